From an optimization exercise on the open Yosys and OpenROAD flow, aimed at small area; shortcuts taken in it are not production practice.
Where RTL was checked, it was by simulation tests only, not by an equivalence proof against the original.
Order is by start time. A run may have started before the one above it ended, and the first run may already hold edits.
Some runs may be left out. An edit can pass the tests and still lose a function that they never use.
For runs 1 to 3, only the layout was checked, not whether the RTL still works.
Power and IR drop assume default switching activity.

<file path="flow/config.mk">
export PLATFORM = sky130hd
export DESIGN_NAME = RAM_
export DESIGN_NICKNAME = RAM_
export VERILOG_FILES = /design/flow/design.v
export SDC_FILE = /design/flow/constraint.sdc
export NUM_CORES = 4
export LEC_CHECK = 0
export CAP_MARGIN = 40
export CORE_MARGIN = 2
export CORE_UTILIZATION = 40
export SLEW_MARGIN = 20
export SYNTH_MEMORY_MAX_BITS = 4096
</file>
<file path="flow/constraint.sdc">
create_clock -name core_clock -period 6.0 [get_ports {clk}]
set_input_delay 1.2000 -clock core_clock [delete_from_list [all_inputs] [get_ports {clk}]]
set_output_delay 1.2000 -clock core_clock [all_outputs]
set_load 0.01 [all_outputs]
</file>
<file path="flow/run.sh">
#!/bin/bash
# synth_recipe.tcl (not shown) runs the flow's synth.tcl, then flattens the netlist and writes it again
# the make line also repeats each setting of config.mk as NAME=value (left out here)
make -C /OpenROAD-flow-scripts/flow DESIGN_CONFIG=/design/flow/config.mk WORK_HOME=/design/flow/orfs CLKGATE_MAP_FILE= SYNTH_SCRIPT=/design/flow/synth_recipe.tcl finish
</file>
<file path="flow/design.v">
module RAM_(clk,rst_n,din,rx_valid,dout,tx_valid);
parameter MEM_DEPTH = 256;
parameter ADDR_SIZE = 8;
parameter DATA_WIDTH = 8;
input clk,rst_n,rx_valid;
input wire [9:0] din;
output reg [7:0] dout;
output reg tx_valid;
reg [DATA_WIDTH-1:0] mem [MEM_DEPTH-1:0];
reg [7:0] temp_address;
always @(posedge clk or negedge rst_n) begin
	if (~rst_n) 
		begin
			dout <= 'b0;
			tx_valid <= 0;
		end
	else begin
		case(din[9:8])
			'b00 : begin 
			if(rx_valid)
				temp_address <= din[7:0];
			tx_valid <= 0;
			end
			'b01 : begin 
			if(rx_valid)
				mem[temp_address] <= din[7:0];
			tx_valid <= 0; 
			end
			'b10 : begin
				temp_address <= din[7:0];
			end
			'b11 : begin
				 dout<= mem[temp_address]; 
				 tx_valid <= 1;
			end
		endcase
	end
end
endmodule
</file>
==> reports/metrics.csv, run 1 <==
stage,metric,value,unit
cts,post-cts resize count,0,
power,Power Density,329,nW/um^2
drt,drt total wl,387000,um
global_route,vias in the first global route,51874,
floorplanning,Die ar.,199000,sq um
cells_and_area,post-route cell area,92400,sq um
cts,Root Buffer,clkbuf_16,
logic_synthesis,Syn Area/Cell,16.3,sq um
logic_synthesis,Yosys warning total,2,
power,Worst VDD drop,0.269,mV
power,Leak Pwr,28.2,nW
setup_path,Crit. End Element,flop,
cells_and_area,Final Core Density,47.4,%
cts,Clock transition at path regs,0.07,ns
cts,CTS HTree Levels,4,
floorplanning,Die X,446,um
global_route,initial antenna violation count,44,
cts,Worst-Skew Late Latency,0.92,ns
drt,DRC violations left,0,
cts,CTS tree,yes,
logic_synthesis,"Seq/Total Area, Yosys",79.1,%
logic_synthesis,area fraction of the dominant cell type after synthesis,78.9,%
drt,Post-DRT Antenna Nets,0,
cts,Setup Buffers After CTS,0,
drt,Initial DRC Count,14497,
status,run status,timing/DRC/antenna clean,
place,Placer Congestion,1.10,
logic_synthesis,top post-synthesis cells by area,"edfxtp_1 79%, a22oi_1 5.1%, nand3_1 2.6%, nor2_1 1.4%, a32oi_1 1.4%",
floorplanning,# IOs,22,
logic_synthesis,Post-Syn Nets,4827,
drt,vias per inst,7.31,
floorplanning,initial core utilization,40.2,%
min_path,hold crit path type,reg -> reg,
sta,setup TNS,0,ns
setup_path,Critical Path Most Common Cell,buf_4,
logic_synthesis,Cells after Synth,4814,
sta,Max Slew Vio Count,0,
setup_path,Startpoint Class,flop,
setup_path,Critical Path RT,6.77,ns
cts,CTS Buf Count,208,
cells_and_area,share of layout cells above drive strength 1,16.8,%
floorplanning,Core Area,195000,sq um
logic_synthesis,Yosys reg bits,2065,
sta,Final Hold Viols,0,
sta,period utilization,87.3,%
place,Port Buffers,21,
cts,clk sink count,2065,
floorplanning,Die Y,446,um
setup_path,Crit Path Category,reg -> reg,
sta,# setup viols final,0,
setup_path,reg2reg setup slack,0.76,ns
global_route,first-pass GRT wire length,500000,um
cts,CTS Hold Buffers Added,0,
cells_and_area,"commonest non-fill, non-tap cell in the layout",edfxtp_1,
setup_path,"Data arrival, critical path",6.01,ns
sta,RSZ-0062 raised after global routing,no,
global_route,largest net degree at the start of global routing,159,
drt,DRT Pass-1 Iters,8,
cells_and_area,nets,5180,
cells_and_area,"commonest non-fill, non-tap cells in the layout","2056 x edfxtp_1, 527 x a22oi_1, 406 x nand3_1",
global_route,total grt overflow,0,
logic_synthesis,Cell variety after synth,51,
logic_synthesis,Post-synth EDFFs,2056,
setup_path,CP max-delay cell,nor4_2,
cts,CTS Buffer Depth,3,
run,max_cap viols,0,
logic_synthesis,main flop type after synthesis,edfxtp_1,
place,DP Area,85200,sq um
cells_and_area,P&R area growth vs syn,18.0,%
power,Final Power,30.4,mW
logic_synthesis,Post-synth ARST share,0.436,%
global_route,GR Util All Layers,38.2,%
drt,via count,58606,
logic_synthesis,top cell type by total area after synthesis,edfxtp_1,
sta,Slew @ Worst Pin,1.38,ns
sta,Max Freq,191,MHz
sta,Rel. slew slack,8.05,%
setup_path,largest stage delay on the critical path,0.88,ns
drt,post-DR wirelength/cell,48.2,um
floorplanning,row cnt,162,
setup_path,CP Cell Sequence,buf_4 > buf_4 > and4_4 > buf_4 > buf_4 > a222oi_1 > o211ai_1 > a2111oi_0 > buf_1 > nand4_1 > nor4_2 > a21oi_1,
setup_path,CP max FO,29,
sta,minimum clock period after layout,5.24,ns
logic_synthesis,mapped cell area,78300,sq um
sta,Fin Clk Skew,0.0813,ns
place,dpl hpwl,254000,um
synthesized netlist by cell type, drive strengths merged, types with 5 or more instances:
cell type,instances
a2111oi,12
a21oi,126
a221o,6
a221oi,20
a222oi,14
a22o,51
a22oi,528
a31oi,6
a32o,10
a32oi,126
and3,36
and4,10
and4b,10
buf,236
clkbuf,149
dfrtp,9
edfxtp,2056
nand2,106
nand3,406
nand4,142
nand4b,8
nand4bb,11
nor2,302
nor3,62
nor3b,6
nor4,87
nor4b,9
nor4bb,14
o2111ai,5
o211ai,13
o21ai,19
o22ai,160
or3,11
or4,26
or4b,7
metrics by stage:
stage	worst slack, ns	hold WS (ns)	std cells
detailed placement	0.792	0.486	7547
floorplan	2.93	0.516	4814
CTS	1.05	0.499	7939
finish	0.761	0.494	8017
global route	0.866	0.506	7979
global placement	-0.173	0.466	7479
per-layer routing:
| metal | vias up | routed length, um | GRT usage, % |
|---|---|---|---|
| li1 | 20657 | - | - |
| met1 | 28933 | 124000 | 46.0 |
| met2 | 7108 | 151000 | 51.4 |
| met3 | 1872 | 72600 | 20.8 |
| met4 | 36 | 38500 | 27.4 |
| met5 | - | 437 | 1.12 |
path summary, 6_finish.rpt:
path	endpoint	cells past startpoint	startpoint
max	dout[3]$_DFFE_PN0P_	12	temp_address[7]$_DFFE_PP_
min	tx_valid$_DFFE_PN0P_	1	tx_valid$_DFFE_PN0P_
max reg2reg	dout[3]$_DFFE_PN0P_	12	temp_address[7]$_DFFE_PP_
min reg2reg	tx_valid$_DFFE_PN0P_	1	tx_valid$_DFFE_PN0P_
min in group asynchronous	dout[5]$_DFFE_PN0P_	2	rst_n
max in group asynchronous	dout[6]$_DFFE_PN0P_	2	rst_n
cell type report:
class / count / area (sq um)
clock buffer: 259 / 5400
sequential: 2065 / 62000
multi-input combinational: 2364 / 15300
timing repair buffer: 528 / 4920
clock inverter: 133 / 1380
fill: 16475 / 102000
antenna: 44 / 110
tap: 2624 / 3280
kinds of logic (layout without fill, tap and decap cells):
logic type	count (synthesis)	count (layout)	synth area share, %
buffers and inverters	385	920	2.14
AND/OR/NAND/NOR	1262	1262	8.42
AO/OA/AOI/OAI	1101	1101	10.3
other	0	44	0
multiplexers	1	1	0.0128
flip-flops	2065	2065	79.1
flip-flops by register name, indices dropped and copies added (netlist names):
signal	flops
temp_address	8
tx_valid	1
mem	2048
dout	8
report_power, final:
part | internal, mW | switching (mW) | total, mW
combinational | 0.293 | 1.13 | 1.42
sequential | 15.9 | 0.0361 | 15.9
clock | 7.10 | 5.95 | 13.1
total | 23.3 | 7.12 | 30.4
critical path: cells and delay by family (launching register included):
kind | cells | cell delay [ns]
buf+inv | 5 | 1.32
flops | 1 | 0.63
simple gates | 3 | 1.41
compound gates | 4 | 1.79
==> inputs of run 2 (changes only) <==
==> flow/design.v (replaced) <==
module RAM_aoi3(s0, d0, s1, d1, s2, d2, y);
input s0, d0, s1, d1, s2, d2;
output y;
assign y = ~((s0 & d0) | (s1 & d1) | (s2 & d2));
endmodule
module RAM_nor2(a, b, y);
input a, b;
output y;
assign y = ~(a | b);
endmodule
module RAM_(clk,rst_n,din,rx_valid,dout,tx_valid);
parameter MEM_DEPTH = 256;
parameter ADDR_SIZE = 8;
parameter DATA_WIDTH = 8;
input clk,rst_n,rx_valid;
input wire [9:0] din;
output reg [7:0] dout;
output reg tx_valid;
reg [DATA_WIDTH-1:0] mem [MEM_DEPTH-1:0];
reg [7:0] temp_address;
wire [15:0] lo_n, hi_n;
genvar gi, gj;
generate
	for (gi = 0; gi < 16; gi = gi + 1) begin : g_pre
		assign lo_n[gi] = ~(temp_address[3:0] == gi);
		assign hi_n[gi] = ~(temp_address[7:4] == gi);
	end
endgenerate
wire [MEM_DEPTH-1:0] sel;
generate
	for (gi = 0; gi < MEM_DEPTH; gi = gi + 1) begin : g_sel
		RAM_nor2 u_sel(.a(lo_n[gi % 16]), .b(hi_n[gi / 16]), .y(sel[gi]));
	end
endgenerate
reg [7:0] rdata;
wire [85:0] term_n [7:0];
generate
	for (gj = 0; gj < 8; gj = gj + 1) begin : g_bit
		for (gi = 0; gi < 85; gi = gi + 1) begin : g_term
			RAM_aoi3 u_t(.s0(sel[3*gi]),   .d0(mem[3*gi][gj]),
			             .s1(sel[3*gi+1]), .d1(mem[3*gi+1][gj]),
			             .s2(sel[3*gi+2]), .d2(mem[3*gi+2][gj]),
			             .y(term_n[gj][gi]));
		end
		assign term_n[gj][85] = ~(sel[255] & mem[255][gj]);
	end
endgenerate
integer i, j;
always @(*) begin
	for (j = 0; j < 8; j = j + 1)
		rdata[j] = ~(&term_n[j]);
end
wire wr = rst_n & (din[9:8] == 2'b01) & rx_valid;
wire [7:0] wdata = wr ? din[7:0] : rdata;
integer k;
always @(posedge clk) begin
	for (k = 0; k < MEM_DEPTH; k = k + 1)
		if (sel[k])
			mem[k] <= wdata;
end
always @(posedge clk) begin
	if (rst_n & ((din[9:8] == 2'b00 & rx_valid) | (din[9:8] == 2'b10)))
		temp_address <= din[7:0];
end
always @(posedge clk or negedge rst_n) begin
	if (~rst_n) begin
		dout <= 'b0;
		tx_valid <= 0;
	end
	else begin
		case(din[9:8])
			2'b00, 2'b01 : tx_valid <= 0;
			2'b10 : ;
			2'b11 : begin
				dout <= rdata;
				tx_valid <= 1;
			end
		endcase
	end
end
endmodule
--- a/flow/config.mk
+++ b/flow/config.mk
@@ -6,7 +6,8 @@
 export NUM_CORES = 4
 export LEC_CHECK = 0
-export CAP_MARGIN = 40
+export CAP_MARGIN = 20
 export CORE_MARGIN = 2
-export CORE_UTILIZATION = 40
+export CORE_UTILIZATION = 65
 export SLEW_MARGIN = 20
+export SYNTH_HIERARCHICAL = 1
 export SYNTH_MEMORY_MAX_BITS = 4096
==> run 2 against run 1 <==
Effect of this change:
- via count is 33% lower
- worst setup slack got worse by 0.038 ns
- highest routed layer unchanged
- sequential share of layout area is 8.0 points higher
- clock skew is 0.053 ns lower
- hold slack worse by 0.0045 ns
- sequential cell count unchanged
- final cell count is 31% lower
- non-clock buffer count is 184 lower
- utilization grew 28 points
==> reports/metrics.csv, run 2 <==
stage,metric,value,unit,change
status,run status,timing/DRC/antenna clean,,unchanged
floorplanning,Die Y,336,um,was 446 um
cells_and_area,Largest register FFs,2048,,unchanged
cells_and_area,"commonest non-fill, non-tap cells in the layout","2056 x edfxtp_1, 680 x a222oi_1, 301 x buf_4",,"was 2056 x edfxtp_1, 527 x a22oi_1, 406 x nand3_1"
setup_path,CP max FO,93,,was 29
floorplanning,# IOs,22,,unchanged
sta,Slew @ Worst Pin,1.16,ns,was 1.38 ns
cts,Clock transition at path regs,0.06,ns,was 0.07 ns
logic_synthesis,Cells after Synth,3335,,was 4814
drt,DRT Pass-1 Iters,9,,was 8
logic_synthesis,mapped cell area,71800,sq um,was 78300 sq um
global_route,GRT busiest layer,met2,,unchanged
logic_synthesis,top post-synthesis cells by area,"edfxtp_1 86%, a222oi_1 9.5%, nor2_1 1.5%, nand4_1 1.4%, dfrtp_1 0.31%",,"was edfxtp_1 79%, a22oi_1 5.1%, nand3_1 2.6%, nor2_1 1.4%, a32oi_1 1.4%"
cells_and_area,share of layout cells above drive strength 1,15.3,%,was 16.8%
sta,minimum clock period after layout,5.28,ns,was 5.24 ns
global_route,vias in the first global route,37819,,was 51874
logic_synthesis,Synth Area in Simple Gates,3.92,%,was 8.42%
power,P_int,23.8,mW,was 23.3 mW
setup_path,Critical R2R Launch,temp_address[3]$_DFFE_PP_,,was temp_address[7]$_DFFE_PP_
setup_path,Crit Path Category,reg -> reg,,unchanged
power,Clk pwr share,37.3,%,was 43.0%
logic_synthesis,"Seq/Total Area, Yosys",86.3,%,was 79.1%
logic_synthesis,Syn Area/Cell,21.5,sq um,was 16.3 sq um
cts,CTS tree,yes,,unchanged
global_route,largest net degree at the start of global routing,164,,was 159
sta,RSZ-0062 raised after global routing,no,,unchanged
power,Comb power frac,6.1,%,was 4.7%
drt,Initial DRC Count,7321,,was 14497
cts,Setup Buffers After CTS,0,,unchanged
cts,CTS HTree Levels,4,,unchanged
cells_and_area,"commonest non-fill, non-tap cell in the layout",edfxtp_1,,unchanged
power,NetSw,6.41,mW,was 7.12 mW
drt,post-DR wirelength/cell,31.1,um,was 48.2 um
power,Final Power,30.2,mW,was 30.4 mW
setup_path,Reg-to-Reg End,mem[24][7]$_DFFE_PP_,,was dout[3]$_DFFE_PN0P_
logic_synthesis,largest family of logic cells by synthesized area,compound AO/OA/AOI/OAI gates,,unchanged
cts,post-cts resize count,0,,unchanged
cells_and_area,P&R area growth vs syn,15.0,%,was 18.0%
sta,setup TNS,0,ns,unchanged
logic_synthesis,mux contribution to synthesized area,0,%,was 0.0128%
global_route,GR Util All Layers,30.6,%,was 38.2%
logic_synthesis,main flop type after synthesis,edfxtp_1,,unchanged
logic_synthesis,Post-synth top cells,"2056 x edfxtp_1, 680 x a222oi_1, 285 x nor2_1",,"was 2056 x edfxtp_1, 527 x a22oi_1, 406 x nand3_1"
power,Seq pwr share,56.6,%,was 52.4%
sta,period utilization,87.9,%,was 87.3%
setup_path,Crit. End Element,flop,,unchanged
place,Placer Congestion,0.881,,was 1.10
cts,Worst-Skew Late Latency,0.79,ns,was 0.92 ns
place,Port Buffers,21,,unchanged
logic_synthesis,Cell variety after synth,24,,was 51
sta,Max Slew Vio Count,0,,unchanged
cells_and_area,nets,3882,,was 5180
place,dpl hpwl,105000,um,was 254000 um
logic_synthesis,area fraction of the dominant cell type after synthesis,86.0,%,was 78.9%
setup_path,reg2reg setup slack,0.72,ns,was 0.76 ns
sta,Max Freq,190,MHz,was 191 MHz
power,Switching Fraction,21.2,%,was 23.4%
global_route,initial antenna violation count,6,,was 44
cts,CTS Hold Buffers Added,0,,unchanged
logic_synthesis,top cell type by total area after synthesis,edfxtp_1,,unchanged
setup_path,Setup crit start,temp_address[3]$_DFFE_PP_,,was temp_address[7]$_DFFE_PP_
logic_synthesis,Post-Synth XOR/XNOR Area,0,%,unchanged
run,max_cap viols,0,,unchanged
min_path,hold crit path type,reg -> reg,,unchanged
sta,Fin Clk Skew,0.0287,ns,was 0.0813 ns
sta,Final Hold Viols,0,,unchanged
global_route,total grt overflow,0,,unchanged
cts,clk sink count,2065,,unchanged
drt,DRC violations left,0,,unchanged
logic_synthesis,Post-synth EDFFs,2056,,unchanged
floorplanning,row cnt,121,,was 162
floorplanning,Die X,336,um,was 446 um
cells_and_area,filler cell count,6131,,was 16475
drt,via count,39370,,was 58606
setup_path,Critical Path RT,6.38,ns,was 6.77 ns
sta,# setup viols final,0,,unchanged
floorplanning,Core Area,109000,sq um,was 195000 sq um
floorplanning,initial core utilization,65.7,%,was 40.2%
floorplanning,Die ar.,113000,sq um,was 199000 sq um
power,Leak Pwr,25.8,nW,was 28.2 nW
setup_path,r2r worst-path depth,11,,was 12
global_route,first-pass GRT wire length,252000,um,was 500000 um
logic_synthesis,Yosys warning total,9,,was 2
cells_and_area,Largest Register,mem,,unchanged
logic_synthesis,Post-Syn Nets,3348,,was 4827
sta,Rel. slew slack,22.2,%,was 8.05%
cts,Root Buffer,clkbuf_16,,unchanged
global_route,met2 Usage GRT,46.5,%,was 51.4%
setup_path,CP Capture Point,mem[24][7]$_DFFE_PP_,,was dout[3]$_DFFE_PN0P_
logic_synthesis,adder-cell share of the synthesized area,0,%,unchanged
logic_synthesis,Yosys reg bits,2065,,unchanged
power,Power Density,366,nW/um^2,was 329 nW/um^2
logic_synthesis,Post-synth ARST share,0.436,%,unchanged
logic_synthesis,most frequent cell after synthesis,edfxtp_1,,unchanged
drt,drt total wl,171000,um,was 387000 um
global_route,met1 usage,45.7,%,was 46.0%
drt,Post-DRT Antenna Nets,0,,unchanged
setup_path,"Data arrival, critical path",5.66,ns,was 6.01 ns
logic_synthesis,post-synthesis compound-gate area fraction,9.70,%,was 10.3%
global_route,met3 GRT Util,5.33,%,was 20.8%
cts,CTS Buf Count,192,,was 208
drt,vias per inst,7.16,,was 7.31
power,Worst VDD drop,0.300,mV,was 0.269 mV
cts,CTS Buffer Depth,3,,unchanged
setup_path,Startpoint Class,flop,,unchanged
cells_and_area,leading registers by flop count,"mem: 2048 flops, dout: 8 flops, temp_address: 8 flops",,unchanged
[run 2: cell families (layout without fill, tap and decap cells)]
group                  after synthesis  count (layout)
flip-flops                        2065            2065
AO/OA/AOI/OAI                      705             705
AND/OR/NAND/NOR                    561             561
buffers and inverters                4             686
other                                0               2
[run 2: worst min path at each step]
stage                               from                   end  cells after the start
detailed placement  tx_valid$_DFFE_PN0P_  tx_valid$_DFFE_PN0P_                      1
finish              tx_valid$_DFFE_PN0P_  tx_valid$_DFFE_PN0P_                      1
global route        tx_valid$_DFFE_PN0P_  tx_valid$_DFFE_PN0P_                      1
CTS                 tx_valid$_DFFE_PN0P_  tx_valid$_DFFE_PN0P_                      1
floorplan           tx_valid$_DFFE_PN0P_  tx_valid$_DFFE_PN0P_                      1
global placement    tx_valid$_DFFE_PN0P_  tx_valid$_DFFE_PN0P_                      1
[run 2: through the flow]
step	instance area [sq um]	hold slack, ns	instances	util, %	setup WS, ns
after detailed placement	76600	0.472	5151	70.2	0.844
after floorplan	71900	0.516	3335	-	0.621
after global placement	76600	0.468	5150	70.2	0.945
final	82500	0.489	5495	75.6	0.723
after CTS	82400	0.489	5493	75.5	0.799
after global routing	82500	0.531	5493	75.6	0.709
[run 2: area by class of cell]
| type | instances | area [sq um] | share of cell area [%] |
|---|---|---|---|
| Antenna cell | 2 | 5.00 | 0.00607 |
| Clock buffer | 260 | 5320 | 6.44 |
| Clock inverter | 82 | 515 | 0.625 |
| Multi-Input combinational cell | 1266 | 9950 | 12.1 |
| Sequential cell | 2065 | 62000 | 75.1 |
| Tap cell | 1476 | 1850 | 2.24 |
| Timing Repair Buffer | 344 | 2910 | 3.53 |
[run 2: worst max-delay path, stage by stage (launching register included)]
cell      delay [ns]
edfxtp_1        0.49
nor2b_1         0.23
nand2_1         0.81
nor2_1          0.36
buf_4           0.30
a222oi_1        0.46
nand4_1         0.14
nor4_1          0.87
buf_4           0.23
and4_1          0.39
a21oi_4         0.12
buf_4           0.40
[run 2: metal layers]
layer / share of wire [%] / vias up
li1: - / 16603
met1: 40 / 20178
met2: 47 / 2295
met3: 10 / 292
met4: 3.3 / 2
met5: 0.0064 / -
[run 2: power groups by stage]
stage	Clock [mW]	Sequential (mW)	Combinational, mW
2_1_floorplan	0	17.5	0.773
3_3_place_gp	0	17.4	1.74
3_5_place_dp	0	17.4	1.86
4_1_cts	11.4	17.1	1.85
5_1_grt	12.0	17.1	1.98
6_report	11.3	17.1	1.83
[run 2: per-module statistics from Yosys (local to each module, per instance)]
module    cells  flops+latches  times used  cell area, sq um
RAM_nor2      1              0         256              3.75
RAM_aoi3      1              0         680              10.0
RAM_       2399           2065           1             64000
==> inputs of run 3 (changes only) <==
--- a/flow/config.mk
+++ b/flow/config.mk
@@ -6,8 +6,9 @@
 export NUM_CORES = 4
 export LEC_CHECK = 0
-export CAP_MARGIN = 20
+export CAP_MARGIN = 10
 export CORE_MARGIN = 2
-export CORE_UTILIZATION = 65
-export SLEW_MARGIN = 20
+export CORE_UTILIZATION = 75
+export CTS_CLUSTER_SIZE = 30
+export SLEW_MARGIN = 10
 export SYNTH_HIERARCHICAL = 1
 export SYNTH_MEMORY_MAX_BITS = 4096
==> run 3 against run 2 <==
Effect of this change:
- still clean on timing, DRC and antenna
- highest routed layer unchanged
- non-clock buffer count rose by 16
- largest cell class unchanged
- critical path type unchanged
- final cell count down 3.7%
- register-to-register slack lost 0.37 ns
- power rose by 1.2%
- synthesized cell count unchanged
- area after synthesis did not move
- largest power group unchanged
- clock skew is 0.0022 ns lower
- sequential cell count stayed put
==> reports/metrics.csv, run 3 <==
stage,metric,value,unit,change
status,run status,timing/DRC/antenna clean,,unchanged
drt,Post-DRT Antenna Nets,0,,unchanged
global_route,initial antenna violation count,8,,was 6
setup_path,Startpoint Class,flop,,unchanged
cells_and_area,"commonest non-fill, non-tap cells in the layout","2056 x edfxtp_1, 680 x a222oi_1, 323 x buf_4",,"was 2056 x edfxtp_1, 680 x a222oi_1, 301 x buf_4"
logic_synthesis,Post-synth top cells,"2056 x edfxtp_1, 680 x a222oi_1, 285 x nor2_1",,unchanged
logic_synthesis,adder-cell share of the synthesized area,0,%,unchanged
floorplanning,Die X,313,um,was 336 um
logic_synthesis,"Seq/Total Area, Yosys",86.3,%,unchanged
setup_path,CP max-delay cell,nand2_1,,was nor4_1
logic_synthesis,Cells after Synth,3335,,unchanged
logic_synthesis,Post-Syn Nets,3348,,unchanged
cts,CTS Buf Count,185,,was 192
logic_synthesis,top cell type by total area after synthesis,edfxtp_1,,unchanged
run,max_cap viols,0,,unchanged
cells_and_area,filler cell count,3696,,was 6131
setup_path,largest stage delay on the critical path,0.94,ns,was 0.87 ns
setup_path,"Data arrival, critical path",5.95,ns,was 5.66 ns
global_route,largest net degree at the start of global routing,194,,was 164
floorplanning,Core Area,94900,sq um,was 109000 sq um
cts,post-cts resize count,0,,unchanged
global_route,GR Util All Layers,37.4,%,was 30.6%
cts,CTS HTree Levels,4,,unchanged
drt,post-DR wirelength/cell,34.1,um,was 31.1 um
logic_synthesis,most frequent cell after synthesis,edfxtp_1,,unchanged
logic_synthesis,Yosys warning total,9,,unchanged
power,P_int,23.9,mW,was 23.8 mW
global_route,vias in the first global route,39911,,was 37819
logic_synthesis,Post-synth ARST share,0.436,%,unchanged
drt,DRC violations left,0,,unchanged
logic_synthesis,area fraction of the dominant cell type after synthesis,86.0,%,unchanged
place,dpl hpwl,104000,um,was 105000 um
logic_synthesis,mapped cell area,71800,sq um,unchanged
floorplanning,Die ar.,98200,sq um,was 113000 sq um
cts,CTS tree,yes,,unchanged
floorplanning,# IOs,22,,unchanged
sta,setup TNS,0,ns,unchanged
sta,# setup viols final,0,,unchanged
global_route,first-pass GRT wire length,267000,um,was 252000 um
logic_synthesis,main flop type after synthesis,edfxtp_1,,unchanged
sta,Max Freq,177,MHz,was 190 MHz
logic_synthesis,Cell variety after synth,24,,unchanged
cells_and_area,leading registers by flop count,"mem: 2048 flops, dout: 8 flops, temp_address: 8 flops",,unchanged
cts,clk sink count,2065,,unchanged
global_route,total grt overflow,0,,unchanged
power,Final Power,30.6,mW,was 30.2 mW
sta,Fin Clk Skew,0.0265,ns,was 0.0287 ns
logic_synthesis,Yosys reg bits,2065,,unchanged
sta,Final Hold Viols,0,,unchanged
cells_and_area,Largest Register,mem,,unchanged
floorplanning,Die Y,313,um,was 336 um
logic_synthesis,Post-Synth XOR/XNOR Area,0,%,unchanged
cts,Worst-Skew Late Latency,0.78,ns,was 0.79 ns
min_path,Worst Min Path Start,tx_valid$_DFFE_PN0P_,,unchanged
sta,Slew @ Worst Pin,1.27,ns,was 1.16 ns
sta,minimum clock period after layout,5.65,ns,was 5.28 ns
drt,drt total wl,181000,um,was 171000 um
setup_path,Setup crit start,temp_address[0]$_DFFE_PP_,,was temp_address[3]$_DFFE_PP_
cells_and_area,nets,3891,,was 3882
cts,CTS Buffer Depth,3,,unchanged
power,Switching Fraction,21.7,%,was 21.2%
setup_path,Critical Path RT,6.30,ns,was 6.38 ns
cts,Clock transition at path regs,0.06,ns,about the same
floorplanning,initial core utilization,75.6,%,was 65.7%
drt,Initial DRC Count,9192,,was 7321
logic_synthesis,post-synthesis compound-gate area fraction,9.70,%,unchanged
place,Port Buffers,21,,unchanged
setup_path,Crit Path Category,reg -> reg,,unchanged
cts,CTS Hold Buffers Added,0,,unchanged
logic_synthesis,Synth Area in Simple Gates,3.92,%,unchanged
drt,vias per inst,7.80,,was 7.16
power,Leak Pwr,25.9,nW,was 25.8 nW
min_path,hold crit path type,reg -> reg,,unchanged
logic_synthesis,largest family of logic cells by synthesized area,compound AO/OA/AOI/OAI gates,,unchanged
cells_and_area,P&R area growth vs syn,14.7,%,was 15.0%
sta,period utilization,94.1,%,was 87.9%
setup_path,Critical R2R Launch,temp_address[0]$_DFFE_PP_,,was temp_address[3]$_DFFE_PP_
place,Placer Congestion,0.889,,was 0.881
logic_synthesis,Post-synth EDFFs,2056,,unchanged
drt,via count,41276,,was 39370
logic_synthesis,mux contribution to synthesized area,0,%,unchanged
power,Power Density,371,nW/um^2,was 366 nW/um^2
cells_and_area,share of layout cells above drive strength 1,15.6,%,was 15.3%
power,Clk pwr share,38.1,%,was 37.3%
power,Worst VDD drop,0.374,mV,was 0.300 mV
power,Seq pwr share,55.9,%,was 56.6%
power,NetSw,6.63,mW,was 6.41 mW
logic_synthesis,top post-synthesis cells by area,"edfxtp_1 86%, a222oi_1 9.5%, nor2_1 1.5%, nand4_1 1.4%, dfrtp_1 0.31%",,unchanged
sta,Rel. slew slack,15.4,%,was 22.2%
setup_path,Crit. End Element,flop,,unchanged
setup_path,CP Cell Sequence,nor2b_1 > nand2_1 > nor2_1 > buf_4 > a222oi_1 > nand4_1 > nor4_1 > and4_1 > a21oi_4 > buf_12,,was nor2b_1 > nand2_1 > nor2_1 > buf_4 > a222oi_1 > nand4_1 > nor4_1 > buf_4 > and4_1 > a21oi_4 > buf_4
floorplanning,row cnt,113,,was 121
power,Comb power frac,6.0,%,was 6.1%
cells_and_area,"commonest non-fill, non-tap cell in the layout",edfxtp_1,,unchanged
drt,DRT Pass-1 Iters,10,,was 9
cts,Root Buffer,clkbuf_16,,unchanged
cells_and_area,Largest register FFs,2048,,unchanged
logic_synthesis,Syn Area/Cell,21.5,sq um,unchanged
sta,Max Slew Vio Count,0,,unchanged
cts,Setup Buffers After CTS,0,,unchanged
setup_path,CP max FO,193,,was 93
sta,RSZ-0062 raised after global routing,no,,unchanged
[run 3: power by group through the flow]
stage / clock network, mW / logic, mW / registers (mW)
6_report: 11.6 / 1.83 / 17.1
5_1_grt: 12.2 / 1.94 / 17.1
4_1_cts: 11.7 / 1.79 / 17.1
3_5_place_dp: 0 / 1.79 / 17.4
3_3_place_gp: 0 / 1.64 / 17.4
2_1_floorplan: 0 / 0.773 / 17.5
[run 3: cell type report]
class	instances	area (sq um)	area share [%]
Tap cell	1265	1580	1.92
Clock buffer	223	4880	5.93
Sequential cell	2065	62000	75.3
Timing Repair Buffer	360	2960	3.59
Multi-Input combinational cell	1266	9880	12.0
Antenna cell	2	5.00	0.00608
Clock inverter	111	1050	1.27
[run 3: critical path: cells and delay by family (launching register included)]
family                 cells  cell delay, ns
AOI/OAI and AO/OA          2            0.57
DFF                        1            0.50
buffers and inverters      2            0.59
and+or+nand+nor            6            3.22
[run 3: modules after synthesis (local to each module, per instance)]
module / copies in the design / cell area [sq um] / cells / flops+latches
RAM_: 1 / 64000 / 2399 / 2065
RAM_aoi3: 680 / 10.0 / 1 / 0
RAM_nor2: 256 / 3.75 / 1 / 0
[run 3: through the flow]
step                setup slack [ns]  utilization (%)  cell area [sq um]  std cells  hold slack [ns]
floorplan                      0.621                -              71900       3335            0.516
global placement               0.791             80.5              76300       4954            0.468
detailed placement             0.693             80.5              76400       4955            0.484
CTS                            0.596             86.7              82300       5289            0.498
global route                   0.268             86.8              82300       5290            0.521
finish                         0.354             86.8              82300       5292            0.490
[run 3: per-layer routing]
metal / share of wire, % / vias to the layer above / track usage, %
met1: 34 / 20606 / 53.3
met4: 4.3 / 12 / 14.5
met2: 49 / 3560 / 59.3
met3: 13 / 476 / 7.35
li1: - / 16622 / -
met5: 0.043 / - / 0.193
[run 3: logic make-up after synthesis]
logic type,after synthesis
flip-flops,2065
AND/OR/NAND/NOR,561
AO/OA/AOI/OAI,705
buffers and inverters,4
[run 3: path summary, 6_finish.rpt]
path                                               to  slack (ns)  cells past startpoint
worst max-delay path            mem[181][1]$_DFFE_PP_        0.35                     10
worst min-delay path             tx_valid$_DFFE_PN0P_        0.49                      1
worst max register to register  mem[181][1]$_DFFE_PP_        0.35                     10
worst min register to register   tx_valid$_DFFE_PN0P_        0.49                      1
max in group asynchronous         dout[7]$_DFFE_PN0P_        4.71                      1
min in group asynchronous        tx_valid$_DFFE_PN0P_        0.84                      1
==> inputs of run 4 (changes only) <==
==> flow/design.v (replaced) <==
module RAM_aoi3(s0, d0, s1, d1, s2, d2, y);
input s0, d0, s1, d1, s2, d2;
output y;
assign y = ~((s0 & d0) | (s1 & d1) | (s2 & d2));
endmodule
module RAM_nor2(a, b, y);
input a, b;
output y;
assign y = ~(a | b);
endmodule
module RAM_(clk,rst_n,din,rx_valid,dout,tx_valid);
parameter MEM_DEPTH = 256;
parameter ADDR_SIZE = 8;
parameter DATA_WIDTH = 8;
input clk,rst_n,rx_valid;
input wire [9:0] din;
output reg [7:0] dout;
output reg tx_valid;
reg [DATA_WIDTH-1:0] ring0 [63:0];
reg [DATA_WIDTH-1:0] ring1 [63:0];
reg [DATA_WIDTH-1:0] ring2 [63:0];
reg [DATA_WIDTH-1:0] ring3 [63:0];
reg [7:0] temp_address;
reg [2:0] m;                  
reg a_valid;                  
reg [7:0] a_data;
reg b_valid;                  
reg [7:0] b_addr;
reg [7:0] b_data;
genvar gi, gj;
wire [1:0] pos_a = temp_address[1:0] + m[1:0];
wire [1:0] pos_b = b_addr[1:0] + m[1:0];
wire tap_a = (pos_a == 2'd3);
wire tap_b = (pos_b == 2'd3);
wire [2:0] pol_t = m - 3'd1 - {1'b0, pos_a};
wire pol_a = pol_t[2];
wire [15:0] hi_n, lo_n;
generate
	for (gi = 0; gi < 16; gi = gi + 1) begin : g_pre
		assign hi_n[gi] = ~(temp_address[7:4] == gi);
		assign lo_n[gi] = ~({temp_address[3:2], pos_a} == gi);
	end
endgenerate
wire [255:0] sel;
generate
	for (gi = 0; gi < 256; gi = gi + 1) begin : g_sel
		RAM_nor2 u_s(.a(lo_n[gi % 16]), .b(hi_n[gi / 16]), .y(sel[gi]));
	end
endgenerate
wire [DATA_WIDTH-1:0] pdat [255:0];
generate
	for (gi = 0; gi < 64; gi = gi + 1) begin : g_pos
		assign pdat[4*gi]   = ring0[gi];
		assign pdat[4*gi+1] = ring1[gi];
		assign pdat[4*gi+2] = ring2[gi];
		assign pdat[4*gi+3] = ring3[gi];
	end
endgenerate
wire [85:0] term_n [7:0];
generate
	for (gj = 0; gj < 8; gj = gj + 1) begin : g_bit
		for (gi = 0; gi < 85; gi = gi + 1) begin : g_term
			RAM_aoi3 u_t(.s0(sel[3*gi]),   .d0(pdat[3*gi][gj]),
			             .s1(sel[3*gi+1]), .d1(pdat[3*gi+1][gj]),
			             .s2(sel[3*gi+2]), .d2(pdat[3*gi+2][gj]),
			             .y(term_n[gj][gi]));
		end
		assign term_n[gj][85] = ~(sel[255] & pdat[255][gj]);
	end
endgenerate
reg [7:0] raw;
integer j;
always @(*) begin
	for (j = 0; j < 8; j = j + 1)
		raw[j] = ~(&term_n[j]);
end
wire b_match = b_valid & (b_addr == temp_address);
wire fwd = a_valid | b_match;
wire [7:0] fwd_data = a_valid ? a_data : b_data;
wire [7:0] rdata = fwd ? fwd_data : (raw ^ {8{pol_a}});
wire wr = rst_n & (din[9:8] == 2'b01) & rx_valid;
wire achg = rst_n & (((din[9:8] == 2'b00) & rx_valid) | (din[9:8] == 2'b10));
wire a_wr = tap_a & (wr | fwd);
wire [7:0] bus_a = (wr ? din[7:0] : fwd_data) ^ {8{~m[2]}};
wire b_ret = b_valid & tap_b;
wire b_wr = b_ret & ~b_match;
wire [7:0] bus_b = b_data ^ {8{~m[2]}};
wire [15:0] bhi_n;
wire [3:0] blo_n, alo_n;
generate
	for (gi = 0; gi < 16; gi = gi + 1) begin : g_bpre
		assign bhi_n[gi] = ~(b_addr[7:4] == gi);
	end
	for (gi = 0; gi < 4; gi = gi + 1) begin : g_bpre2
		assign blo_n[gi] = ~(b_wr & (b_addr[3:2] == gi));
		assign alo_n[gi] = ~(a_wr & (temp_address[3:2] == gi));
	end
endgenerate
wire [63:0] en_a, en_b, keep;
generate
	for (gi = 0; gi < 64; gi = gi + 1) begin : g_ring
		RAM_nor2 u_ea(.a(alo_n[gi % 4]), .b(hi_n[gi / 4]), .y(en_a[gi]));
		RAM_nor2 u_eb(.a(blo_n[gi % 4]), .b(bhi_n[gi / 4]), .y(en_b[gi]));
		RAM_nor2 u_k(.a(en_a[gi]), .b(en_b[gi]), .y(keep[gi]));
		for (gj = 0; gj < 8; gj = gj + 1) begin : g_b
			wire nx;
			RAM_aoi3 u_w(.s0(en_a[gi]), .d0(bus_a[gj]), .s1(en_b[gi]), .d1(bus_b[gj]),
			             .s2(keep[gi]), .d2(ring3[gi][gj]), .y(nx));
			always @(posedge clk) ring0[gi][gj] <= nx;
		end
	end
endgenerate
integer k;
always @(posedge clk) begin
	for (k = 0; k < 64; k = k + 1) begin
		ring1[k] <= ring0[k];
		ring2[k] <= ring1[k];
		ring3[k] <= ring2[k];
	end
end
always @(posedge clk) begin
	m <= m + 3'd1;
	if (wr) begin
		a_valid <= ~tap_a;
		a_data <= din[7:0];
	end
	else if (tap_a | achg)
		a_valid <= 1'b0;
	if (achg & a_valid & ~tap_a) begin
		b_valid <= 1'b1;
		b_addr <= temp_address;
		b_data <= a_data;
	end
	else if (b_ret)
		b_valid <= 1'b0;
end
always @(posedge clk) begin
	if (achg)
		temp_address <= din[7:0];
end
always @(posedge clk or negedge rst_n) begin
	if (~rst_n) begin
		dout <= 'b0;
		tx_valid <= 0;
	end
	else begin
		case(din[9:8])
			2'b00, 2'b01 : tx_valid <= 0;
			2'b10 : ;
			2'b11 : begin
				dout <= rdata;
				tx_valid <= 1;
			end
		endcase
	end
end
endmodule
==> flow/config.mk (replaced) <==
export PLATFORM = sky130hd
export DESIGN_NAME = RAM_
export DESIGN_NICKNAME = RAM_
export VERILOG_FILES = /design/flow/design.v
export SDC_FILE = /design/flow/constraint.sdc
export NUM_CORES = 4
export LEC_CHECK = 0
export CAP_MARGIN = 20
export CORE_MARGIN = 2
export CORE_UTILIZATION = 55
export CTS_CLUSTER_DIAMETER = 90
export CTS_CLUSTER_SIZE = 25
export SLEW_MARGIN = 20
export SYNTH_HIERARCHICAL = 1
export SYNTH_MEMORY_MAX_BITS = 4096
==> run 4 against run 3 <==
Effect of this change:
- now fails the layout checks on setup timing
- sequential share of layout area down 9.3 points
- critical path type unchanged
- highest routed layer unchanged
- via count rose by 7.2%
- global-route usage increased by 0.93 points
- maximum frequency shrank 6.2%
- final cell count increased by 9.2%
==> reports/metrics.csv, run 4 <==
stage,metric,value,unit,change
status,run status,"complete, but fails checks",,was timing/DRC/antenna clean
status,Layout Check Fail Reasons,setup timing,,
setup_path,Critical Path RT,6.62,ns,was 6.30 ns
sta,# setup viols final,1,,was 0
sta,Slew @ Worst Pin,1.17,ns,was 1.27 ns
cts,CTS Buffer Depth,3,,unchanged
sta,Max Slew Vio Count,0,,unchanged
drt,post-DR wirelength/cell,37.4,um,was 34.1 um
cells_and_area,P&R area growth vs syn,9.16,%,was 14.7%
cts,Worst-Skew Late Latency,0.74,ns,was 0.78 ns
power,Worst VDD drop,0.316,mV,was 0.374 mV
cts,CTS tree,yes,,unchanged
power,NetSw,5.17,mW,was 6.63 mW
logic_synthesis,top post-synthesis cells by area,"dfxtp_1 70%, a222oi_1 20%, nor2_1 3.0%, nand4_1 1.8%, edfxtp_1 1.7%",,"was edfxtp_1 86%, a222oi_1 9.5%, nor2_1 1.5%, nand4_1 1.4%, dfrtp_1 0.31%"
cts,CTS Hold Buffers Added,0,,unchanged
sta,Fin Clk Skew,0.0211,ns,was 0.0265 ns
min_path,hold crit path type,reg -> reg,,unchanged
global_route,first-pass GRT wire length,302000,um,was 267000 um
sta,Rel. slew slack,21.6,%,was 15.4%
cells_and_area,Reg area,42300,sq um,was 62000 sq um
place,dpl hpwl,139000,um,was 104000 um
cells_and_area,Final Core Density,60.7,%,was 86.8%
cts,clk sink count,2094,,was 2065
logic_synthesis,Syn Area/Cell,14.0,sq um,was 21.5 sq um
logic_synthesis,Yosys warning total,15,,was 9
setup_path,"Data arrival, critical path",6.63,ns,was 5.95 ns
power,Power Density,354,nW/um^2,was 371 nW/um^2
cells_and_area,filler cell count,8402,,was 3696
drt,vias per inst,7.66,,was 7.80
global_route,GR Util All Layers,38.4,%,was 37.4%
place,Port Buffers,21,,unchanged
floorplanning,row cnt,119,,was 113
logic_synthesis,Yosys reg bits,2094,,was 2065
cells_and_area,"commonest non-fill, non-tap cell in the layout",dfxtp_1,,was edfxtp_1
logic_synthesis,most frequent cell after synthesis,dfxtp_1,,was edfxtp_1
sta,final worst slack,-0.0183,ns,was 0.354 ns
drt,DRC violations left,0,,unchanged
cells_and_area,share of layout cells above drive strength 1,5.36,%,was 15.6%
power,Leak Pwr,23.0,nW,was 25.9 nW
power,P_int,17.5,mW,was 23.9 mW
place,Cells after DPL,5668,,was 4955
global_route,total grt overflow,0,,unchanged
logic_synthesis,Cell variety after synth,35,,was 24
sta,RSZ-0062 raised after global routing,no,,unchanged
logic_synthesis,mapped cell area,58700,sq um,was 71800 sq um
min_path,Worst Min Path Start,ring2[17][1]$_DFF_P_,,was tx_valid$_DFFE_PN0P_
setup_path,CP max FO,8,,was 193
sta,Max Freq,166,MHz,was 177 MHz
setup_path,Critical R2R Launch,temp_address[0]$_DFFE_PP_,,unchanged
min_path,Hold Path Sink,ring3[17][1]$_DFF_P_,,was tx_valid$_DFFE_PN0P_
cts,Setup Buffers After CTS,0,,unchanged
setup_path,r2r worst-path depth,13,,was 10
floorplanning,# IOs,22,,unchanged
logic_synthesis,"Seq/Total Area, Yosys",72.1,%,was 86.3%
logic_synthesis,main flop type after synthesis,dfxtp_1,,was edfxtp_1
sta,Final Hold Viols,0,,unchanged
setup_path,Startpoint Class,flop,,unchanged
logic_synthesis,Cells after Synth,4181,,was 3335
cells_and_area,nets,4390,,was 3891
sta,minimum clock period after layout,6.02,ns,was 5.65 ns
cells_and_area,post-route cell area,64100,sq um,was 82300 sq um
setup_path,Crit. End Element,flop,,unchanged
cts,post-cts resize count,0,,unchanged
setup_path,reg2reg setup slack,-0.02,ns,was 0.35 ns
global_route,largest net degree at the start of global routing,65,,was 194
cells_and_area,Final Non-Filler Cells,5777,,was 5292
cells_and_area,"commonest non-fill, non-tap cells in the layout","2051 x dfxtp_1, 1192 x a222oi_1, 473 x nor2_1",,"was 2056 x edfxtp_1, 680 x a222oi_1, 323 x buf_4"
logic_synthesis,Post-synth top cells,"2052 x dfxtp_1, 1192 x a222oi_1, 473 x nor2_1",,"was 2056 x edfxtp_1, 680 x a222oi_1, 285 x nor2_1"
cts,CTS HTree Levels,3,,was 4
drt,Post-DRT Antenna Nets,0,,unchanged
drt,Initial DRC Count,11434,,was 9192
power,Comb power frac,3.9,%,was 6.0%
cts,Clock transition at path regs,0.11,ns,was 0.06 ns
logic_synthesis,Post-Syn Nets,4199,,was 3348
place,Placer Congestion,0.932,,was 0.889
run,max_cap viols,0,,unchanged
floorplanning,Core Area,106000,sq um,was 94900 sq um
logic_synthesis,top cell type by total area after synthesis,dfxtp_1,,was edfxtp_1
floorplanning,initial core utilization,55.6,%,was 75.6%
power,Switching Fraction,22.8,%,was 21.7%
place,DP Area,61600,sq um,was 76400 sq um
drt,DRT Pass-1 Iters,12,,was 10
logic_synthesis,Post-synth EDFFs,33,,was 2056
drt,drt total wl,216000,um,was 181000 um
cts,Root Buffer,clkbuf_16,,unchanged
setup_path,Reg-to-Reg End,dout[2]$_DFFE_PN0P_,,was mem[181][1]$_DFFE_PP_
power,Seq pwr share,64.6,%,was 55.9%
logic_synthesis,Post-synth ARST share,0.430,%,was 0.436%
floorplanning,Die X,331,um,was 313 um
cells_and_area,Multi-input gate area,16500,sq um,was 9880 sq um
global_route,initial antenna violation count,1,,was 8
min_path,hold path cells,0,,was 1
power,Clk pwr share,31.5,%,was 38.1%
setup_path,Crit Path Category,reg -> reg,,unchanged
floorplanning,Die ar.,109000,sq um,was 98200 sq um
sta,period utilization,100,%,was 94.1%
cts,CTS Buf Count,93,,was 185
logic_synthesis,area fraction of the dominant cell type after synthesis,70.0,%,was 86.0%
drt,via count,44242,,was 41276
global_route,vias in the first global route,41433,,was 39911
floorplanning,Die Y,331,um,was 313 um
## run 4: area by class of cell
class	count	share of cell area, %
multi-input combinational	2067	25.7
timing repair buffer	114	1.62
antenna	3	0.0117
tap	1391	2.72
clock inverter	4	0.0703
inverter	2	0.0117
sequential	2094	66.0
clock buffer	102	3.82
## run 4: how the worst max path moves through the flow
stage                     slack [ns]                   to                      start  cells after the start
after CTS                       0.24  dout[2]$_DFFE_PN0P_  temp_address[0]$_DFFE_PP_                     13
after global routing            0.05  dout[2]$_DFFE_PN0P_  temp_address[0]$_DFFE_PP_                     13
final                          -0.02  dout[2]$_DFFE_PN0P_  temp_address[0]$_DFFE_PP_                     13
after floorplan                 1.14  ring0[0][6]$_DFF_P_                     din[9]                      6
after detailed placement        0.28  dout[2]$_DFFE_PN0P_  temp_address[0]$_DFFE_PP_                     13
after global placement         -0.04  dout[7]$_DFFE_PN0P_  temp_address[0]$_DFFE_PP_                     13
## run 4: worst max-delay path: stages, from the launching register on
cell and delay [ns]:
edfxtp_1 0.46, ha_1 0.24, xor2_1 0.15, xnor2_1 0.23, nor2b_1 0.24, nand2_1 0.63, nor2_1 0.40, a222oi_1 1.02
nand4_1 0.35, nor4_1 0.90, nand4_1 0.56, nor4_2 0.44, xnor2_1 0.19, o21ai_1 0.08
## run 4: Yosys stat by module (local to each module, per instance)
module / flops+latches / copies in the design
RAM_: 2094 / 1
RAM_aoi3: 0 / 1192
RAM_nor2: 0 / 448
## run 4: layer usage
metal / part of all wire (%) / GRT usage, % / vias up / routed length [um]
met5: 0.0060 / 0 / - / 13
met2: 43 / 58.1 / 3163 / 93900
li1: - / - / 18488 / -
met3: 12 / 8.20 / 623 / 25800
met4: 5.9 / 18.9 / 2 / 12700
met1: 39 / 52.3 / 21966 / 83800
## run 4: power by group through the flow
stage | logic (mW) | registers, mW | clock network (mW)
finish | 0.880 | 14.7 | 7.16
global route | 0.870 | 14.7 | 7.65
CTS | 0.838 | 14.6 | 7.17
detailed placement | 0.836 | 15.0 | 0
global placement | 0.830 | 15.0 | 0
floorplan | 0.361 | 14.8 | 0
## run 4: kinds of logic after synthesis
| logic type | Yosys count | synth area share (%) |
|---|---|---|
| flip-flops | 2094 | 72.1 |
| AO/OA/AOI/OAI | 1222 | 20.6 |
| AND/OR/NAND/NOR | 794 | 6.29 |
| XOR/XNOR | 38 | 0.599 |
| buffers and inverters | 20 | 0.173 |
| multiplexers | 8 | 0.136 |
| adder cells (fa/ha/maj) | 5 | 0.107 |
## run 4: through the flow
| step | hold slack, ns | power (mW) | setup slack [ns] | setup TNS (ns) |
|---|---|---|---|---|
| after floorplan | 0.330 | 15.2 | 1.14 | 0 |
| after global placement | 0.330 | 15.8 | -0.0441 | -0.0441 |
| after detailed placement | 0.335 | 15.8 | 0.279 | 0 |
| after CTS | 0.338 | 22.7 | 0.241 | 0 |
| after global routing | 0.343 | 23.2 | 0.0510 | 0 |
| final | 0.343 | 22.7 | -0.0183 | -0.0183 |
==> inputs of run 5 (changes only) <==
--- a/flow/config.mk
+++ b/flow/config.mk
@@ -8,5 +8,5 @@
 export CAP_MARGIN = 20
 export CORE_MARGIN = 2
-export CORE_UTILIZATION = 55
+export CORE_UTILIZATION = 70
 export CTS_CLUSTER_DIAMETER = 90
 export CTS_CLUSTER_SIZE = 25
==> run 5 against run 4 <==
Effect of this change:
- now clean on timing, DRC and antenna
- non-clock buffer count is 6 lower
- sequential cell count stayed put
- area after synthesis stayed put
- via count is 2.8% higher
- global-route usage is 8.1 points higher
- maximum frequency is 1.0% higher
- die area is 21% lower
- worst setup slack better by 0.062 ns
- hold slack worse by 0.0073 ns
- final area is 0.80% lower
- critical endpoint is now dout[6]$_DFFE_PN0P_
- highest routed layer unchanged
==> reports/metrics.csv, run 5 <==
stage,metric,value,unit,change
status,run status,timing/DRC/antenna clean,,"was complete, but fails checks"
sta,Rel. slew slack,13.8,%,was 21.6%
drt,Post-DRT Antenna Nets,0,,unchanged
cts,CTS Buf Count,93,,unchanged
floorplanning,initial core utilization,70.5,%,was 55.6%
place,Port Buffers,21,,unchanged
logic_synthesis,Yosys reg bits,2094,,unchanged
logic_synthesis,area fraction of the dominant cell type after synthesis,70.0,%,unchanged
setup_path,CP Cell Sequence,ha_1 > xor2_1 > xnor2_1 > nor2_1 > nand2_1 > buf_4 > nor2_1 > a222oi_1 > nand4_1 > nor4_1 > buf_4 > nand4_1 > nor4_2 > xnor2_1 > o21ai_1,,was ha_1 > xor2_1 > xnor2_1 > nor2b_1 > nand2_1 > nor2_1 > a222oi_1 > nand4_1 > nor4_1 > nand4_1 > nor4_2 > xnor2_1 > o21ai_1
cts,CTS Hold Buffers Added,0,,unchanged
sta,Fin Clk Skew,0.0327,ns,was 0.0211 ns
global_route,initial antenna violation count,6,,was 1
sta,Max Slew Vio Count,0,,unchanged
sta,setup TNS,0,ns,was -0.0183 ns
global_route,first-pass GRT wire length,293000,um,was 302000 um
sta,period utilization,99.3,%,was 100%
logic_synthesis,top post-synthesis cells by area,"dfxtp_1 70%, a222oi_1 20%, nor2_1 3.0%, nand4_1 1.8%, edfxtp_1 1.7%",,unchanged
cts,Setup Buffers After CTS,0,,unchanged
sta,Max Freq,168,MHz,was 166 MHz
place,DP Area,61000,sq um,was 61600 sq um
logic_synthesis,mapped cell area,58700,sq um,unchanged
global_route,total grt overflow,0,,unchanged
cts,Root Buffer,clkbuf_16,,unchanged
setup_path,Critical Path RT,6.57,ns,was 6.62 ns
global_route,GR Util All Layers,46.5,%,was 38.4%
logic_synthesis,Yosys warning total,15,,unchanged
cts,Worst-Skew Late Latency,0.70,ns,was 0.74 ns
floorplanning,Die Y,294,um,was 331 um
cts,CTS Buffer Depth,3,,unchanged
cts,Clock transition at path regs,0.10,ns,was 0.11 ns
global_route,largest net degree at the start of global routing,65,,unchanged
drt,drt total wl,207000,um,was 216000 um
cells_and_area,nets,4384,,was 4390
drt,Initial DRC Count,13861,,was 11434
logic_synthesis,top cell type by total area after synthesis,dfxtp_1,,unchanged
power,Switching Fraction,22.4,%,was 22.8%
logic_synthesis,Post-synth ARST share,0.430,%,unchanged
sta,# setup viols final,0,,was 1
setup_path,CP max FO,9,,was 8
cells_and_area,share of layout cells above drive strength 1,4.93,%,was 5.36%
global_route,vias in the first global route,42889,,was 41433
cells_and_area,"commonest non-fill, non-tap cells in the layout","2051 x dfxtp_1, 1192 x a222oi_1, 473 x nor2_1",,unchanged
cells_and_area,post-route cell area,63600,sq um,was 64100 sq um
drt,DRC violations left,0,,unchanged
drt,vias per inst,8.32,,was 7.66
sta,minimum clock period after layout,5.96,ns,was 6.02 ns
sta,RSZ-0062 raised after global routing,no,,unchanged
setup_path,CP max-delay cell,nand2_1,,was a222oi_1
floorplanning,# IOs,22,,unchanged
cells_and_area,Final Core Density,76.3,%,was 60.7%
setup_path,"Data arrival, critical path",6.53,ns,was 6.63 ns
logic_synthesis,Post-synth EDFFs,33,,unchanged
floorplanning,Die X,294,um,was 331 um
power,Worst VDD drop,0.296,mV,was 0.316 mV
setup_path,Crit Path Category,reg -> reg,,unchanged
setup_path,Crit. End Element,flop,,unchanged
cells_and_area,filler cell count,5302,,was 8402
power,Leak Pwr,22.9,nW,was 23.0 nW
logic_synthesis,Syn Area/Cell,14.0,sq um,unchanged
cells_and_area,Multi-input gate area,16400,sq um,was 16500 sq um
cells_and_area,"commonest non-fill, non-tap cell in the layout",dfxtp_1,,unchanged
run,max_cap viols,0,,unchanged
floorplanning,Core Area,83300,sq um,was 106000 sq um
cts,clk sink count,2094,,unchanged
setup_path,Startpoint Class,flop,,unchanged
logic_synthesis,main flop type after synthesis,dfxtp_1,,unchanged
cells_and_area,Reg area,42300,sq um,unchanged
power,Comb power frac,3.8,%,was 3.9%
power,Clk pwr share,31.2,%,was 31.5%
setup_path,largest stage delay on the critical path,0.82,ns,was 1.02 ns
cts,post-cts resize count,0,,unchanged
cts,CTS tree,yes,,unchanged
logic_synthesis,Cell variety after synth,35,,unchanged
logic_synthesis,most frequent cell after synthesis,dfxtp_1,,unchanged
cts,CTS HTree Levels,3,,unchanged
power,Seq pwr share,64.9,%,was 64.6%
floorplanning,Die ar.,86200,sq um,was 109000 sq um
logic_synthesis,Post-Syn Nets,4199,,unchanged
place,dpl hpwl,132000,um,was 139000 um
cells_and_area,P&R area growth vs syn,8.28,%,was 9.16%
power,NetSw,5.05,mW,was 5.17 mW
place,Placer Congestion,1.03,,was 0.932
sta,hold_ws,0.336,ns,was 0.343 ns
sta,Final Hold Viols,0,,unchanged
floorplanning,row cnt,106,,was 119
logic_synthesis,Cells after Synth,4181,,unchanged
drt,via count,45465,,was 44242
power,Power Density,355,nW/um^2,was 354 nW/um^2
logic_synthesis,Post-synth top cells,"2052 x dfxtp_1, 1192 x a222oi_1, 473 x nor2_1",,unchanged
logic_synthesis,"Seq/Total Area, Yosys",72.1,%,unchanged
sta,Slew @ Worst Pin,1.29,ns,was 1.17 ns
drt,post-DR wirelength/cell,37.8,um,was 37.4 um
drt,DRT Pass-1 Iters,14,,was 12
power,P_int,17.5,mW,about the same
min_path,hold crit path type,reg -> reg,,unchanged
## run 5: cell count changes in the layout (fill, tap and decap cells not counted), moves of 2 or more
| cell | change |
|---|---|
| nand2_1 | +5 |
| clkbuf_1 | +4 |
| nor4_2 | -3 |
| buf_4 | -3 |
| nand3_1 | +4 |
| buf_12 | -2 |
| clkinv_8 | +2 |
| nand2_2 | -5 |
| nand3_2 | -4 |
| nor4_1 | +3 |
## run 5: kinds of logic (layout without fill, tap and decap cells)
logic type               count (synthesis)  in the layout  share of synthesized area (%)
AO/OA/AOI/OAI                         1222           1222                           20.6
XOR/XNOR                                38             38                          0.599
adder cells (fa/ha/maj)                  5              5                          0.107
buffers and inverters                   20            220                          0.173
flip-flops                            2094           2094                           72.1
multiplexers                             8              8                          0.136
other                                    0              2                              0
AND/OR/NAND/NOR                        794            794                           6.29
## run 5: through the flow
step                      worst slack [ns]  power (mW)  instances
after CTS                            0.498        22.5       5460
after global routing                 0.247        23.0       5461
final                               0.0434        22.6       5463
after floorplan                       1.14        15.2       4181
after global placement               0.664        15.7       5350
after detailed placement             0.536        15.7       5350
## run 5: path summary, 6_finish.rpt
path                                            from              endpoint  slack (ns)  depth (start not counted)
hold / removal                  ring1[60][0]$_DFF_P_  ring2[60][0]$_DFF_P_        0.34                          0
setup reg to reg           temp_address[0]$_DFFE_PP_   dout[6]$_DFFE_PN0P_        0.04                         15
max in group asynchronous                      rst_n   dout[7]$_DFFE_PN0P_        5.02                          2
min in group asynchronous                      rst_n   dout[2]$_DFFE_PN0P_        0.80                          2
setup / recovery           temp_address[0]$_DFFE_PP_   dout[6]$_DFFE_PN0P_        0.04                         15
hold reg to reg                 ring1[60][0]$_DFF_P_  ring2[60][0]$_DFF_P_        0.34                          0
## run 5: worst max-delay path: cells and delay by family, from the launching register on
family | cells | cell delay, ns
xor+xnor | 3 | 0.68
simple gates | 7 | 2.82
fa+ha+maj | 1 | 0.26
buf+inv | 2 | 0.76
compound gates | 2 | 0.81
flops | 1 | 0.47
## run 5: Yosys stat by module (local to each module, per instance)
module | cells inside | copies in the design
RAM_ | 2541 | 1
RAM_aoi3 | 1 | 1192
RAM_nor2 | 1 | 448
## run 5: layer usage
metal  routed length (um)  vias to the layer above  global-route usage (%)  part of all wire, %
met5                   35                        -                       0                0.017
met4                15400                        6                    27.9                  7.4
met3                34900                      882                    13.6                   17
met2                83200                     4232                    64.9                   40
met1                73200                    21863                    64.1                   35
li1                     -                    18482                       -                    -
## run 5: power by group through the flow
stage	Combinational (mW)	Sequential (mW)	Clock, mW
after floorplan	0.361	14.8	0
after global placement	0.788	14.9	0
after detailed placement	0.794	15.0	0
after CTS	0.799	14.6	7.04
after global routing	0.844	14.7	7.50
final	0.864	14.7	7.06
## run 5: area by class of cell
type / instances / share of cell area [%]
Antenna cell: 2 / 0.00787
Clock buffer: 106 / 3.87
Clock inverter: 4 / 0.0787
Inverter: 2 / 0.0118
Multi-Input combinational cell: 2067 / 25.9
Sequential cell: 2094 / 66.5
Tap cell: 1080 / 2.13
Timing Repair Buffer: 108 / 1.49
==> inputs of run 6 (changes only) <==
--- a/flow/design.v
+++ b/flow/design.v
@@ -21,18 +21,17 @@
 reg [DATA_WIDTH-1:0] ring2 [63:0];
 reg [DATA_WIDTH-1:0] ring3 [63:0];
-reg [7:0] temp_address;
+reg [7:2] temp_address;       
+reg [1:0] pos_a;              
+reg pol_a;                    
 reg [2:0] m;                  
 reg a_valid;                  
 reg [7:0] a_data;
 reg b_valid;                  
-reg [7:0] b_addr;
+reg [7:2] b_addr;             
+reg [1:0] pos_b;              
 reg [7:0] b_data;
 genvar gi, gj;
-wire [1:0] pos_a = temp_address[1:0] + m[1:0];
-wire [1:0] pos_b = b_addr[1:0] + m[1:0];
 wire tap_a = (pos_a == 2'd3);
 wire tap_b = (pos_b == 2'd3);
-wire [2:0] pol_t = m - 3'd1 - {1'b0, pos_a};
-wire pol_a = pol_t[2];
 wire [15:0] hi_n, lo_n;
 generate
@@ -75,5 +74,5 @@
 		raw[j] = ~(&term_n[j]);
 end
-wire b_match = b_valid & (b_addr == temp_address);
+wire b_match = b_valid & (b_addr == temp_address) & (pos_b == pos_a);
 wire fwd = a_valid | b_match;
 wire [7:0] fwd_data = a_valid ? a_data : b_data;
@@ -134,8 +133,18 @@
 	else if (b_ret)
 		b_valid <= 1'b0;
+	pos_b <= (achg & a_valid & ~tap_a) ? pos_a + 2'd1 : pos_b + 2'd1;
 end
+wire [1:0] pos_n = din[1:0] + m[1:0] + 2'd1;
+wire [2:0] pol_t = m - {1'b0, pos_n};
 always @(posedge clk) begin
-	if (achg)
-		temp_address <= din[7:0];
+	if (achg) begin
+		temp_address <= din[7:2];
+		pos_a <= pos_n;
+		pol_a <= pol_t[2];
+	end
+	else begin
+		pos_a <= pos_a + 2'd1;
+		pol_a <= pol_a ^ tap_a;
+	end
 end
 always @(posedge clk or negedge rst_n) begin
--- a/flow/config.mk
+++ b/flow/config.mk
@@ -8,7 +8,7 @@
 export CAP_MARGIN = 20
 export CORE_MARGIN = 2
-export CORE_UTILIZATION = 70
-export CTS_CLUSTER_DIAMETER = 90
-export CTS_CLUSTER_SIZE = 25
+export CORE_UTILIZATION = 65
+export CTS_CLUSTER_DIAMETER = 100
+export CTS_CLUSTER_SIZE = 30
 export SLEW_MARGIN = 20
 export SYNTH_HIERARCHICAL = 1
==> run 6 against run 5 <==
Effect of this change:
- critical path depth down 4
- combinational power up 120%
- utilization down 5.6 points
- worst setup slack better by 0.36 ns
- sequential power up 6%
- global-route usage about the same
- area after synthesis about the same
- final area down 0.18%
- via count up 1.2%
- critical path type unchanged
- largest power group unchanged
- clock skew down 0.0052 ns
- clock power down 7.6%
==> reports/metrics.csv, run 6 <==
stage,metric,value,unit,change
global_route,total grt overflow,0,,unchanged
power,Worst VDD drop,0.318,mV,was 0.296 mV
cts,CTS Buffer Depth,3,,unchanged
logic_synthesis,most frequent cell after synthesis,dfxtp_1,,unchanged
place,Port Buffers,21,,unchanged
logic_synthesis,Post-synth ARST share,0.430,%,about the same
place,dpl hpwl,148000,um,was 132000 um
cts,post-cts resize count,0,,unchanged
drt,Initial DRC Count,15143,,was 13861
cells_and_area,"commonest non-fill, non-tap cells in the layout","2056 x dfxtp_1, 1192 x a222oi_1, 478 x nor2_1",,"was 2051 x dfxtp_1, 1192 x a222oi_1, 473 x nor2_1"
cts,CTS HTree Levels,3,,unchanged
power,Clk pwr share,27.2,%,was 31.2%
setup_path,CP Capture Point,dout[0]$_DFFE_PN0P_,,was dout[6]$_DFFE_PN0P_
sta,hold_ws,0.338,ns,was 0.336 ns
setup_path,Setup crit start,pos_a[0]$_DFF_P_,,was temp_address[0]$_DFFE_PP_
setup_path,reg2reg setup slack,0.40,ns,was 0.04 ns
logic_synthesis,main flop type after synthesis,dfxtp_1,,unchanged
global_route,initial antenna violation count,7,,was 6
drt,Post-DRT Antenna Nets,0,,unchanged
place,Placer Congestion,1.03,,about the same
cts,Setup Buffers After CTS,0,,unchanged
logic_synthesis,mapped cell area,58700,sq um,about the same
global_route,GR Util All Layers,46.5,%,about the same
cts,Worst-Skew Late Latency,0.70,ns,about the same
setup_path,r2r worst-path depth,11,,was 15
setup_path,Startpoint Class,flop,,unchanged
cells_and_area,Final Core Density,70.7,%,was 76.3%
drt,DRT Pass-1 Iters,14,,unchanged
cts,Root Buffer,clkbuf_16,,unchanged
logic_synthesis,area fraction of the dominant cell type after synthesis,70.1,%,was 70.0%
setup_path,"Data arrival, critical path",6.18,ns,was 6.53 ns
sta,Slew @ Worst Pin,1.26,ns,was 1.29 ns
sta,minimum clock period after layout,5.60,ns,was 5.96 ns
power,Switching Fraction,25.4,%,was 22.4%
power,Leak Pwr,22.9,nW,about the same
logic_synthesis,Syn Area/Cell,14.0,sq um,about the same
drt,drt total wl,225000,um,was 207000 um
cts,CTS Buf Count,79,,was 93
floorplanning,initial core utilization,65.5,%,was 70.5%
drt,DRC violations left,0,,unchanged
cells_and_area,Multi-input gate area,16500,sq um,was 16400 sq um
cells_and_area,nets,4401,,was 4384
sta,Max Slew Vio Count,0,,unchanged
logic_synthesis,Post-synth top cells,"2057 x dfxtp_1, 1192 x a222oi_1, 478 x nor2_1",,"was 2052 x dfxtp_1, 1192 x a222oi_1, 473 x nor2_1"
logic_synthesis,Yosys reg bits,2095,,was 2094
sta,Rel. slew slack,15.5,%,was 13.8%
cells_and_area,P&R area growth vs syn,7.99,%,was 8.28%
cts,CTS Hold Buffers Added,0,,unchanged
sta,Fin Clk Skew,0.0275,ns,was 0.0327 ns
global_route,first-pass GRT wire length,311000,um,was 293000 um
logic_synthesis,Post-synth EDFFs,29,,was 33
logic_synthesis,top cell type by total area after synthesis,dfxtp_1,,unchanged
logic_synthesis,Post-Syn Nets,4218,,was 4199
sta,RSZ-0062 raised after global routing,no,,unchanged
floorplanning,Core Area,89700,sq um,was 83300 sq um
floorplanning,Die ar.,92800,sq um,was 86200 sq um
cells_and_area,filler cell count,6237,,was 5302
cts,Clock transition at path regs,0.12,ns,was 0.10 ns
power,Comb power frac,7.7,%,was 3.8%
setup_path,Critical R2R Launch,pos_a[0]$_DFF_P_,,was temp_address[0]$_DFFE_PP_
cts,clk sink count,2095,,was 2094
sta,period utilization,93.3,%,was 99.3%
cells_and_area,share of layout cells above drive strength 1,4.94,%,was 4.93%
drt,vias per inst,8.25,,was 8.32
setup_path,Reg-to-Reg End,dout[0]$_DFFE_PN0P_,,was dout[6]$_DFFE_PN0P_
min_path,hold crit path type,reg -> reg,,unchanged
sta,setup TNS,0,ns,unchanged
logic_synthesis,"Seq/Total Area, Yosys",72.0,%,was 72.1%
cells_and_area,Reg area,42300,sq um,about the same
power,Seq pwr share,65.1,%,was 64.9%
setup_path,CP max FO,11,,was 9
drt,via count,45995,,was 45465
setup_path,Crit. End Element,flop,,unchanged
logic_synthesis,Cells after Synth,4197,,was 4181
sta,Max Freq,179,MHz,was 168 MHz
power,NetSw,6.09,mW,was 5.05 mW
status,run status,timing/DRC/antenna clean,,unchanged
setup_path,Crit Path Category,reg -> reg,,unchanged
min_path,Worst Min Path Start,ring2[11][1]$_DFF_P_,,was ring1[60][0]$_DFF_P_
floorplanning,Die Y,305,um,was 294 um
power,P_int,17.9,mW,was 17.5 mW
logic_synthesis,Cell variety after synth,38,,was 35
global_route,vias in the first global route,42327,,was 42889
cts,CTS tree,yes,,unchanged
sta,# setup viols final,0,,unchanged
cells_and_area,"commonest non-fill, non-tap cell in the layout",dfxtp_1,,unchanged
sta,Final Hold Viols,0,,unchanged
power,Power Density,378,nW/um^2,was 355 nW/um^2
run,max_cap viols,0,,unchanged
floorplanning,Die X,305,um,was 294 um
logic_synthesis,Yosys warning total,15,,unchanged
floorplanning,# IOs,22,,unchanged
setup_path,Critical Path RT,6.58,ns,was 6.57 ns
drt,post-DR wirelength/cell,40.3,um,was 37.8 um
logic_synthesis,top post-synthesis cells by area,"dfxtp_1 70%, a222oi_1 20%, nor2_1 3.1%, nand4_1 1.8%, edfxtp_1 1.5%",,"was dfxtp_1 70%, a222oi_1 20%, nor2_1 3.0%, nand4_1 1.8%, edfxtp_1 1.7%"
floorplanning,row cnt,110,,was 106
global_route,largest net degree at the start of global routing,65,,unchanged
-- run 6: cell types whose count changed in the layout (fill, tap and decap cells not counted), sizes merged, moves of 7 or more --
| cell | change |
|---|---|
| clkbuf | -12 |
| or4 | -8 |
| nand2 | +9 |
| xor2 | +16 |
| a211oi | +8 |
| nand3 | -8 |
| xnor2 | -19 |
| buf | +10 |
| inv | +7 |
-- run 6: power by group through the flow --
stage / Sequential (mW) / Combinational [mW] / Clock (mW)
floorplan: 15.6 / 0.764 / 0
global placement: 15.8 / 1.68 / 0
detailed placement: 15.9 / 1.70 / 0
CTS: 15.6 / 1.71 / 6.49
global route: 15.7 / 1.80 / 6.94
finish: 15.6 / 1.86 / 6.52
-- run 6: cells by family (layout without fill, tap and decap cells) --
kind of cell / after synthesis / count (layout) / synth area share, %
mux: 11 / 11 / 0.190
other cells: 0 / 7 / 0
xor+xnor: 35 / 35 / 0.522
flops: 2095 / 2095 / 72.0
buf+inv: 29 / 223 / 0.260
fa+ha+maj: 8 / 8 / 0.183
simple gates: 788 / 788 / 6.08
compound gates: 1231 / 1231 / 20.8
-- run 6: Yosys stat by module (local to each module, per instance) --
| module | cell area (sq um) | flip-flops and latches |
|---|---|---|
| RAM_nor2 | 3.75 | 0 |
| RAM_aoi3 | 10.0 | 0 |
| RAM_ | 45100 | 2095 |
-- run 6: per-layer routing --
metal	GRT usage, %	vias to the layer above	share of wire, %
met2	62.7	4426	39
met1	65.0	22179	36
met5	0	-	0.0080
li1	-	18488	-
met4	27.3	2	7.6
met3	15.6	900	17
-- run 6: stage by stage --
stage | total power [mW] | std cells | area, sq um | setup WS, ns
2_1_floorplan | 16.3 | 4197 | 58700 | 1.14
3_3_place_gp | 17.5 | 5465 | 61200 | 0.778
3_5_place_dp | 17.6 | 5471 | 61300 | 1.13
4_1_cts | 23.7 | 5563 | 63400 | 1.04
5_1_grt | 24.4 | 5567 | 63400 | 0.738
6_report | 24.0 | 5574 | 63400 | 0.400
-- run 6: worst min path at each step --
stage	to	slack, ns	depth (start not counted)
after floorplan	ring1[0][0]$_DFF_P_	0.33	0
after global placement	ring2[56][7]$_DFF_P_	0.33	0
after detailed placement	ring2[23][1]$_DFF_P_	0.33	0
after CTS	ring1[33][7]$_DFF_P_	0.35	0
after global routing	ring3[51][5]$_DFF_P_	0.35	0
final	ring3[11][1]$_DFF_P_	0.34	0
-- run 6: area by class of cell --
cell class | instances | share of cell area [%]
antenna | 7 | 0.0276
clock buffer | 91 | 3.25
clock inverter | 1 | 0.0118
inverter | 10 | 0.0592
multi-input combinational | 2073 | 26.0
sequential | 2095 | 66.6
tap | 1176 | 2.32
timing repair buffer | 121 | 1.69
-- run 6: critical path, stage by stage (launching register included) --
cell and delay (ns):
dfxtp_1 0.47, inv_1 0.12, ha_1 0.28, nand2_1 0.80, nor2_1 0.36, a222oi_1 0.78
nand4_1 0.46, nor4_1 1.06, nand4_1 0.54, nor2_1 0.28, xor2_1 0.25, o21ai_2 0.07
==> inputs of run 7 (changes only) <==
--- a/flow/config.mk
+++ b/flow/config.mk
@@ -8,6 +8,6 @@
 export CAP_MARGIN = 20
 export CORE_MARGIN = 2
-export CORE_UTILIZATION = 65
-export CTS_CLUSTER_DIAMETER = 100
+export CORE_UTILIZATION = 72
+export CTS_CLUSTER_DIAMETER = 90
 export CTS_CLUSTER_SIZE = 30
 export SLEW_MARGIN = 20
==> run 7 against run 6 <==
Effect of this change:
- still clean on timing, DRC and antenna
- final area decreased by 0.28%
- count of clock-buffer cells in the layout decreased by 1
- combinational power down 3%
- power down 0.14%
- sequential share of layout area is 0.19 points higher
- worst setup slack gained 0.26 ns
- non-clock buffer count is 3 lower
- clock power is 0.6% higher
- global-route usage increased by 1.9 points
- sequential cell count unchanged
==> reports/metrics.csv, run 7 <==
stage,metric,value,unit,change
status,run status,timing/DRC/antenna clean,,unchanged
run,max_cap viols,0,,unchanged
sta,# setup viols final,0,,unchanged
power,Leak Pwr,22.9,nW,about the same
logic_synthesis,Cells after Synth,4197,,unchanged
logic_synthesis,Cell variety after synth,38,,unchanged
cts,CTS tree,yes,,unchanged
floorplanning,initial core utilization,72.8,%,was 65.5%
drt,DRC violations left,0,,unchanged
cells_and_area,"commonest non-fill, non-tap cell in the layout",dfxtp_1,,unchanged
sta,Fin Clk Skew,0.0263,ns,was 0.0275 ns
cts,Setup Buffers After CTS,0,,unchanged
logic_synthesis,Yosys warning total,15,,unchanged
place,Port Buffers,21,,unchanged
min_path,hold crit path type,reg -> reg,,unchanged
cells_and_area,"commonest non-fill, non-tap cells in the layout","2056 x dfxtp_1, 1192 x a222oi_1, 478 x nor2_1",,unchanged
setup_path,Startpoint Class,flop,,unchanged
setup_path,Crit Path Category,reg -> reg,,unchanged
setup_path,"Data arrival, critical path",5.91,ns,was 6.18 ns
cts,Root Buffer,clkbuf_16,,unchanged
cells_and_area,share of layout cells above drive strength 1,4.99,%,was 4.94%
floorplanning,Die Y,290,um,was 305 um
sta,Max Freq,187,MHz,was 179 MHz
sta,hold_ws,0.335,ns,was 0.338 ns
drt,Post-DRT Antenna Nets,0,,unchanged
floorplanning,Die ar.,83900,sq um,was 92800 sq um
setup_path,CP max FO,9,,was 11
floorplanning,row cnt,104,,was 110
global_route,largest net degree at the start of global routing,65,,unchanged
sta,Max Slew Vio Count,0,,unchanged
place,Placer Congestion,1.08,,was 1.03
cts,CTS Buffer Depth,3,,unchanged
sta,minimum clock period after layout,5.34,ns,was 5.60 ns
logic_synthesis,main flop type after synthesis,dfxtp_1,,unchanged
global_route,initial antenna violation count,6,,was 7
cells_and_area,P&R area growth vs syn,7.68,%,was 7.99%
sta,period utilization,88.9,%,was 93.3%
cts,post-cts resize count,0,,unchanged
power,Power Density,379,nW/um^2,was 378 nW/um^2
global_route,first-pass GRT wire length,294000,um,was 311000 um
logic_synthesis,area fraction of the dominant cell type after synthesis,70.1,%,unchanged
sta,Rel. slew slack,10.7,%,was 15.5%
drt,vias per inst,8.47,,was 8.25
place,dpl hpwl,137000,um,was 148000 um
power,Worst VDD drop,0.352,mV,was 0.318 mV
drt,via count,46220,,was 45995
cells_and_area,nets,4398,,was 4401
drt,post-DR wirelength/cell,38.6,um,was 40.3 um
drt,DRT Pass-1 Iters,17,,was 14
logic_synthesis,Yosys reg bits,2095,,unchanged
logic_synthesis,Post-synth ARST share,0.430,%,unchanged
setup_path,Critical Path RT,6.58,ns,about the same
logic_synthesis,top post-synthesis cells by area,"dfxtp_1 70%, a222oi_1 20%, nor2_1 3.1%, nand4_1 1.8%, edfxtp_1 1.5%",,unchanged
logic_synthesis,Post-Syn Nets,4218,,unchanged
global_route,GR Util All Layers,48.4,%,was 46.5%
cts,CTS HTree Levels,3,,unchanged
sta,setup TNS,0,ns,unchanged
drt,drt total wl,211000,um,was 225000 um
drt,Initial DRC Count,14300,,was 15143
cts,CTS Buf Count,79,,unchanged
cts,Clock transition at path regs,0.11,ns,was 0.12 ns
floorplanning,Core Area,80700,sq um,was 89700 sq um
sta,RSZ-0062 raised after global routing,no,,unchanged
cts,clk sink count,2095,,unchanged
floorplanning,Die X,290,um,was 305 um
logic_synthesis,Post-synth top cells,"2057 x dfxtp_1, 1192 x a222oi_1, 478 x nor2_1",,unchanged
logic_synthesis,most frequent cell after synthesis,dfxtp_1,,unchanged
min_path,hold path cells,0,,unchanged
logic_synthesis,mapped cell area,58700,sq um,unchanged
cts,Worst-Skew Late Latency,0.69,ns,was 0.70 ns
logic_synthesis,Syn Area/Cell,14.0,sq um,unchanged
global_route,vias in the first global route,42698,,was 42327
logic_synthesis,"Seq/Total Area, Yosys",72.0,%,unchanged
power,Final Power,24.0,mW,about the same
sta,Slew @ Worst Pin,1.33,ns,was 1.26 ns
sta,Final Hold Viols,0,,unchanged
floorplanning,# IOs,22,,unchanged
logic_synthesis,top cell type by total area after synthesis,dfxtp_1,,unchanged
cts,CTS Hold Buffers Added,0,,unchanged
setup_path,r2r worst-path depth,12,,was 11
setup_path,Crit. End Element,flop,,unchanged
global_route,total grt overflow,0,,unchanged
logic_synthesis,Post-synth EDFFs,29,,unchanged
-- run 7: cell count changes in the layout (fill, tap and decap cells not counted), sizes merged --
cell | previous run | this run
diode | 7 | 6
clkinvlp | 1 | 0
inv | 10 | 13
clkbuf | 94 | 90
-- run 7: report_power, final --
| group | internal (mW) | switching [mW] | leakage [nW] |
|---|---|---|---|
| Sequential | 14.9 | 0.676 | 17.6 |
| Combinational | 0.505 | 1.29 | 4.24 |
| Clock | 2.55 | 4.01 | 1.06 |
| Total | 18.0 | 5.98 | 22.9 |
-- run 7: through the flow --
step           util [%]  instance area (sq um)  setup slack (ns)  instances
3_3_place_gp       75.7                  61100             0.637       5355
6_report           78.4                  63300             0.664       5455
3_5_place_dp       75.7                  61100              1.06       5356
2_1_floorplan         -                  58700              1.14       4197
5_1_grt            78.4                  63200             0.874       5449
4_1_cts            78.4                  63200              1.21       5449
-- run 7: layout make-up --
type	instances	area (sq um)
multi-input cells	2073	16500
well taps	1060	1330
repair buffers	118	988
clock inverters	3	26.3
fillers	5002	17400
inverters	10	37.5
diodes	6	15.0
flip-flops and latches	2095	42300
clock buffers	90	2120
-- run 7: metal layers --
| metal | track usage, % | wire, um |
|---|---|---|
| met2 | 65.6 | 82300 |
| met1 | 65.6 | 72000 |
| met4 | 31.2 | 17600 |
| met5 | 0 | 80 |
| met3 | 17.4 | 38600 |
-- run 7: logic make-up after synthesis --
group           count (synthesis)  share of synthesized area [%]
compound gates               1231                           20.8
mux                            11                          0.190
flops                        2095                           72.0
xor+xnor                       35                          0.522
simple gates                  788                           6.08
fa+ha+maj                       8                          0.183
buf+inv                        29                          0.260
-- run 7: path summary, 6_finish.rpt --
check / slack [ns] / end / from
setup / recovery: 0.66 / dout[1]$_DFFE_PN0P_ / pos_a[1]$_DFF_P_
hold / removal: 0.34 / ring3[18][3]$_DFF_P_ / ring2[18][3]$_DFF_P_
setup reg to reg: 0.66 / dout[1]$_DFFE_PN0P_ / pos_a[1]$_DFF_P_
hold reg to reg: 0.34 / ring3[18][3]$_DFF_P_ / ring2[18][3]$_DFF_P_
max in group asynchronous: 4.99 / tx_valid$_DFFE_PN0P_ / rst_n
min in group asynchronous: 0.84 / dout[1]$_DFFE_PN0P_ / rst_n
-- run 7: per-module statistics from Yosys (local to each module, per instance) --
module    cells inside  cell area (sq um)  flip-flops and latches  copies in the design
RAM_              2557              45100                    2095                     1
RAM_aoi3             1               10.0                       0                  1192
RAM_nor2             1               3.75                       0                   448
-- run 7: critical path, stage by stage, from the launching register on --
cell      delay (ns)
dfxtp_1         0.41
inv_1           0.08
ha_1            0.24
nand3_1         0.85
buf_4           0.51
nor2_1          0.25
a222oi_1        0.38
nand4_1         0.34
nor4_1          1.16
nand4_1         0.38
nor2_1          0.34
xor2_1          0.22
o21ai_2         0.07

[static timing again, ports no longer ideal]
In the flow no input, the clock included, has a driving cell. The finished layouts below were timed again as built, in two steps. Step 1 (the two cells are an assumption about what drives the block):
set clk [get_ports {clk}]
set_driving_cell -lib_cell sky130_fd_sc_hd__clkbuf_16 $clk
set_driving_cell -lib_cell sky130_fd_sc_hd__buf_2 [delete_from_list [all_inputs] $clk]
Step 2 moves the port delays by t, midway between the first and last clock arrival at a register: inputs arrive t later, outputs are due t later. That takes back most of the time a late clock gives input paths. Three values: no drivers, after step 1, after step 2; two values: the first two.
run	t (ns)	slack for setup (ns)	worst data-port slew with drivers (ns)	pins driven straight from the clock port
run 1	0.966	0.761 / 0.761 / 0.525	0.06	1
run 2	0.852	0.723 / 0.723 / 0.723	0.04	1
run 3	0.841	0.354 / 0.354 / 0.354	0.16	1
run 4	0.798	-0.018 / -0.018 / -0.018	0.04	1
run 5	0.760	0.043 / 0.043 / 0.043	0.07	1
run 6	0.762	0.400 / 0.400 / 0.400	0.05	1
run 7	0.748	0.664 / 0.664 / 0.664	0.03	1
For run 1, which loses most, drivers alone change the setup slack by 0.000 ns; drivers and shift together by -0.236 ns.
